What follows belongs to an exercise in optimizing a design on an open flow for small area; a production flow would make more cautious choices.
RTL that was checked went through simulation tests only; none was proved equivalent to the original.
The runs stand in the order in which they began. Some may have run side by side, so a run need not build on the results above it, and the first need not be the original design.
Some runs may be left out. An edit can pass the tests and still lose a function that they never use.
Only the layout flow was run in run 4; the RTL was not checked for function there.
The clock cells of runs 5, 6 and 8 to 12 come from the design's own scripts or RTL, not from TritonCTS.
The clock input has no modelled driver; a real chip could not lean on it and would need a root buffer or a full tree.
Power figures rest on the tool's default switching activity, not on a simulated workload.

<file path="flow/run.sh">
#!/bin/bash
# synth_recipe.tcl (not shown) runs the flow's synth.tcl, then flattens the netlist and writes it again
# the make line also repeats each setting of config.mk as NAME=value (left out here)
make -C /OpenROAD-flow-scripts/flow DESIGN_CONFIG=/design/flow/config.mk WORK_HOME=/design/flow/orfs CLKGATE_MAP_FILE= SYNTH_SCRIPT=/design/flow/synth_recipe.tcl finish
</file>
<file path="flow/config.mk">
export PLATFORM = sky130hd
export DESIGN_NAME = MOTOR
export DESIGN_NICKNAME = MOTOR
export VERILOG_FILES = /design/flow/design.v
export SDC_FILE = /design/flow/constraint.sdc
export NUM_CORES = 4
export LEC_CHECK = 0
export CAP_MARGIN = 20
export CORE_MARGIN = 2
export CORE_UTILIZATION = 40
export SLEW_MARGIN = 20
</file>
<file path="flow/constraint.sdc">
create_clock -name core_clock -period 8.0 [get_ports {PCLK}]
set_input_delay 1.6000 -clock core_clock [delete_from_list [all_inputs] [get_ports {PCLK}]]
set_output_delay 1.6000 -clock core_clock [all_outputs]
set_load 0.01 [all_outputs]
</file>
<file path="flow/design.v">
`timescale 1ns / 100ps
module HBRIDGE #(
    parameter BASE_ADDR = 16'h0000
)
(
input PCLK,
input PRESERN,
input PSEL,
input PENABLE,
output PREADY,
output PSLVERR,
input PWRITE,
input [31:0] PADDR,
input [31:0] PWDATA,
output [31:0] PRDATA,
output [1:0] HBRIDGE_CMD,
output HBRIDGE_EN
);
localparam HBRIDGE_CMD_REG_ADDR = BASE_ADDR;
localparam HBRIDGE_EN_REG_ADDR = BASE_ADDR + 16'h0004;
assign PSLVERR = 0;
assign PREADY = 1;
wire WRITE_EN = (PENABLE & PWRITE & PSEL);
wire HBRIDGE_CMD_REG_SEL = (WRITE_EN & (PADDR[15:0] == HBRIDGE_CMD_REG_ADDR));
wire HBRIDGE_EN_REG_SEL = (WRITE_EN & (PADDR[15:0] == HBRIDGE_EN_REG_ADDR));
reg[1:0] HBRIDGE_CMD_REG;
reg HBRIDGE_EN_REG;
assign HBRIDGE_EN = HBRIDGE_EN_REG;
assign HBRIDGE_CMD = HBRIDGE_CMD_REG;
assign PRDATA = 0;
always @(posedge PCLK) begin
    if (!PRESERN) begin
        HBRIDGE_CMD_REG <= 2'b0;
        HBRIDGE_EN_REG <= 1'b0;
    end
    else if (HBRIDGE_CMD_REG_SEL) begin
        HBRIDGE_CMD_REG <= PWDATA[1:0];
    end
    else if(HBRIDGE_EN_REG_SEL) begin
        HBRIDGE_EN_REG <= PWDATA[0];
    end
end
endmodule
`timescale 1ns / 100ps
module PWM #(
    parameter BASE_ADDR = 16'h0000,
    parameter DEFAULT_PERIOD_CC = 32'd5000,
    parameter DEFAULT_PULSE_WIDTH_CC = 32'd2500
)
(
    input PCLK,
    input PRESERN,
    input PSEL,
    input PENABLE,
    output PREADY,
    output PSLVERR,
    input PWRITE,
    input [31:0] PADDR,
    input [31:0] PWDATA,
    output [31:0] PRDATA,
    input PWM_EN,
    output PWM_OUT
);
localparam PERIOD_CC_REG_ADDR = BASE_ADDR;
localparam PULSE_WIDTH_CC_REG_ADDR = BASE_ADDR + 4;
assign PSLVERR = 0;
assign PREADY = 1;
wire WRITE_EN = (PENABLE & PWRITE & PSEL);
wire PERIOD_CC_REG_SEL = (PADDR[15:0] == PERIOD_CC_REG_ADDR);
wire PULSE_WIDTH_CC_REG_SEL = (PADDR[15:0] == PULSE_WIDTH_CC_REG_ADDR);
reg [31:0] PERIOD_CC_REG;
reg [31:0] PULSE_WIDTH_CC_REG;
reg [31:0] PRDATA_REG;
reg [31:0] CC_COUNT_REG;
assign PWM_OUT = (PWM_EN & (CC_COUNT_REG < PULSE_WIDTH_CC_REG));
assign PRDATA = PRDATA_REG;
always @(posedge PCLK) begin
    if (!PRESERN) begin
        CC_COUNT_REG <= 0;
    end
    else if (CC_COUNT_REG == PERIOD_CC_REG) begin
        CC_COUNT_REG <= 0;
    end
    else begin
        CC_COUNT_REG <= CC_COUNT_REG + 1;
    end
end
always @(posedge PCLK) begin
    if (!PRESERN) begin
        PERIOD_CC_REG <= DEFAULT_PERIOD_CC;
        PULSE_WIDTH_CC_REG <= DEFAULT_PULSE_WIDTH_CC;
        PRDATA_REG <= 0;
    end
    else if(PULSE_WIDTH_CC_REG_SEL) begin
        PRDATA_REG <= PULSE_WIDTH_CC_REG;
        if(WRITE_EN) begin
            PULSE_WIDTH_CC_REG <= PWDATA;
        end
    end
    else if(PERIOD_CC_REG_SEL) begin
        PRDATA_REG <= PERIOD_CC_REG;
        if(WRITE_EN) begin
            PERIOD_CC_REG <= PWDATA;
        end
    end
    else begin
        PRDATA_REG <= 0;
    end
end
endmodule
`timescale 1ns / 100ps
module MOTOR #(
    parameter BASE_ADDR = 16'h0000
)
(
    PADDR,
    PCLK,
    PENABLE,
    PRESERN,
    PSEL,
    PWDATA,
    PWRITE,
    HBRIDGE_CMD,
    PRDATA,
    PREADY,
    PSLVERR,
    PWM_OUT
);
localparam HBRIDGE_ADDR = BASE_ADDR;
localparam PWM_ADDR = BASE_ADDR + 16'h0008;
input  [31:0] PADDR;
input         PCLK;
input         PENABLE;
input         PRESERN;
input         PSEL;
input  [31:0] PWDATA;
input         PWRITE;
output [1:0]  HBRIDGE_CMD;
output [31:0] PRDATA;
output        PREADY;
output        PSLVERR;
output        PWM_OUT;
wire HBRIDGE_EN;
wire [31:0] PRDATA_0;
assign PREADY = 1'b1;
assign PSLVERR = 1'b0;
assign PRDATA = PRDATA_0;
HBRIDGE #( 
        .BASE_ADDR ( HBRIDGE_ADDR ) 
)
HBRIDGE_0(
        .PCLK        (PCLK),
        .PRESERN     (PRESERN),
        .PSEL        (PSEL),
        .PENABLE     (PENABLE),
        .PWRITE      (PWRITE),
        .PADDR       (PADDR),
        .PWDATA      (PWDATA),
        .PREADY      (),
        .PSLVERR     (),
        .PRDATA      (),
        .HBRIDGE_CMD (HBRIDGE_CMD),
        .HBRIDGE_EN  (HBRIDGE_EN) 
        );
PWM #( 
        .BASE_ADDR              (PWM_ADDR),
        .DEFAULT_PERIOD_CC      (5000),
        .DEFAULT_PULSE_WIDTH_CC (2500)
)
PWM_0(
        .PCLK    (PCLK),
        .PRESERN (PRESERN),
        .PSEL    (PSEL),
        .PENABLE (PENABLE),
        .PWRITE  (PWRITE),
        .PADDR   (PADDR),
        .PWDATA  (PWDATA),
        .PWM_EN  (1'b1),
        .PREADY  (),
        .PSLVERR (),
        .PRDATA  (PRDATA_0),
        .PWM_OUT (PWM_OUT) 
        );
endmodule
</file>
==> results of run 1 <==
-- power by group through the flow --
stage / Sequential [mW] / Combinational [mW] / Clock [mW]
finish: 0.651 / 0.0563 / 0.767
floorplan: 0.665 / 0.0226 / 0
global route: 0.651 / 0.0610 / 0.810
CTS: 0.651 / 0.0569 / 0.781
global placement: 0.665 / 0.0555 / 0
detailed placement: 0.665 / 0.0565 / 0
-- worst reg2reg max path, stage by stage (launching register included) --
cell and delay [ps]:
dfxtp_1 500, xor2_1 140, nor4_1 390, nand4_1 180, o21ai_2 600, buf_4 340, nor2_1 80
-- cell usage after synthesis (4+ instances only) --
cell type,number
a22oi_1,32
and4_1,4
and3_1,5
xor2_1,52
nor4_1,12
nand2_1,109
o21ai_0,8
a21oi_1,11
clkbuf_1,23
a21boi_1,19
inv_1,36
a21boi_0,9
xnor2_1,10
nand4_1,13
mux2i_1,7
ha_1,32
o21ai_1,24
o211ai_1,5
nor2b_1,35
nand3_1,45
nor4_4,5
buf_2,14
nor2_1,41
dfxtp_1,130
nor3_1,8
-- cells by family after synthesis --
logic type | Yosys count | synth area share [%]
compound gates | 116 | 12.44
flops | 130 | 42.15
fa+ha+maj | 32 | 6.484
other cells | 2 | 0.1216
simple gates | 286 | 23.85
buf+inv | 76 | 5.025
xor+xnor | 62 | 8.794
mux | 7 | 1.135
-- stage by stage --
step	hold slack (ps)	cell area (um^2)	std cells
finish	467.4	7752	984
global route	482.3	7752	984
CTS	468.7	7751	984
detailed placement	460.7	7163	952
global placement	454.8	7163	952
floorplan	443.4	6175	711
-- flip-flops by register name, indices dropped and copies added (netlist names) --
signal	cells
PWM_0.PRDATA_REG	32
PWM_0.PULSE_WIDTH_CC_REG	32
HBRIDGE_0.HBRIDGE_CMD_REG	2
PWM_0.CC_COUNT_REG	32
PWM_0.PERIOD_CC_REG	32
-- routing by layer --
layer	vias to the layer above	GRT usage (%)	routed length [um]
li1	2562	-	-
met1	2371	25.36	7097
met2	128	30.07	6981
met3	14	5.634	736
met4	0	4.783	117
met5	-	0	0
-- path summary, 6_finish.rpt --
path,from,to,cells past startpoint
max,PWM_0.CC_COUNT_REG[1],PWM_OUT,6
min reg2reg,PWM_0.PULSE_WIDTH_CC_REG[22],PWM_0.PULSE_WIDTH_CC_REG[22],2
min,PWM_0.PULSE_WIDTH_CC_REG[22],PWM_0.PULSE_WIDTH_CC_REG[22],2
max reg2reg,PWM_0.CC_COUNT_REG[7],PWM_0.CC_COUNT_REG[31],6
-- cell type report --
type                       instances  area [um^2]
timing repair buffer              93        913.4
inverter                          36        135.1
sequential                       130         2603
fill                            1439         7393
multi-input combinational        505         3278
clock inverter                    13        135.1
tap                              188        235.2
clock buffer                      19        452.9
-- cells in the final DEF, fill, tap and decap left out, types with 5 or more instances in the layout --
cell,instances
a21boi_0,9
a21boi_1,19
a21oi_1,11
a22oi_1,32
and3_1,5
buf_4,7
clkbuf_16,17
clkdlybuf4s50_1,86
clkinvlp_4,5
dfxtp_1,130
ha_1,32
inv_1,36
mux2i_1,7
nand2_1,109
nand3_1,45
nand4_1,13
nor2_1,41
nor2b_1,35
nor3_1,7
nor4_1,12
nor4_4,5
o211ai_1,5
o21ai_0,8
o21ai_1,23
xnor2_1,10
xor2_1,52
==> run notes, run 1 <==
* Post-Route Skew at 13.79 ps
* Maxcap violations at 0
* CTS Buffer Depth at 2
* Die X at between 100 and 150 um
* Synth Instances at approximately 710
* CP delay by family, top: compound AO/OA/AOI/OAI gates
* Worst path max stage delay at 580 ps
* Worst-margin pin slew at 703.9 ps
* Hold Path Class: reg2reg
* Int Pwr at 1.153 mW
* Ys async rst share at 0%
* Die H at 128.2 um
* Leakage power at ~2.9 nW
* Fin. Hold Viols at 0
* Final wirelength at 14.93 mm
* Combinational share of power at about 3.8%
* Post-cts resize count at 0
* Layout area overhead at 25.55%
* Initial Utilization at 40.77%
* Share of cells above drive strength 1 at 6.407%
* Avg WL per Cell at 15.17 um
* Pwr Total at 1.475 mW
* PwrDens at 190.2 nW/um^2
* Max_slew headroom at 52.72%
* Total grt overflow at 0
* H-tree depth at 4
* Synth unique cells at between 40 and 50
* Vias per cell at around 5.2
* WP data required at around 6400 ps
* Global-route wire length before repair at between 20 and 25 mm
* GRT Total Usage at 18.98%
* Clk pwr share at between 50 and 60%
* Setup ws final at 3277 ps
* Worst skew pair latency at 430 ps
* Yosys reg bits at 130
* Fin. max-slew vios at 0
* Pre-antenna DRT Iters at 5
* Fin util at 51.19%
* Top Ports at between 100 and 150
* Iteration-0 DRC Markers at between 300 and 400
* Crit Path Class: reg2out
* Postcts setup bufs at 0
* Mean Syn Cell Area at 8.684 um^2
* Crit path cell chain: ha_1 > a2111oi_0 > nor4b_1 > or4_1 > a21oi_1 > clkdlybuf4s50_1
* Tcrit/Tclk final at 59.03%
* Number of flops mapped to enable cells by yosys at 0
* Max frequency at 211.7 MHz
* Yosys warns at 2
* DP Wirelength at 10.32 mm
* Register area share after synthesis at 42.15%
* GP Congestion at between 0.8 and 0.9
* Area leader, netlist: dfxtp_1
* Die Area at roughly 16000 um^2
* Inserted Diodes at 0
* Crit-path max FO at 5
* Vias in the first global route at 4879
* RSZ-0062 raised after global routing: false
* Hold buffers post-CTS at 0
* Root Driver: clkbuf_16
* Reg clk slew, reported paths at 60 ps
* Port Buffers at between 80 and 90
* Synth Cell Area at approximately 6200 um^2
* Synth top area share at 42.15%
* Reg power frac at around 44%
* Total CTS buffers at 17
* Setup TNS Final at 0 ps
* Antenna violations before repair at 0
* Minimum clock period at 4723 ps
* Area contributors post-synth: dfxtp_1 (42%), xor2_1 (7.4%), nand2_1 (6.6%)
* CP max-delay cell: clkdlybuf4s50_1
* Sw frac at 21.80%
* Crit path buffers/inverters at 1
* Largest net degree at the start of global routing at 65
* Psw at 0.3214 mW
* Setup slack, reg-to-reg at 5660 ps
* Row count at between 40 and 50
* CTS tree: built
* Pre-CTS setup slack at 3740 ps
* Routed Antenna Nets at 0
* Core area at 15150 um^2
* Startpoint types: flop
* Maximum vdd drop at 0.1471 mV
* Vias post-DR at 5075
* Critical Path Sink Type: output port
* Critical Path AT at approximately 3100 ps
* Primary FF master, synth: dfxtp_1
* Nets@finish at 884
* Residual DRC at 0
* TritonCTS Sinks at 130
* Outcome: finished clean
* Final setup violation count at 0
* Synth Net Count at 812
==> run 2: changes to the inputs <==
==> flow/design.v (replaced) <==
`timescale 1ns / 100ps
module HBRIDGE (
    input        PCLK,
    input        PRESERN,
    input        WR_CMD,
    input  [1:0] WDATA,
    output reg [1:0] HBRIDGE_CMD
);
always @(posedge PCLK) begin
    if (!PRESERN)
        HBRIDGE_CMD <= 2'b0;
    else if (WR_CMD)
        HBRIDGE_CMD <= WDATA;
end
endmodule
`timescale 1ns / 100ps
module PWM #(
    parameter DEFAULT_PERIOD_CC = 32'd5000,
    parameter DEFAULT_PULSE_WIDTH_CC = 32'd2500
)
(
    input         PCLK,
    input         PRESERN,
    input         WR_PERIOD,
    input         WR_WIDTH,
    input  [31:0] PWDATA,
    output reg [31:0] PERIOD_CC_REG,
    output reg [31:0] PULSE_WIDTH_CC_REG,
    output        PWM_OUT
);
reg [31:0] CC_COUNT_REG;
assign PWM_OUT = (CC_COUNT_REG < PULSE_WIDTH_CC_REG);
always @(posedge PCLK) begin
    if (!PRESERN || CC_COUNT_REG == PERIOD_CC_REG)
        CC_COUNT_REG <= 0;
    else
        CC_COUNT_REG <= CC_COUNT_REG + 1;
end
always @(posedge PCLK) begin
    if (!PRESERN) begin
        PERIOD_CC_REG <= DEFAULT_PERIOD_CC;
        PULSE_WIDTH_CC_REG <= DEFAULT_PULSE_WIDTH_CC;
    end
    else begin
        if (WR_PERIOD) PERIOD_CC_REG <= PWDATA;
        if (WR_WIDTH) PULSE_WIDTH_CC_REG <= PWDATA;
    end
end
endmodule
`timescale 1ns / 100ps
module MOTOR (
    input  [31:0] PADDR,
    input         PCLK,
    input         PENABLE,
    input         PRESERN,
    input         PSEL,
    input  [31:0] PWDATA,
    input         PWRITE,
    output [1:0]  HBRIDGE_CMD,
    output [31:0] PRDATA,
    output        PREADY,
    output        PSLVERR,
    output        PWM_OUT
);
assign PREADY = 1'b1;
assign PSLVERR = 1'b0;
wire WRITE_EN = PSEL & PENABLE & PWRITE;
wire HI_ZERO  = (PADDR[15:4] == 12'd0) & (PADDR[1:0] == 2'd0);
wire SEL_CMD  = HI_ZERO & (PADDR[3:2] == 2'd0);
wire SEL_PER  = HI_ZERO & (PADDR[3:2] == 2'd2);
wire SEL_WID  = HI_ZERO & (PADDR[3:2] == 2'd3);
wire [31:0] PERIOD, WIDTH;
HBRIDGE HBRIDGE_0 (
    .PCLK(PCLK), .PRESERN(PRESERN),
    .WR_CMD(WRITE_EN & SEL_CMD), .WDATA(PWDATA[1:0]),
    .HBRIDGE_CMD(HBRIDGE_CMD));
PWM PWM_0 (
    .PCLK(PCLK), .PRESERN(PRESERN),
    .WR_PERIOD(WRITE_EN & SEL_PER), .WR_WIDTH(WRITE_EN & SEL_WID),
    .PWDATA(PWDATA),
    .PERIOD_CC_REG(PERIOD), .PULSE_WIDTH_CC_REG(WIDTH),
    .PWM_OUT(PWM_OUT));
assign PRDATA = ({32{SEL_PER}} & PERIOD) | ({32{SEL_WID}} & WIDTH);
endmodule
==> run notes, run 2 <==
* Outcome: finished clean (unchanged)
* Leakage power at 2.902 nW (was 2.867 nW)
* Global route hottest layer: met2 (unchanged)
* Reg clk slew, reported paths at 70 ps (was 60 ps)
* Die Area at 14800 um^2 (was 16450 um^2)
* Leading cell type in the layout, fill and taps excluded: dfxtp_1 (unchanged)
* Fill cell count at 1237 (was 1439)
* H-tree depth at 3 (was 4)
* Synth top area share at 35.43% (was 42.15%)
* Cell area after placement at 6500 um^2 (was 7163 um^2)
* Synth Instances at 609 (was 711)
* Avg WL per Cell at 15.58 um (was 15.17 um)
* CP max-delay cell: clkdlybuf4s50_1 (unchanged)
* Vias per cell at 5.075 (was 5.158)
* Max_slew headroom at 27.32% (was 52.72%)
* Routed Antenna Nets at 0 (unchanged)
* Count leader, synth: dfxtp_1 (unchanged)
* Global-route wire length before repair at 21.96 mm (was 24.45 mm)
* Ys async rst share at 0% (unchanged)
* Worst path max stage delay at 560 ps (was 580 ps)
* Largest regs: PWM_0.CC_COUNT_REG: 32 flops, PWM_0.PERIOD_CC_REG: 32 flops, PWM_0.PULSE_WIDTH_CC_REG: 32 flops
* Initial Utilization at 41.33% (was 40.77%)
* Worst skew pair latency at 360 ps (was 430 ps)
* Met1 Use GR at 25.47% (was 25.36%)
* Hold buffers post-CTS at 0 (unchanged)
* Share of cells above drive strength 1 at 4.373% (was 6.407%)
* Area leader, netlist: dfxtp_1 (unchanged)
* GP Congestion at 0.7991 (was 0.8403)
* Core area at 13400 um^2 (was 15150 um^2)
* Fin util at 51.03% (was 51.19%)
* Largest net degree at the start of global routing at 68 (was 65)
* Area contributors post-synth: dfxtp_1 (35%), mux2i_1 (17%), xor2_1 (8.4%) (was dfxtp_1 (42%), xor2_1 (7.4%), nand2_1 (6.6%))
* Vias in the first global route at 4355 (was 4879)
* Synth unique cells at 44 (was 41)
* Antenna violations before repair at 0 (unchanged)
* Maxcap violations at 0 (unchanged)
* Worst-margin pin slew at 1090 ps (was 703.9 ps)
* Fin. max-slew vios at 0 (unchanged)
* Post-cts resize count at 0 (unchanged)
* Setup TNS Final at 0 ps (unchanged)
* Post-synth top cells: dfxtp_1 (98), mux2i_1 (93), nor2_1 (73) (was dfxtp_1 (130), nand2_1 (109), xor2_1 (52))
* Fin area at 6838 um^2 (was 7752 um^2)
* Fin. Hold Viols at 0 (unchanged)
* Met3 global-route usage at 2.996% (was 5.634%)
* Vias post-DR at 4375 (was 5075)
* GRT Total Usage at 19.06% (was 18.98%)
* Synth Net Count at 710 (was 812)
* CTS Buffer Depth at 2 (unchanged)
* PwrDens at 152.6 nW/um^2 (was 190.2 nW/um^2)
* Crit path cell chain: clkdlybuf4s50_1 > nor4_1 > and4_1 > nand2_1 > buf_4 > nor2_1 > clkdlybuf4s50_1 (was ha_1 > a2111oi_0 > nor4b_1 > or4_1 > a21oi_1 > clkdlybuf4s50_1)
* Startpoint types: input pin (was flop)
* Number of flops mapped to enable cells by yosys at 0 (unchanged)
* Nets@finish at 782 (was 884)
* TritonCTS Sinks at 98 (was 130)
* DP Wirelength at 9.579 mm (was 10.32 mm)
* Postcts setup bufs at 0 (unchanged)
* Critical Path Sink Type: output port (unchanged)
* Multi-input combinational cell area at 3291 um^2 (was 3278 um^2)
* Yosys reg bits at 98 (was 130)
* Die H at 121.7 um (was 128.2 um)
* Die X at 121.7 um (was 128.2 um)
* Final wirelength at 13.43 mm (was 14.93 mm)
* Maximum vdd drop at 0.09570 mV (was 0.1471 mV)
* Port Buffers at 87 (unchanged)
* RSZ-0062 raised after global routing: false (unchanged)
* Top cell by count, worst path: clkdlybuf4s50_1
* Tcrit/Tclk final at 65.76% (was 59.03%)
* Root Driver: clkbuf_16 (unchanged)
* Inserted Diodes at 0 (unchanged)
* Minimum clock period at 5261 ps (was 4723 ps)
* Pre-antenna DRT Iters at 4 (was 5)
* GRT met2 Usage at 30.65% (was 30.07%)
* Residual DRC at 0 (unchanged)
* Hold Slack at 500.7 ps (was 467.4 ps)
* Max frequency at 190.1 MHz (was 211.7 MHz)
* Crit-path max FO at 32 (was 5)
* Hold Path Class: reg2reg (unchanged)
* Primary FF master, synth: dfxtp_1 (unchanged)
* CTS tree: built (unchanged)
* Post-Route Skew at 5.657 ps (was 13.79 ps)
* Mean Syn Cell Area at 9.093 um^2 (was 8.684 um^2)
* Row count at 42 (was 45)
* Critical Path AT at 3660 ps (was 3120 ps)
* Total CTS buffers at 9 (was 17)
* Total grt overflow at 0 (unchanged)
* WP data required at 6400 ps (about the same)
* Synth Cell Area at 5538 um^2 (was 6175 um^2)
* Sequential cell area at 1962 um^2 (was 2603 um^2)
* Top Ports at 106 (unchanged)
* Crit Path Class: in2out (was reg2out)
* Yosys warns at 2 (unchanged)
* Commonest non-fill, non-tap cells in the layout: dfxtp_1 (98), mux2i_1 (93), clkdlybuf4s50_1 (86) (was dfxtp_1 (130), nand2_1 (109), clkdlybuf4s50_1 (86))
* Register area share after synthesis at 35.43% (was 42.15%)
* Layout area overhead at 23.47% (was 25.55%)
* Final setup violation count at 0 (unchanged)
* Iteration-0 DRC Markers at 156 (was 363)
run 2: kinds of logic after synthesis:
logic type | Yosys count | share of synthesized area [%]
adder cells (fa/ha/maj) | 32 | 7.230
AO/OA/AOI/OAI | 32 | 3.728
XOR/XNOR | 61 | 9.648
other | 2 | 0.1356
AND/OR/NAND/NOR | 226 | 21.62
flip-flops | 98 | 35.43
multiplexers | 93 | 16.81
buffers and inverters | 65 | 5.400
run 2: critical path, delay by kind of cell:
kind,cells,cell delay (ps)
buf+inv,3,1250
simple gates,4,810
run 2: per-layer routing:
layer | part of all wire (%) | wire, um
met2 | 45 | 6062
met3 | 5.3 | 718
met4 | 2.2 | 293
met5 | 0 | 0
met1 | 47 | 6360
run 2: per-stage QoR:
stage	cells	worst slack, ps	total power, mW
2_1_floorplan	609	3780	0.5262
6_report	862	2739	1.044
5_1_grt	862	2580	1.080
3_3_place_gp	846	2810	0.5588
4_1_cts	862	2743	1.054
3_5_place_dp	846	2756	0.5599
run 2: final timing paths:
kind	end	slack [ps]	cells past startpoint	startpoint
max	PRDATA[15]	2740	7	PADDR[8]
min	PWM_0.CC_COUNT_REG[0]	500	1	PWM_0.CC_COUNT_REG[0]
max reg2reg	PWM_0.CC_COUNT_REG[24]	5510	6	PWM_0.CC_COUNT_REG[10]
min reg2reg	PWM_0.CC_COUNT_REG[0]	500	1	PWM_0.CC_COUNT_REG[0]
run 2: where the power goes:
part / total (mW) / switching, mW / internal [mW]
Combinational: 0.0573 / 0.0223 / 0.0350
Clock: 0.495 / 0.191 / 0.304
Sequential: 0.491 / 0.00208 / 0.489
run 2: layout make-up:
type / instances / area share (%)
multi-input cells: 446 / 48.12
flip-flops and latches: 98 / 28.69
repair buffers: 92 / 13.21
clock buffers: 10 / 3.349
well taps: 176 / 3.220
inverters: 34 / 1.866
clock inverters: 6 / 1.537
==> run 3: changes to the inputs <==
==> flow/design.v (replaced) <==
`timescale 1ns / 100ps
module HBRIDGE (
    input        PCLK,
    input        WR,
    input        HOLD,
    input  [1:0] WDATA,
    output reg [1:0] HBRIDGE_CMD
);
always @(posedge PCLK)
    HBRIDGE_CMD <= ({2{WR}} & WDATA) | ({2{HOLD}} & HBRIDGE_CMD);
endmodule
`timescale 1ns / 100ps
module PWM #(
    parameter [31:0] DEFAULT_PERIOD_CC = 32'd5000,
    parameter [31:0] DEFAULT_PULSE_WIDTH_CC = 32'd2500
)
(
    input         PCLK,
    input         PRESERN,
    input         WR_PERIOD,     
    input         HOLD_PERIOD,   
    input         WR_WIDTH,
    input         HOLD_WIDTH,
    input  [31:0] PWDATA,
    output [31:0] PERIOD_N,      
    output [31:0] WIDTH_N,       
    output        PWM_OUT
);
localparam [31:0] PMASK = DEFAULT_PERIOD_CC;
localparam [31:0] WMASK = DEFAULT_PULSE_WIDTH_CC;
reg [31:0] PERIOD_S, WIDTH_S;    
wire RST = !PRESERN;
assign PERIOD_N = PERIOD_S ^ PMASK;
assign WIDTH_N  = WIDTH_S  ^ WMASK;
wire [31:0] P_NEXT = ({32{WR_PERIOD}} & PWDATA) | ({32{HOLD_PERIOD}} & ~PERIOD_N);
wire [31:0] W_NEXT = ({32{WR_WIDTH}}  & PWDATA) | ({32{HOLD_WIDTH}}  & ~WIDTH_N);
always @(posedge PCLK) begin
    PERIOD_S <= (~P_NEXT ^ PMASK) | ({32{RST}} & PMASK);
    WIDTH_S  <= (~W_NEXT ^ WMASK) | ({32{RST}} & WMASK);
end
reg [31:0] COUNT;
wire [31:0] MATCH = COUNT ^ PERIOD_N;    
wire EQ  = &MATCH;
wire CLR = RST | EQ;
wire [32:0] K;                           
assign K[0] = 1'b1;
genvar i;
generate for (i = 0; i < 32; i = i + 1) begin : g_cnt
    assign K[i+1] = K[i] & COUNT[i];
end endgenerate
always @(posedge PCLK)
    COUNT <= ~{32{CLR}} & (COUNT ^ K[31:0]);
wire [32:0] NLT;
assign NLT[0] = 1'b1;
generate for (i = 0; i < 32; i = i + 1) begin : g_lt
    assign NLT[i+1] = (COUNT[i] & WIDTH_N[i]) | ((COUNT[i] | WIDTH_N[i]) & NLT[i]);
end endgenerate
assign PWM_OUT = ~NLT[32];
endmodule
`timescale 1ns / 100ps
module MOTOR (
    input  [31:0] PADDR,
    input         PCLK,
    input         PENABLE,
    input         PRESERN,
    input         PSEL,
    input  [31:0] PWDATA,
    input         PWRITE,
    output [1:0]  HBRIDGE_CMD,
    output [31:0] PRDATA,
    output        PREADY,
    output        PSLVERR,
    output        PWM_OUT
);
assign PREADY = 1'b1;
assign PSLVERR = 1'b0;
wire HI_ZERO = (PADDR[15:4] == 12'd0) & (PADDR[1:0] == 2'd0);
wire SEL_CMD = HI_ZERO & (PADDR[3:2] == 2'd0);
wire SEL_PER = HI_ZERO & (PADDR[3:2] == 2'd2);
wire SEL_WID = HI_ZERO & (PADDR[3:2] == 2'd3);
wire WE      = PSEL & PENABLE & PWRITE & PRESERN;
wire WR_CMD  = WE & SEL_CMD;
wire WR_PER  = WE & SEL_PER;
wire WR_WID  = WE & SEL_WID;
wire HOLD_CMD = PRESERN & ~WR_CMD;
wire HOLD_PER = PRESERN & ~WR_PER;
wire HOLD_WID = PRESERN & ~WR_WID;
wire [31:0] PERIOD_N, WIDTH_N;
HBRIDGE HBRIDGE_0 (
    .PCLK(PCLK), .WR(WR_CMD), .HOLD(HOLD_CMD), .WDATA(PWDATA[1:0]),
    .HBRIDGE_CMD(HBRIDGE_CMD));
PWM PWM_0 (
    .PCLK(PCLK), .PRESERN(PRESERN),
    .WR_PERIOD(WR_PER), .HOLD_PERIOD(HOLD_PER),
    .WR_WIDTH(WR_WID), .HOLD_WIDTH(HOLD_WID),
    .PWDATA(PWDATA),
    .PERIOD_N(PERIOD_N), .WIDTH_N(WIDTH_N),
    .PWM_OUT(PWM_OUT));
assign PRDATA = ~(({32{~SEL_PER}} | PERIOD_N) & ({32{~SEL_WID}} | WIDTH_N));
endmodule
==> flow/flow/run.sh (new file) <==
#!/bin/bash
# Own layout flow: the standard layout (standard.sh) with
#  - synthesis whose abc step maps for area (flow/synth.tcl, flow/area.abc),
#    and without the adder mapping step;
#  - port buffers of the smallest buffer cell;
#  - a clock tree without dummy loads.
# Each step's full output goes to a log file in the work folder.
set -euo pipefail
W=$PWD
VARS=(
  "SYNTH_SCRIPT=$W/flow/synth.tcl"
  "ADDER_MAP_FILE="
  "BUFFER_PORTS_ARGS=-buffer_cell sky130_fd_sc_hd__buf_1"
  "CTS_ARGS=-sink_clustering_enable -repair_clock_nets -dont_use_dummy_load"
)
bash standard.sh "${VARS[@]}" synth > $W/synth.log 2>&1
bash standard.sh "${VARS[@]}" finish > $W/layout.log 2>&1
==> flow/flow/area.abc (new file) <==
strash
&get -n
&dch
&nf -a
&st
&dch
&nf -a
&st
&dch
&nf -a
&put
==> flow/flow/synth.tcl (new file) <==
# The standard synthesis (synth_recipe.tcl in the work folder), with abc
# mapping for area: abc is given the script area.abc in place of ORFS's.
set flow_dir [file dirname [file normalize [info script]]]
set area_script [file join $flow_dir area.abc]
proc abc {args} {
  set i [lsearch -exact $args -script]
  if { $i >= 0 } {
    set args [lreplace $args $i [expr { $i + 1 }] -script $::area_script]
  }
  yosys abc {*}$args
}
source [file join [file dirname $flow_dir] synth_recipe.tcl]
==> flow/standard.sh (new file) <==
#!/bin/bash
# synth_recipe.tcl (not shown) runs the flow's synth.tcl, then flattens the netlist and writes it again
# the make line also repeats each setting of config.mk as NAME=value (left out here)
make -C /OpenROAD-flow-scripts/flow DESIGN_CONFIG=/design/flow/config.mk WORK_HOME=/design/flow/orfs CLKGATE_MAP_FILE= SYNTH_SCRIPT=/design/flow/synth_recipe.tcl "${@:-finish}"
removed: flow/run.sh
==> run notes, run 3 <==
* Max frequency at 144.2 MHz (was 190.1 MHz)
* Total grt overflow at 0 (unchanged)
* Outcome: finished clean (unchanged)
* Minimum clock period at 6934 ps (was 5261 ps)
* Number of flops mapped to enable cells by yosys at 0 (unchanged)
* Worst skew pair latency at 360 ps (about the same)
* Hold Path Class: reg2reg (unchanged)
* Port Buffers at 87 (unchanged)
* Largest regs: PWM_0.COUNT: 32 flops, PWM_0.PERIOD_S: 32 flops, PWM_0.WIDTH_S: 32 flops (was PWM_0.CC_COUNT_REG: 32 flops, PWM_0.PERIOD_CC_REG: 32 flops, PWM_0.PULSE_WIDTH_CC_REG: 32 flops)
* Top Ports at 106 (unchanged)
* CP delay by family, top: compound AO/OA/AOI/OAI gates (was buffers and inverters)
* Area contributors post-synth: dfxtp_1 (49%), a21oi_1 (8.8%), nor2_1 (8.4%) (was dfxtp_1 (35%), mux2i_1 (17%), xor2_1 (8.4%))
* Hold buffers post-CTS at 0 (unchanged)
* Global-route wire length before repair at 18.64 mm (was 21.96 mm)
* Maxcap violations at 0 (unchanged)
* Pre-antenna DRT Iters at 5 (was 4)
* Final non-filler cell total at 709 (was 862)
* CP max-delay cell: dfxtp_1 (was clkdlybuf4s50_1)
* Post-synthesis mux area share at 0% (was 16.81%)
* PwrDens at 164.8 nW/um^2 (was 152.6 nW/um^2)
* Post-cts resize count at 0 (unchanged)
* Final setup violation count at 0 (unchanged)
* Vias in the first global route at 3759 (was 4355)
* Startpoint types: flop (was input pin)
* Worst-margin pin slew at 637.6 ps (was 1090 ps)
* Post-synth top cells: dfxtp_1 (98), nor2_1 (90), a21oi_1 (71) (was dfxtp_1 (98), mux2i_1 (93), nor2_1 (73))
* Critical Path Sink Type: output port (unchanged)
* Synth unique cells at 34 (was 44)
* H-tree depth at 3 (unchanged)
* Inserted Diodes at 0 (unchanged)
* Maximum vdd drop at 0.07584 mV (was 0.09570 mV)
* CTS Buffer Depth at 2 (unchanged)
* Leakage power at 1.539 nW (was 2.902 nW)
* Crit path buffers/inverters at 1 (was 3)
* Share of cells above drive strength 1 at 3.819% (was 4.373%)
* Placed cell count at 700 (was 846)
* Synth Instances at 474 (was 609)
* Yosys warns at 2 (unchanged)
* Nets@finish at 647 (was 782)
* WP data required at 6400 ps (about the same)
* Critical Path AT at 5330 ps (was 3660 ps)
* Initial Utilization at 41.19% (was 41.33%)
* Mean Syn Cell Area at 8.494 um^2 (was 9.093 um^2)
* Largest net degree at the start of global routing at 36 (was 68)
* DP Wirelength at 7.943 mm (was 9.579 mm)
* Layout area overhead at 16.84% (was 23.47%)
* Yosys reg bits at 98 (unchanged)
* RSZ-0062 raised after global routing: false (unchanged)
* Die X at 104.3 um (was 121.7 um)
* Count leader, synth: dfxtp_1 (unchanged)
* Worst path max stage delay at 370 ps (was 560 ps)
* Avg WL per Cell at 16.27 um (was 15.58 um)
* Top cell by count, worst path: a222oi_1 (was clkdlybuf4s50_1)
* Cell area after placement at 4581 um^2 (was 6500 um^2)
* Routed Antenna Nets at 0 (unchanged)
* Antenna violations before repair at 0 (unchanged)
* Synth Area in Adders at 0% (was 7.230%)
* Fin. max-slew vios at 0 (unchanged)
* GRT Total Usage at 21.07% (was 19.06%)
* Crit path cell chain: o22a_1 > a221oi_1 > o21ai_0 > a222oi_1 > o22ai_1 > a222oi_1 > o21ai_0 > a222oi_1 > o21ai_0 > a222oi_1 > o21ai_0 > a222oi_1 > o21ai_0 > a222oi_1 > o21ai_0 > a222oi_1 > o21ai_0 > a222oi_1 > o21ai_0 > a222oi_1 > a2bb2oi_1 > buf_1 (was clkdlybuf4s50_1 > nor4_1 > and4_1 > nand2_1 > buf_4 > nor2_1 > clkdlybuf4s50_1)
* Leading cell type in the layout, fill and taps excluded: dfxtp_1 (unchanged)
* Post-Route Skew at 16.06 ps (was 5.657 ps)
* Area leader, netlist: dfxtp_1 (unchanged)
* Row count at 36 (was 42)
* Core area at 9774 um^2 (was 13400 um^2)
* Crit-path max FO at 6 (was 32)
* Synth Area in XOR/XNOR at 3.480% (was 9.648%)
* Residual DRC at 0 (unchanged)
* Synth top area share at 48.73% (was 35.43%)
* Final wirelength at 11.54 mm (was 13.43 mm)
* Synth Area in Compound Gates at 27.75% (was 3.728%)
* Vias per cell at 5.636 (was 5.075)
* Die H at 104.3 um (was 121.7 um)
* Die Area at 10880 um^2 (was 14800 um^2)
* Vias post-DR at 3996 (was 4375)
* Reg clk slew, reported paths at 80 ps (was 70 ps)
* Crit Path Class: reg2out (was in2out)
* Max_slew headroom at 57.49% (was 27.32%)
* Ys async rst share at 0% (unchanged)
* TritonCTS Sinks at 98 (unchanged)
* Simple-Gate Fraction of Synth Area at 18.46% (was 21.62%)
* Hold Slack at 486.6 ps (was 500.7 ps)
* Combinational family with the most area after synthesis: compound AO/OA/AOI/OAI gates (was simple AND/OR/NAND/NOR gates)
* Tcrit/Tclk final at 86.67% (was 65.76%)
* Primary FF master, synth: dfxtp_1 (unchanged)
* Synth Cell Area at 4026 um^2 (was 5538 um^2)
* Total CTS buffers at 9 (unchanged)
* Fin. Hold Viols at 0 (unchanged)
* Synth Net Count at 543 (was 710)
* Iteration-0 DRC Markers at 213 (was 156)
* Commonest non-fill, non-tap cells in the layout: dfxtp_1 (98), nor2_1 (88), buf_1 (87) (was dfxtp_1 (98), mux2i_1 (93), clkdlybuf4s50_1 (86))
* Fin area at 4705 um^2 (was 6838 um^2)
* Fin util at 48.13% (was 51.03%)
* Postcts setup bufs at 0 (unchanged)
* Setup TNS Final at 0 ps (unchanged)
* Register area share after synthesis at 48.73% (was 35.43%)
* GP Congestion at 0.8297 (was 0.7991)
* CTS tree: built (unchanged)
* Root Driver: clkbuf_8 (was clkbuf_16)
run 3: per-stage QoR:
stage                     setup WS [ps]  power, mW
after floorplan                    2274     0.5137
after global placement             1452     0.5325
after detailed placement           1516     0.5333
after CTS                          1083     0.7820
after global routing              543.9     0.8002
final                              1066     0.7752
run 3: final cells by class:
cell class | count | area (um^2)
tap | 133 | 166.4
clock buffer | 9 | 123.9
multi-input combinational | 363 | 2024
fill | 1034 | 5070
sequential | 98 | 1962
timing repair buffer | 95 | 386.6
inverter | 11 | 41.29
run 3: power by group:
part | leakage, nW | switching (mW) | internal [mW] | total, mW
combinational | 0.682 | 0.0202 | 0.0112 | 0.0314
sequential | 0.792 | 0.00194 | 0.489 | 0.490
clock | 0.0647 | 0.152 | 0.101 | 0.253
total | 1.54 | 0.174 | 0.601 | 0.775
run 3: kinds of logic after synthesis:
group	Yosys count
AOI/OAI and AO/OA	178
xor gates and xnor gates	16
buffers and inverters	13
DFF	98
other	2
and+or+nand+nor	167
run 3: worst paths after layout:
kind	startpoint	to	slack (ps)	depth (start not counted)
max	PWM_0.COUNT[0]	PWM_OUT	1070	22
min	HBRIDGE_0.HBRIDGE_CMD[1]	HBRIDGE_0.HBRIDGE_CMD[1]	490	1
max reg2reg	PWM_0.COUNT[1]	PWM_0.COUNT[31]	2930	20
min reg2reg	HBRIDGE_0.HBRIDGE_CMD[1]	HBRIDGE_0.HBRIDGE_CMD[1]	490	1
run 3: routing by layer:
layer / track usage, % / share of wire [%] / vias up
met5: 0 / 0 / -
met4: 6.467 / 1.7 / 0
met1: 27.92 / 47 / 1906
li1: - / - / 1980
met3: 4.511 / 4.7 / 15
met2: 34.31 / 47 / 95
==> run 4: changes to the inputs <==
==> flow/design.v (replaced) <==
`timescale 1ns / 100ps
module HBRIDGE (
    input        PCLK,
    input        WR,
    input        HOLD,
    input  [1:0] WDATA,
    output reg [1:0] HBRIDGE_CMD
);
always @(posedge PCLK)
    HBRIDGE_CMD <= ({2{WR}} & WDATA) | ({2{HOLD}} & HBRIDGE_CMD);
endmodule
`timescale 1ns / 100ps
module PWM #(
    parameter [31:0] DEFAULT_PERIOD_CC = 32'd5000,
    parameter [31:0] DEFAULT_PULSE_WIDTH_CC = 32'd2500
)
(
    input         PCLK,
    input         PRESERN,
    input         WR_PERIOD,     
    input         HOLD_PERIOD,   
    input         WR_WIDTH,
    input         HOLD_WIDTH,
    input  [31:0] PWDATA,
    output [31:0] PERIOD,
    output [31:0] WIDTH,
    output        PWM_OUT
);
localparam [31:0] PX = 32'hFFFFFFFF;
localparam [31:0] WX = 32'hFFFFFFFF;
localparam [31:0] CX = 32'h00000000;
reg [31:0] P_S, W_S, C_S;
assign PERIOD = P_S ^ PX;
assign WIDTH  = W_S ^ WX;
wire [31:0] COUNT = C_S ^ CX;
always @(posedge PCLK) begin
    P_S <= (({32{WR_PERIOD}} & PWDATA) | ({32{HOLD_PERIOD}} & PERIOD)
         | ({32{~WR_PERIOD & ~HOLD_PERIOD}} & DEFAULT_PERIOD_CC)) ^ PX;
    W_S <= (({32{WR_WIDTH}} & PWDATA) | ({32{HOLD_WIDTH}} & WIDTH)
         | ({32{~WR_WIDTH & ~HOLD_WIDTH}} & DEFAULT_PULSE_WIDTH_CC)) ^ WX;
end
wire CLR = ~PRESERN | (COUNT == PERIOD);
wire [32:0] K;                   
assign K[0] = 1'b1;
genvar i;
generate for (i = 0; i < 32; i = i + 1) begin : g_cnt
    assign K[i+1] = K[i] & COUNT[i];
end endgenerate
always @(posedge PCLK)
    C_S <= ({32{~CLR}} & (COUNT ^ K[31:0])) ^ CX;
wire [32:0] L;
assign L[0] = 1'b0;
generate for (i = 0; i < 32; i = i + 1) begin : g_lt
    assign L[i+1] = (~COUNT[i] & WIDTH[i]) | ((~COUNT[i] | WIDTH[i]) & L[i]);
end endgenerate
assign PWM_OUT = L[32];
endmodule
`timescale 1ns / 100ps
module MOTOR (
    input  [31:0] PADDR,
    input         PCLK,
    input         PENABLE,
    input         PRESERN,
    input         PSEL,
    input  [31:0] PWDATA,
    input         PWRITE,
    output [1:0]  HBRIDGE_CMD,
    output [31:0] PRDATA,
    output        PREADY,
    output        PSLVERR,
    output        PWM_OUT
);
assign PREADY = 1'b1;
assign PSLVERR = 1'b0;
wire HI_ZERO = (PADDR[15:4] == 12'd0) & (PADDR[1:0] == 2'd0);
wire SEL_CMD = HI_ZERO & (PADDR[3:2] == 2'd0);
wire SEL_PER = HI_ZERO & (PADDR[3:2] == 2'd2);
wire SEL_WID = HI_ZERO & (PADDR[3:2] == 2'd3);
wire WE       = PSEL & PENABLE & PWRITE & PRESERN;
wire WR_CMD   = WE & SEL_CMD;
wire WR_PER   = WE & SEL_PER;
wire WR_WID   = WE & SEL_WID;
wire HOLD_CMD = PRESERN & ~WR_CMD;
wire HOLD_PER = PRESERN & ~WR_PER;
wire HOLD_WID = PRESERN & ~WR_WID;
wire [31:0] PERIOD, WIDTH;
HBRIDGE HBRIDGE_0 (
    .PCLK(PCLK), .WR(WR_CMD), .HOLD(HOLD_CMD), .WDATA(PWDATA[1:0]),
    .HBRIDGE_CMD(HBRIDGE_CMD));
PWM PWM_0 (
    .PCLK(PCLK), .PRESERN(PRESERN),
    .WR_PERIOD(WR_PER), .HOLD_PERIOD(HOLD_PER),
    .WR_WIDTH(WR_WID), .HOLD_WIDTH(HOLD_WID),
    .PWDATA(PWDATA),
    .PERIOD(PERIOD), .WIDTH(WIDTH),
    .PWM_OUT(PWM_OUT));
assign PRDATA = ({32{SEL_PER}} & PERIOD) | ({32{SEL_WID}} & WIDTH);
endmodule
==> flow/flow/area.abc (replaced) <==
strash
&get -n
&dch -f
&nf -a -R 1000
&st
&dch -f
&nf -a -R 1000
&st
&dch -f
&nf -a -R 1000
&st
&dch -f
&nf -a -R 1000
&put
--- a/flow/config.mk
+++ b/flow/config.mk
@@ -8,4 +8,4 @@
 export CAP_MARGIN = 20
 export CORE_MARGIN = 2
-export CORE_UTILIZATION = 40
+export CORE_UTILIZATION = 70
 export SLEW_MARGIN = 20
==> run notes, run 4 <==
* Initial Utilization at 72.27% (was 41.19%)
* GP Congestion at 0.8774 (was 0.8297)
* Commonest non-fill, non-tap cells in the layout: dfxtp_1 (98), a21oi_1 (89), buf_1 (87) (was dfxtp_1 (98), nor2_1 (88), buf_1 (87))
* Tcrit/Tclk final at 76.34% (was 86.67%)
* Crit Path Class: reg2out (unchanged)
* Synth Net Count at 532 (was 543)
* Share of cells above drive strength 1 at 3.552% (was 3.819%)
* Core area at 5473 um^2 (was 9774 um^2)
* Post-cts resize count at 0 (unchanged)
* Postcts setup bufs at 0 (unchanged)
* Die H at 79.17 um (was 104.3 um)
* Startpoint types: flop (unchanged)
* R2R depth at 20 (unchanged)
* Pre-antenna DRT Iters at 6 (was 5)
* Area leader, netlist: dfxtp_1 (unchanged)
* Total grt overflow at 0 (unchanged)
* Hold Path Class: reg2reg (unchanged)
* Ys async rst share at 0% (unchanged)
* Outcome: finished clean (unchanged)
* Register area share after synthesis at 49.60% (was 48.73%)
* PwrDens at 170.0 nW/um^2 (was 164.8 nW/um^2)
* Fin. Hold Viols at 0 (unchanged)
* Met2 WL at 5.338 mm (was 5.379 mm)
* Leading cell type in the layout, fill and taps excluded: dfxtp_1 (unchanged)
* Layout area overhead at 15.41% (was 16.84%)
* Synth unique cells at 29 (was 34)
* Worst path max stage delay at 510 ps (was 370 ps)
* Avg WL per Cell at 17.68 um (was 16.27 um)
* Pre-CTS setup slack at 2492 ps (was 1516 ps)
* Setup slack, reg-to-reg at 2640 ps (was 2930 ps)
* Reg clk slew, reported paths at 90 ps (was 80 ps)
* Antenna violations before repair at 0 (unchanged)
* Setup ws final at 1893 ps (was 1066 ps)
* Top layer in use: met4 (unchanged)
* Root Driver: clkbuf_8 (unchanged)
* Final wirelength at 11.23 mm (was 11.54 mm)
* Wl on met1 at 4.635 mm (was 5.428 mm)
* Vias post-DR at 4182 (was 3996)
* WP data required at 6400 ps (about the same)
* Largest net degree at the start of global routing at 35 (was 36)
* Met3 wire len at 937 um (was 538 um)
* CP max-delay cell: dfxtp_1 (unchanged)
* Die X at 79.17 um (was 104.3 um)
* Area contributors post-synth: dfxtp_1 (50%), a21oi_1 (11%), nor2_1 (7.9%) (was dfxtp_1 (49%), a21oi_1 (8.8%), nor2_1 (8.4%))
* Max_slew headroom at 43.63% (was 57.49%)
* Top Ports at 106 (unchanged)
* Inserted Diodes at 0 (unchanged)
* Maxcap violations at 0 (unchanged)
* Worst skew pair latency at 370 ps (was 360 ps)
* Global-route wire length before repair at 17.80 mm (was 18.64 mm)
* Fin. max-slew vios at 0 (unchanged)
* H-tree depth at 3 (unchanged)
* Hold buffers post-CTS at 0 (unchanged)
* Leakage power at 1.528 nW (was 1.539 nW)
* Number of flops mapped to enable cells by yosys at 0 (unchanged)
* Setup TNS Final at 0 ps (unchanged)
* Nets@finish at 634 (was 647)
* Max frequency at 163.7 MHz (was 144.2 MHz)
* Post-synth top cells: dfxtp_1 (98), a21oi_1 (89), nor2_1 (83) (was dfxtp_1 (98), nor2_1 (90), a21oi_1 (71))
* Final setup violation count at 0 (unchanged)
* Critical Path Sink Type: output port (unchanged)
* DP Wirelength at 7.822 mm (was 7.943 mm)
* Largest regs: PWM_0.C_S: 32 flops, PWM_0.P_S: 32 flops, PWM_0.W_S: 32 flops (was PWM_0.COUNT: 32 flops, PWM_0.PERIOD_S: 32 flops, PWM_0.WIDTH_S: 32 flops)
* Synth Instances at 463 (was 474)
* Yosys warns at 2 (unchanged)
* Synth Cell Area at 3955 um^2 (was 4026 um^2)
* Primary FF master, synth: dfxtp_1 (unchanged)
* Synth top area share at 49.60% (was 48.73%)
* Hold depth at 1 (unchanged)
* Critical Path AT at 4510 ps (was 5330 ps)
* Total CTS buffers at 9 (unchanged)
* GRT Total Usage at 36.09% (was 21.07%)
* CTS Buffer Depth at 2 (unchanged)
* Row count at 27 (was 36)
* Residual DRC at 0 (unchanged)
* Die Area at 6267 um^2 (was 10880 um^2)
* Post-Route Skew at 19.27 ps (was 16.06 ps)
* Routed Antenna Nets at 0 (unchanged)
* Vias in the first global route at 3825 (was 3759)
* Maximum vdd drop at 0.1592 mV (was 0.07584 mV)
* Vias per cell at 6.586 (was 5.636)
* Port Buffers at 87 (unchanged)
* Count leader, synth: dfxtp_1 (unchanged)
* Iteration-0 DRC Markers at 477 (was 213)
* Mean Syn Cell Area at 8.542 um^2 (was 8.494 um^2)
* Yosys reg bits at 98 (unchanged)
* CTS tree: built (unchanged)
* Minimum clock period at 6107 ps (was 6934 ps)
* Fin util at 83.40% (was 48.13%)
* Crit-path max FO at 7 (was 6)
* TritonCTS Sinks at 98 (unchanged)
* Top cell by count, worst path: o21ai_0 (was a222oi_1)
* RSZ-0062 raised after global routing: false (unchanged)
* Worst-margin pin slew at 842.3 ps (was 637.6 ps)
-- run 4: changes by cell type after synthesis, sizes merged, moves of 7 or more --
| cell | previous run | this run |
|---|---|---|
| a21oi | 71 | 89 |
| nand2 | 21 | 10 |
| clkinv | 11 | 1 |
| a222oi | 9 | 0 |
| o22a | 9 | 0 |
| a22oi | 1 | 9 |
| o22ai | 39 | 47 |
| nor2 | 90 | 83 |
-- run 4: path summary, 6_finish.rpt --
path | end | from
hold / removal | HBRIDGE_0.HBRIDGE_CMD[1] | HBRIDGE_0.HBRIDGE_CMD[1]
setup reg to reg | PWM_0.C_S[31] | PWM_0.C_S[1]
hold reg to reg | HBRIDGE_0.HBRIDGE_CMD[1] | HBRIDGE_0.HBRIDGE_CMD[1]
setup / recovery | PWM_OUT | PWM_0.C_S[3]
-- run 4: area by class of cell --
type,count,area (um^2)
Fill cell,357,908.4
Tap cell,72,90.09
Clock buffer,9,123.9
Inverter,1,3.754
Timing Repair Buffer,93,371.6
Multi-Input combinational cell,362,2013
Sequential cell,98,1962
-- run 4: stage by stage --
stage | hold slack, ps | total power [mW] | area (um^2) | std cells
global route | 523.0 | 0.7892 | 4564 | 635
global placement | 456.0 | 0.5309 | 4422 | 626
finish | 487.9 | 0.7760 | 4564 | 635
detailed placement | 464.4 | 0.5326 | 4429 | 626
CTS | 491.2 | 0.7691 | 4553 | 635
floorplan | 466.7 | 0.5149 | 3955 | 463
-- run 4: metal layers --
metal / GRT usage, % / vias up
li1: - / 1964
met1: 45.84 / 1939
met2: 60.42 / 245
met3: 6.591 / 34
met4: 15.34 / 0
met5: 0 / -
-- run 4: critical path, delay by kind of cell (launching register included) --
family | cells | cell delay (ps)
and+or+nand+nor | 1 | 110
DFF | 1 | 510
AOI/OAI and AO/OA | 26 | 3410
buffers and inverters | 1 | 130
-- run 4: kinds of logic after synthesis --
logic type	Yosys count	synth area share, %
AO/OA/AOI/OAI	201	30.43
XOR/XNOR	11	2.436
buffers and inverters	3	0.4743
flip-flops	98	49.60
other	2	0.1899
AND/OR/NAND/NOR	148	16.86
-- run 4: power by group --
group          internal [mW]  switching (mW)
registers              0.489         0.00246
logic                 0.0120          0.0197
clock network          0.101           0.152
total                  0.602           0.174
==> run 5: changes to the inputs <==
--- a/flow/design.v
+++ b/flow/design.v
@@ -52,5 +52,5 @@
 assign L[0] = 1'b0;
 generate for (i = 0; i < 32; i = i + 1) begin : g_lt
-    assign L[i+1] = (~COUNT[i] & WIDTH[i]) | ((~COUNT[i] | WIDTH[i]) & L[i]);
+    assign L[i+1] = (COUNT[i] ^ WIDTH[i]) ? WIDTH[i] : L[i];
 end endgenerate
 assign PWM_OUT = L[32];
--- a/flow/flow/run.sh
+++ b/flow/flow/run.sh
@@ -4,5 +4,6 @@
 #    and without the adder mapping step;
 #  - port buffers of the smallest buffer cell;
-#  - a clock tree without dummy loads.
+#  - a clock tree of four clock buffers fed by the clock port, each driving
+#    the flip-flops nearest to it (flow/clock.tcl, run by ORFS's cts step).
 # Each step's full output goes to a log file in the work folder.
 set -euo pipefail
@@ -12,5 +13,5 @@
   "ADDER_MAP_FILE="
   "BUFFER_PORTS_ARGS=-buffer_cell sky130_fd_sc_hd__buf_1"
-  "CTS_ARGS=-sink_clustering_enable -repair_clock_nets -dont_use_dummy_load"
+  "PRE_CTS_TCL=$W/flow/clock.tcl"
 )
 bash standard.sh "${VARS[@]}" synth > $W/synth.log 2>&1
==> flow/flow/clock.tcl (new file) <==
# Clock distribution without a clock tree synthesis run: the flip-flops are
# split into groups by place (k-means on their locations), and each group's
# clock pins are driven by one clock buffer placed at the group's centroid.
# The clock port feeds only these buffers.
proc my_clock_buffers { master_name ngroups } {
  set db [ord::get_db]
  set block [ord::get_db_block]
  set master [$db findMaster $master_name]
  set port_net [$block findNet PCLK]
  $port_net setSigType CLOCK
  set pins {}
  foreach it [$port_net getITerms] {
    set box [[$it getInst] getBBox]
    lappend pins [list $it [expr {([$box xMin] + [$box xMax]) / 2.0}] [expr {([$box yMin] + [$box yMax]) / 2.0}]]
  }
  set pins [lsort -real -index 1 $pins]
  set n [llength $pins]
  # start from groups of the pins sorted by x
  set cx {}; set cy {}
  for {set g 0} {$g < $ngroups} {incr g} {
    set p [lindex $pins [expr {int(($g + 0.5) * $n / $ngroups)}]]
    lappend cx [lindex $p 1]; lappend cy [lindex $p 2]
  }
  for {set iter 0} {$iter < 50} {incr iter} {
    set sx [lrepeat $ngroups 0.0]; set sy [lrepeat $ngroups 0.0]; set cnt [lrepeat $ngroups 0]
    set assign {}
    foreach p $pins {
      set best 0; set bd 1e30
      for {set g 0} {$g < $ngroups} {incr g} {
        set d [expr {abs([lindex $p 1] - [lindex $cx $g]) + abs([lindex $p 2] - [lindex $cy $g])}]
        if {$d < $bd} { set bd $d; set best $g }
      }
      lappend assign $best
      lset sx $best [expr {[lindex $sx $best] + [lindex $p 1]}]
      lset sy $best [expr {[lindex $sy $best] + [lindex $p 2]}]
      lset cnt $best [expr {[lindex $cnt $best] + 1}]
    }
    for {set g 0} {$g < $ngroups} {incr g} {
      if {[lindex $cnt $g] > 0} {
        lset cx $g [expr {[lindex $sx $g] / [lindex $cnt $g]}]
        lset cy $g [expr {[lindex $sy $g] / [lindex $cnt $g]}]
      }
    }
  }
  for {set g 0} {$g < $ngroups} {incr g} {
    if {[lindex $cnt $g] == 0} { continue }
    set net [odb::dbNet_create $block clknet_${g}_PCLK]
    $net setSigType CLOCK
    set inst [odb::dbInst_create $block $master clkbuf_${g}_PCLK]
    [$inst findITerm A] connect $port_net
    [$inst findITerm X] connect $net
    $inst setLocation [expr {int([lindex $cx $g])}] [expr {int([lindex $cy $g])}]
    $inst setPlacementStatus PLACED
    set k 0
    foreach p $pins a $assign {
      if {$a == $g} { set it [lindex $p 0]; $it disconnect; $it connect $net; incr k }
    }
    puts "clock buffer clkbuf_${g}_PCLK ($master_name) drives $k flip-flops"
  }
}

# cts.tcl sources this file (PRE_CTS_TCL) just before it builds the clock
# tree; the tree is built here instead: four clock buffers, each driving the
# clock pins of the flip-flops nearest to it.
proc clock_tree_synthesis { args } {
  my_clock_buffers sky130_fd_sc_hd__clkbuf_16 4
}
==> run notes, run 5 <==
* Outcome: finished clean (unchanged)
* Fin. Hold Viols at 0 (unchanged)
* Fin area at 4526 um^2 (was 4564 um^2)
* Simple-Gate Fraction of Synth Area at 16.07% (was 16.86%)
* Hold buffers post-CTS at 0 (unchanged)
* Worst-margin pin slew at 927.3 ps (was 842.3 ps)
* Met2 WL at 5.501 mm (was 5.338 mm)
* Combinational family with the most area after synthesis: compound AO/OA/AOI/OAI gates (unchanged)
* Met3 wire len at 976 um (was 937 um)
* Startpoint types: flop (unchanged)
* Worst skew pair latency at 170 ps (was 370 ps)
* Critical Path Sink Type: output port (unchanged)
* Maximum vdd drop at 0.1433 mV (was 0.1592 mV)
* Leading cell type in the layout, fill and taps excluded: dfxtp_1 (unchanged)
* Final wirelength at 11.21 mm (was 11.23 mm)
* Crit Path Class: reg2out (unchanged)
* Core area at 5473 um^2 (unchanged)
* Nets@finish at 619 (was 634)
* Antenna violations before repair at 0 (unchanged)
* Wl on met1 at 4.472 mm (was 4.635 mm)
* Die H at 79.03 um (was 79.17 um)
* Register area share after synthesis at 49.79% (was 49.60%)
* Yosys reg bits at 98 (unchanged)
* Port Buffers at 87 (unchanged)
* GP Congestion at 0.9149 (was 0.8774)
* Largest regs: PWM_0.C_S: 32 flops, PWM_0.P_S: 32 flops, PWM_0.W_S: 32 flops (unchanged)
* Inserted Diodes at 0 (unchanged)
* Primary FF master, synth: dfxtp_1 (unchanged)
* Die X at 79.03 um (was 79.17 um)
* Critical Path AT at 4050 ps (was 4510 ps)
* Hold Path Class: reg2reg (unchanged)
* Iteration-0 DRC Markers at 432 (was 477)
* Maxcap violations at 0 (unchanged)
* Reg clk slew, reported paths at 100 ps (was 90 ps)
* Post-Route Skew at 16.46 ps (was 19.27 ps)
* Area leader, netlist: dfxtp_1 (unchanged)
* Die Area at 6245 um^2 (was 6267 um^2)
* Routed Antenna Nets at 0 (unchanged)
* Max_slew headroom at 38.18% (was 43.63%)
* Vias per cell at 6.700 (was 6.586)
* Post-cts resize count at 0 (unchanged)
* Top Ports at 106 (unchanged)
* Cell area after placement at 4414 um^2 (was 4429 um^2)
* Layout area overhead at 14.86% (was 15.41%)
* Crit-path max FO at 7 (unchanged)
* Fin. max-slew vios at 0 (unchanged)
* Post-synth top cells: dfxtp_1 (98), a21oi_1 (85), nor2_1 (78) (was dfxtp_1 (98), a21oi_1 (89), nor2_1 (83))
* Postcts setup bufs at 0 (unchanged)
* DP Wirelength at 7.789 mm (was 7.822 mm)
* Largest net degree at the start of global routing at 35 (unchanged)
* Hold Slack at 501.1 ps (was 487.9 ps)
* Synth top area share at 49.79% (was 49.60%)
* Synth Cell Area at 3940 um^2 (was 3955 um^2)
* Initial Utilization at 71.99% (was 72.27%)
* Count leader, synth: dfxtp_1 (unchanged)
* RSZ-0062 raised after global routing: false (unchanged)
* Pwr Total at 0.7359 mW (was 0.7760 mW)
* Final setup violation count at 0 (unchanged)
* GRT Total Usage at 34.92% (was 36.09%)
* Row count at 27 (unchanged)
* Global-route wire length before repair at 17.73 mm (was 17.80 mm)
* Minimum clock period at 5652 ps (was 6107 ps)
* Pre-antenna DRT Iters at 5 (was 6)
* Synth unique cells at 30 (was 29)
* Mean Syn Cell Area at 8.698 um^2 (was 8.542 um^2)
* Tcrit/Tclk final at 70.65% (was 76.34%)
* WP data required at 6400 ps (about the same)
* Leakage power at 1.489 nW (was 1.528 nW)
* Synth Net Count at 522 (was 532)
* Top layer in use: met4 (unchanged)
* Max frequency at 176.9 MHz (was 163.7 MHz)
* Post-synthesis mux area share at 0% (unchanged)
* PwrDens at 162.6 nW/um^2 (was 170.0 nW/um^2)
* Setup TNS Final at 0 ps (unchanged)
* Ys async rst share at 0% (unchanged)
* Yosys warns at 2 (unchanged)
* Residual DRC at 0 (unchanged)
* Total grt overflow at 0 (unchanged)
* Vias in the first global route at 3667 (was 3825)
* Avg WL per Cell at 18.07 um (was 17.68 um)
* Share of cells above drive strength 1 at 2.737% (was 3.552%)
* Number of flops mapped to enable cells by yosys at 0 (unchanged)
* Synth Area in XOR/XNOR at 2.445% (was 2.436%)
* Area contributors post-synth: dfxtp_1 (50%), a21oi_1 (11%), o22ai_1 (7.5%) (was dfxtp_1 (50%), a21oi_1 (11%), nor2_1 (7.9%))
* Vias post-DR at 4154 (was 4182)
* Synth Area in Compound Gates at 31.03% (was 30.43%)
* Synth Area in Adders at 0% (unchanged)
* Commonest non-fill, non-tap cells in the layout: dfxtp_1 (98), buf_1 (87), a21oi_1 (85) (was dfxtp_1 (98), a21oi_1 (89), buf_1 (87))
* Synth Instances at 453 (was 463)
[run 5: worst paths after layout]
check	slack (ps)	startpoint	depth (start not counted)	end
setup / recovery	2350	PWM_0.C_S[1]	23	PWM_OUT
hold / removal	500	HBRIDGE_0.HBRIDGE_CMD[1]	1	HBRIDGE_0.HBRIDGE_CMD[1]
setup reg to reg	2590	PWM_0.C_S[0]	20	PWM_0.C_S[31]
hold reg to reg	500	HBRIDGE_0.HBRIDGE_CMD[1]	1	HBRIDGE_0.HBRIDGE_CMD[1]
[run 5: cells by family after synthesis]
group,count (synthesis)
xor+xnor,11
compound gates,200
other cells,2
buf+inv,3
flops,98
simple gates,139
[run 5: layout make-up]
class,instances,area (um^2)
sequential,98,1962
fill,380,947.2
inverter,1,3.754
buffer,4,100.1
multi-input combinational,352,1998
timing repair buffer,93,371.6
tap,72,90.09
[run 5: metrics by stage]
step	std cells	util, %	setup WS (ps)
2_1_floorplan	453	-	3377
3_3_place_gp	616	80.52	2849
6_report	620	82.69	2348
5_1_grt	620	82.69	2086
4_1_cts	620	82.49	2653
3_5_place_dp	616	80.66	2720
[run 5: worst max-delay path, cell delays in order (launching register included)]
cell and delay, ps:
dfxtp_1 390, a211oi_1 240, o21ai_0 120, o221ai_1 90, a21oi_1 90, a221oi_1 220
o21ai_0 180, o221ai_1 130, a21oi_1 130, a221oi_1 230, o21ai_0 130, o221ai_1 100
a21oi_1 100, a221oi_1 260, o21ai_0 150, o221ai_1 110, a21oi_1 110, a221oi_1 270
o21ai_0 150, o221ai_1 90, a21oi_1 100, a221o_1 260, o21ai_0 80, buf_1 170
[run 5: power by group]
group	total [mW]	switching, mW	internal [mW]	leakage [nW]
Combinational	0.0313	0.0197	0.0116	0.648
Sequential	0.491	0.00230	0.489	0.792
Clock	0.214	0.122	0.0918	0.0493
[run 5: routing by layer]
metal	up-vias	global-route usage [%]
li1	1934	-
met1	1959	48.12
met2	234	59.66
met3	27	3.182
met4	0	8.448
met5	-	0
==> run 6: changes to the inputs <==
--- a/flow/config.mk
+++ b/flow/config.mk
@@ -6,6 +6,7 @@
 export NUM_CORES = 4
 export LEC_CHECK = 0
-export CAP_MARGIN = 20
+export CAP_MARGIN = 0
 export CORE_MARGIN = 2
 export CORE_UTILIZATION = 70
-export SLEW_MARGIN = 20
+export GPL_TIMING_DRIVEN = 0
+export SLEW_MARGIN = 0
==> run notes, run 6 <==
* GP Congestion at 0.8909 (was 0.9149)
* Share of cells above drive strength 1 at 3.267% (was 2.737%)
* Tcrit/Tclk final at 70.64% (was 70.65%)
* Combinational family with the most area after synthesis: compound AO/OA/AOI/OAI gates (unchanged)
* Vias in the first global route at 3808 (was 3667)
* Fin area at 4559 um^2 (was 4526 um^2)
* Critical Path Start: PWM_0.C_S[1] (unchanged)
* Routed Antenna Nets at 0 (unchanged)
* Core area at 5473 um^2 (unchanged)
* Area leader, netlist: dfxtp_1 (unchanged)
* Setup TNS Final at 0 ps (unchanged)
* Critical Path AT at 4050 ps (about the same)
* Iteration-0 DRC Markers at 402 (was 432)
* Synth Area in XOR/XNOR at 2.445% (unchanged)
* Synth unique cells at 30 (unchanged)
* Inserted Diodes at 0 (unchanged)
* Synth Cell Area at 3940 um^2 (unchanged)
* Count leader, synth: dfxtp_1 (unchanged)
* Maximum vdd drop at 0.1612 mV (was 0.1433 mV)
* PwrDens at 162.1 nW/um^2 (was 162.6 nW/um^2)
* DP Wirelength at 7.879 mm (was 7.789 mm)
* Minimum clock period at 5651 ps (was 5652 ps)
* Leakage power at 1.489 nW (about the same)
* Row count at 27 (unchanged)
* Crit path cell chain: a211oi_1 > o21ai_0 > o221ai_1 > a21oi_1 > a221oi_1 > o21ai_0 > o221ai_1 > a21oi_1 > a221oi_1 > o21ai_0 > o221ai_1 > a21oi_1 > a221oi_1 > o21ai_0 > o221ai_1 > a21oi_1 > a221oi_1 > o21ai_0 > o221ai_1 > a21oi_1 > a221o_1 > o21ai_0 > buf_1 (unchanged)
* Ys async rst share at 0% (unchanged)
* Max_slew headroom at 9.516% (was 38.18%)
* Worst-margin pin slew at 1357 ps (was 927.3 ps)
* Hold buffers post-CTS at 0 (unchanged)
* Synth Net Count at 522 (unchanged)
* Port Buffers at 87 (unchanged)
* Antenna violations before repair at 0 (unchanged)
* Yosys reg bits at 98 (unchanged)
* GRT Total Usage at 35.73% (was 34.92%)
* Layout area overhead at 15.72% (was 14.86%)
* Top cell by count, worst path: o21ai_0 (unchanged)
* Worst skew pair latency at 160 ps (was 170 ps)
* Vias post-DR at 4206 (was 4154)
* Synth top area share at 49.79% (unchanged)
* Top layer in use: met4 (unchanged)
* CP max-delay cell: dfxtp_1 (unchanged)
* Post-Route Skew at 18.69 ps (was 16.46 ps)
* Fin. Hold Viols at 0 (unchanged)
* Crit-path max FO at 7 (unchanged)
* Nets@finish at 622 (was 619)
* Reg clk slew, reported paths at 90 ps (was 100 ps)
* Top Ports at 106 (unchanged)
* Synth Area in Compound Gates at 31.03% (unchanged)
* Post-synth top cells: dfxtp_1 (98), a21oi_1 (85), nor2_1 (78) (unchanged)
* Simple-Gate Fraction of Synth Area at 16.07% (unchanged)
* Startpoint types: flop (unchanged)
* Largest regs: PWM_0.C_S: 32 flops, PWM_0.P_S: 32 flops, PWM_0.W_S: 32 flops (unchanged)
* Hold Path Class: reg2reg (unchanged)
* Final setup violation count at 0 (unchanged)
* RSZ-0062 raised after global routing: false (unchanged)
* Crit path buffers/inverters at 1 (unchanged)
* Fin. max-slew vios at 0 (unchanged)
* Postcts setup bufs at 0 (unchanged)
* Post-cts resize count at 0 (unchanged)
* Area contributors post-synth: dfxtp_1 (50%), a21oi_1 (11%), o22ai_1 (7.5%) (unchanged)
* Hold wc startpoint: HBRIDGE_0.HBRIDGE_CMD[1] (unchanged)
* Critical Path Sink Type: output port (unchanged)
* Outcome: finished clean (unchanged)
* Met3 wire len at 996 um (was 976 um)
* Residual DRC at 0 (unchanged)
* Register area share after synthesis at 49.79% (unchanged)
* Yosys warns at 2 (unchanged)
* Die X at 79.03 um (unchanged)
* Avg WL per Cell at 18.24 um (was 18.07 um)
* Worst r2r src: PWM_0.C_S[0] (unchanged)
* Wl on met1 at 4.598 mm (was 4.472 mm)
* Commonest non-fill, non-tap cells in the layout: dfxtp_1 (98), buf_1 (87), a21oi_1 (85) (unchanged)
* Vias per cell at 6.751 (was 6.700)
* Number of flops mapped to enable cells by yosys at 0 (unchanged)
* Die Area at 6245 um^2 (unchanged)
* Post-synthesis mux area share at 0% (unchanged)
* Worst path max stage delay at 470 ps (was 390 ps)
* Final wirelength at 11.37 mm (was 11.21 mm)
* Largest net degree at the start of global routing at 35 (unchanged)
* Total grt overflow at 0 (unchanged)
* Crit Path Class: reg2out (unchanged)
* Pre-antenna DRT Iters at 5 (unchanged)
* Fin util at 83.31% (was 82.69%)
* Leading cell type in the layout, fill and taps excluded: dfxtp_1 (unchanged)
* Synth Area in Adders at 0% (unchanged)
* WP data required at 6400 ps (about the same)
* Primary FF master, synth: dfxtp_1 (unchanged)
* Synth Instances at 453 (unchanged)
* Die H at 79.03 um (unchanged)
* Mean Syn Cell Area at 8.698 um^2 (unchanged)
* Max frequency at 177.0 MHz (was 176.9 MHz)
* CP delay by family, top: compound AO/OA/AOI/OAI gates (unchanged)
* Initial Utilization at 71.99% (unchanged)
* Met2 WL at 5.482 mm (was 5.501 mm)
* Maxcap violations at 0 (unchanged)
* Global-route wire length before repair at 18.22 mm (was 17.73 mm)
* Cell area after placement at 4459 um^2 (was 4414 um^2)
run 6: layout make-up:
| type | count | area (um^2) |
|---|---|---|
| Tap cell | 72 | 90.09 |
| Fill cell | 385 | 913.4 |
| Multi-Input combinational cell | 352 | 1979 |
| Buffer | 6 | 115.1 |
| Timing Repair Buffer | 94 | 409.1 |
| Sequential cell | 98 | 1962 |
| Inverter | 1 | 3.754 |
run 6: path summary, 6_finish.rpt:
path                               to  slack (ps)  cells after the start
max                           PWM_OUT        2350                     23
min          HBRIDGE_0.HBRIDGE_CMD[1]         490                      1
max reg2reg             PWM_0.C_S[31]        2480                     20
min reg2reg  HBRIDGE_0.HBRIDGE_CMD[1]         490                      1
run 6: layer usage:
metal  vias up  GRT usage [%]
met2       255          62.12
met1      1968          49.04
met3        35          2.614
met5         -              0
li1       1948              -
met4         0          7.931
run 6: metrics by stage:
stage	setup WS (ps)	hold WS, ps	std cells	power [mW]
finish	2349	489.2	623	0.7389
global route	2005	514.6	623	0.7537
detailed placement	2756	463.5	619	0.5346
CTS	2616	466.7	623	0.6993
global placement	1918	460.9	612	0.5303
floorplan	3377	467.0	453	0.5143
run 6: where the power goes:
group / switching [mW] / leakage, nW / internal (mW) / total [mW]
Combinational: 0.0202 / 0.648 / 0.0135 / 0.0337
Clock: 0.122 / 0.0493 / 0.0919 / 0.214
Sequential: 0.00235 / 0.792 / 0.489 / 0.491
Total: 0.145 / 1.49 / 0.594 / 0.739
run 6: logic make-up (layout without fill, tap and decap cells):
| group | after synthesis | count (layout) |
|---|---|---|
| DFF | 98 | 98 |
| other | 2 | 2 |
| xor gates and xnor gates | 11 | 11 |
| buffers and inverters | 3 | 101 |
| and+or+nand+nor | 139 | 139 |
| AOI/OAI and AO/OA | 200 | 200 |
==> run 7: changes to the inputs <==
--- a/flow/config.mk
+++ b/flow/config.mk
@@ -6,7 +6,6 @@
 export NUM_CORES = 4
 export LEC_CHECK = 0
-export CAP_MARGIN = 0
+export CAP_MARGIN = 20
 export CORE_MARGIN = 2
-export CORE_UTILIZATION = 70
-export GPL_TIMING_DRIVEN = 0
-export SLEW_MARGIN = 0
+export CORE_UTILIZATION = 80
+export SLEW_MARGIN = 20
==> run notes, run 7 <==
* Primary FF master, synth: dfxtp_1 (unchanged)
* Synth unique cells at 30 (unchanged)
* Register area share after synthesis at 49.79% (unchanged)
* Die H at 74.18 um (was 79.03 um)
* Outcome: stopped before the end (was finished clean)
* Ys async rst share at 0% (unchanged)
* Post-synth top cells: dfxtp_1 (98), a21oi_1 (85), nor2_1 (78) (unchanged)
* Initial Utilization at 83.42% (was 71.99%)
* Port Buffers at 87 (unchanged)
* Synth Instances at 453 (unchanged)
* Yosys warns at 2 (unchanged)
* Area contributors post-synth: dfxtp_1 (50%), a21oi_1 (11%), o22ai_1 (7.5%) (unchanged)
* Last stage: global placement
* Mean Syn Cell Area at 8.698 um^2 (unchanged)
* Synth top area share at 49.79% (unchanged)
* First Err: [ERROR GPL-0301] Utilization 103.784 % exceeds 100%.
* Area leader, netlist: dfxtp_1 (unchanged)
* Die X at 74.18 um (was 79.03 um)
* Count leader, synth: dfxtp_1 (unchanged)
* Top Ports at 106 (unchanged)
* Row count at 25 (was 27)
* Yosys reg bits at 98 (unchanged)
* Synth Cell Area at 3940 um^2 (unchanged)
* Number of flops mapped to enable cells by yosys at 0 (unchanged)
* Synth Net Count at 522 (unchanged)
[run 7: cell counts after synthesis]
No cell type changed its count.
[run 7: cell families after synthesis]
logic type	count (synthesis)	share of synthesized area [%]
simple gates	139	16.07
buf+inv	3	0.4761
other cells	2	0.1906
xor+xnor	11	2.445
flops	98	49.79
compound gates	200	31.03
==> run 8: changes to the inputs <==
--- a/flow/config.mk
+++ b/flow/config.mk
@@ -8,4 +8,4 @@
 export CAP_MARGIN = 20
 export CORE_MARGIN = 2
-export CORE_UTILIZATION = 80
+export CORE_UTILIZATION = 60
 export SLEW_MARGIN = 20
==> run notes, run 8 <==
* Largest net degree at the start of global routing at 35
* Port Buffers at 87 (unchanged)
* Initial Utilization at 62.05% (was 83.42%)
* Ys async rst share at 0% (unchanged)
* Iteration-0 DRC Markers at ~310
* Worst-margin pin slew at 836.3 ps
* Pre-CTS setup slack at about 2800 ps
* Worst skew pair latency at ~170 ps
* Vias per cell at 6.388
* Yosys reg bits at 98 (unchanged)
* Fin area at 4532 um^2
* Synth Cell Area at 3940 um^2 (unchanged)
* Critical Path Sink Type: output port
* Residual DRC at 0
* Max_slew headroom at 44.25%
* Post-Route Skew at 25.43 ps
* Maximum vdd drop at 0.1594 mV
* Reg-to-Reg End: PWM_0.C_S[31]
* Routed Antenna Nets at 0
* Inserted Diodes at 0
* Commonest non-fill, non-tap cells in the layout: dfxtp_1 (98), buf_1 (87), a21oi_1 (85)
* Top Ports at 106 (unchanged)
* Crit-path max FO at 7
* Vias in the first global route at 3642
* Critical Path AT at 3840 ps
* Core area at 6350 um^2
* Max frequency at 183.9 MHz
* Global-route wire length before repair at approximately 18 mm
* Leakage power at 1.493 nW
* Outcome: finished clean (was stopped before the end)
* Fin util at 71.37%
* Hold wc startpoint: HBRIDGE_0.HBRIDGE_CMD[0]
* Crit Path Class: reg2out
* Avg WL per Cell at 17.50 um
* GP Congestion at a little over 0.9
* Synth top area share at 49.79% (unchanged)
* WP data required at around 6400 ps
* Die H at 85.04 um (was 74.18 um)
* Worst hold path endpoint: HBRIDGE_0.HBRIDGE_CMD[0]
* Reg clk slew, reported paths at 90 ps
* Mean Syn Cell Area at 8.698 um^2 (unchanged)
* Fin. max-slew vios at 0
* Worst r2r src: PWM_0.C_S[0]
* Vias post-DR at 3999
* Crit path cell chain: a211oi_1 > o21ai_0 > o221ai_1 > a21oi_1 > a221oi_1 > o21ai_0 > o221ai_1 > a21oi_1 > a221oi_1 > o21ai_0 > o221ai_1 > a21oi_1 > a221oi_1 > o21ai_0 > o221ai_1 > a21oi_1 > a221oi_1 > o21ai_0 > o221ai_1 > a21oi_1 > a221o_1 > o21ai_0 > buf_1
* Cell area after placement at 4432 um^2
* Top cell by count, worst path: o21ai_0
* Sequential cell area at 1962 um^2
* Hold Path Class: reg2reg
* Post-cts resize count at 0
* Minimum clock period at between 5000 and 6000 ps
* Tcrit/Tclk final at between 60% and 70%
* Startpoint types: flop
* Final setup violation count at 0
* Count leader, synth: dfxtp_1 (unchanged)
* R2R depth at 20
* Layout area overhead at 15.02%
* Post-synth top cells: dfxtp_1 (98), a21oi_1 (85), nor2_1 (78) (unchanged)
* Synth Instances at 453 (unchanged)
* Final wirelength at 10.95 mm
* Hold buffers post-CTS at 0
* Maxcap violations at 0
* Share of cells above drive strength 1 at ~2.9%
* DP Wirelength at 7.919 mm
* Fill cell count at 545
* Number of flops mapped to enable cells by yosys at 0 (unchanged)
* Hold depth at 1
* CP delay by family, top: compound AO/OA/AOI/OAI gates
* Setup slack, reg-to-reg at 2590 ps
* Largest regs: PWM_0.C_S: 32 flops, PWM_0.P_S: 32 flops, PWM_0.W_S: 32 flops
* Synth unique cells at 30 (unchanged)
* Nets@finish at 620
* Pre-antenna DRT Iters at 5
* Row count at 29 (was 25)
* Die X at 85.04 um (was 74.18 um)
* Area contributors post-synth: dfxtp_1 (50%), a21oi_1 (11%), o22ai_1 (7.5%) (unchanged)
* GRT Total Usage at approximately 29%
* Leading cell type in the layout, fill and taps excluded: dfxtp_1
* Worst path max stage delay at 390 ps
* PwrDens at 161.9 nW/um^2
* Yosys warns at 2 (unchanged)
* Postcts setup bufs at 0
* RSZ-0062 raised after global routing: false
* Setup ws final at 2564 ps
* Multi-input combinational cell area at 1991 um^2
* Synth Net Count at 522 (unchanged)
* Primary FF master, synth: dfxtp_1 (unchanged)
* Pwr Total at 0.7337 mW
* Die Area at ~7200 um^2
* Crit path buffers/inverters at 1
* Total grt overflow at 0
* Fin. Hold Viols at 0
* Area leader, netlist: dfxtp_1 (unchanged)
* Register area share after synthesis at 49.79% (unchanged)
* Setup TNS Final at 0 ps
* Antenna violations before repair at 0
* CP max-delay cell: dfxtp_1
run 8: cell counts after synthesis:
No cell type changed its count.
run 8: report_power, final:
part	internal (mW)	switching, mW	leakage (nW)	total [mW]
Clock	0.0918	0.120	0.0493	0.211
Combinational	0.0117	0.0197	0.651	0.0314
Sequential	0.489	0.00235	0.792	0.491
run 8: logic make-up after synthesis:
logic type,Yosys count,share of synthesized area [%]
buf+inv,3,0.4761
xor+xnor,11,2.445
flops,98,49.79
simple gates,139,16.07
compound gates,200,31.03
other cells,2,0.1906
run 8: per-layer routing:
layer | up-vias | track usage [%] | routed length [um]
met5 | - | 0 | 0
met4 | 0 | 5.916 | 152
met3 | 14 | 2.432 | 960
met2 | 207 | 48.79 | 5102
met1 | 1848 | 41.05 | 4736
li1 | 1930 | - | -
run 8: how the worst max path moves through the flow:
stage	start	endpoint	slack [ps]	depth (start not counted)
after global routing	PWM_0.C_S[1]	PWM_OUT	2180	23
after detailed placement	PWM_0.C_S[0]	PWM_0.C_S[31]	2760	20
after floorplan	PWM_0.C_S[0]	PWM_0.C_S[30]	3380	20
after CTS	PWM_0.C_S[0]	PWM_0.C_S[31]	2690	20
after global placement	PWM_0.C_S[1]	PWM_OUT	2850	23
final	PWM_0.C_S[1]	PWM_OUT	2560	23
run 8: layout make-up:
class | instances | area share [%]
timing repair buffer | 94 | 8.366
sequential | 98 | 43.29
multi-input combinational | 352 | 43.93
inverter | 1 | 0.08283
buffer | 4 | 2.209
tap | 77 | 2.126
run 8: per-stage QoR:
stage	hold WS, ps	cells
floorplan	467.0	453
global placement	458.2	622
detailed placement	465.6	622
CTS	472.4	626
global route	530.0	626
finish	492.3	626
==> run 9: changes to the inputs <==
--- a/flow/flow/run.sh
+++ b/flow/flow/run.sh
@@ -4,5 +4,5 @@
 #    and without the adder mapping step;
 #  - port buffers of the smallest buffer cell;
-#  - a clock tree of four clock buffers fed by the clock port, each driving
+#  - a clock tree of four buffers fed by the clock port, each driving
 #    the flip-flops nearest to it (flow/clock.tcl, run by ORFS's cts step).
 # Each step's full output goes to a log file in the work folder.
--- a/flow/flow/clock.tcl
+++ b/flow/flow/clock.tcl
@@ -61,7 +61,7 @@
 
 # cts.tcl sources this file (PRE_CTS_TCL) just before it builds the clock
-# tree; the tree is built here instead: four clock buffers, each driving the
+# tree; the tree is built here instead: four buffers, each driving the
 # clock pins of the flip-flops nearest to it.
 proc clock_tree_synthesis { args } {
-  my_clock_buffers sky130_fd_sc_hd__clkbuf_16 4
+  my_clock_buffers sky130_fd_sc_hd__buf_12 4
 }
--- a/flow/config.mk
+++ b/flow/config.mk
@@ -8,4 +8,4 @@
 export CAP_MARGIN = 20
 export CORE_MARGIN = 2
-export CORE_UTILIZATION = 60
+export CORE_UTILIZATION = 70
 export SLEW_MARGIN = 20
==> run notes, run 9 <==
* Pre-antenna DRT Iters at 5 (unchanged)
* Layout area overhead at 14.35% (was 15.02%)
* Postcts setup bufs at 0 (unchanged)
* Hold Slack at 503.8 ps (was 492.3 ps)
* Row count at 27 (was 29)
* Total grt overflow at 0 (unchanged)
* Crit-path max FO at 7 (unchanged)
* Share of cells above drive strength 1 at 2.737% (was 2.914%)
* Yosys warns at 2 (unchanged)
* Commonest non-fill, non-tap cells in the layout: dfxtp_1 (98), buf_1 (87), a21oi_1 (85) (unchanged)
* Synth top area share at 49.79% (unchanged)
* Core area at 5473 um^2 (was 6350 um^2)
* Hold buffers post-CTS at 0 (unchanged)
* Vias in the first global route at 3649 (was 3642)
* Met3 global-route usage at 1.705% (was 2.432%)
* Synth Cell Area at 3940 um^2 (unchanged)
* Reg clk slew, reported paths at 110 ps (was 90 ps)
* Hold Path Class: reg2reg (unchanged)
* Pwr Total at 0.7244 mW (was 0.7337 mW)
* Met1 Use GR at 48.56% (was 41.05%)
* Tcrit/Tclk final at 71.21% (was 67.96%)
* Port Buffers at 87 (unchanged)
* Area contributors post-synth: dfxtp_1 (50%), a21oi_1 (11%), o22ai_1 (7.5%) (unchanged)
* Outcome: finished clean (unchanged)
* Nets@finish at 619 (was 620)
* GRT met2 Usage at 59.83% (was 48.79%)
* Largest regs: PWM_0.C_S: 32 flops, PWM_0.P_S: 32 flops, PWM_0.W_S: 32 flops (unchanged)
* Avg WL per Cell at 17.96 um (was 17.50 um)
* Top Ports at 106 (unchanged)
* Initial Utilization at 71.99% (was 62.05%)
* Number of flops mapped to enable cells by yosys at 0 (unchanged)
* Synth unique cells at 30 (unchanged)
* Residual DRC at 0 (unchanged)
* Die Area at 6245 um^2 (was 7231 um^2)
* Post-Route Skew at 16.52 ps (was 25.43 ps)
* Yosys reg bits at 98 (unchanged)
* Ys async rst share at 0% (unchanged)
* Antenna violations before repair at 0 (unchanged)
* WP data required at 6400 ps (about the same)
* Post-cts resize count at 0 (unchanged)
* Primary FF master, synth: dfxtp_1 (unchanged)
* GP Congestion at 0.9149 (was 0.9241)
* Leakage power at 1.477 nW (was 1.493 nW)
* Setup TNS Final at 0 ps (unchanged)
* Max frequency at 175.5 MHz (was 183.9 MHz)
* Final setup violation count at 0 (unchanged)
* Mean Syn Cell Area at 8.698 um^2 (unchanged)
* RSZ-0062 raised after global routing: false (unchanged)
* Vias post-DR at 4146 (was 3999)
* DP Wirelength at 7.789 mm (was 7.919 mm)
* Minimum clock period at 5697 ps (was 5436 ps)
* Global-route wire length before repair at 17.66 mm (was 17.53 mm)
* Post-synth top cells: dfxtp_1 (98), a21oi_1 (85), nor2_1 (78) (unchanged)
* Synth Instances at 453 (unchanged)
* Global route hottest layer: met2 (unchanged)
* Fin. max-slew vios at 0 (unchanged)
* Critical Path Sink Type: output port (unchanged)
* Vias per cell at 6.687 (was 6.388)
* Area leader, netlist: dfxtp_1 (unchanged)
* Crit Path Class: reg2out (unchanged)
* Iteration-0 DRC Markers at 420 (was 314)
* Leading cell type in the layout, fill and taps excluded: dfxtp_1 (unchanged)
* Final wirelength at 11.14 mm (was 10.95 mm)
* Routed Antenna Nets at 0 (unchanged)
* Critical Path AT at 4100 ps (was 3840 ps)
* Fin. Hold Viols at 0 (unchanged)
* Die X at 79.03 um (was 85.04 um)
* GRT Total Usage at 34.65% (was 28.97%)
* Die H at 79.03 um (was 85.04 um)
* Worst-margin pin slew at 871.2 ps (was 836.3 ps)
* Maxcap violations at 0 (unchanged)
* Worst skew pair latency at 140 ps (was 170 ps)
* Inserted Diodes at 0 (unchanged)
* Register area share after synthesis at 49.79% (unchanged)
* Synth Net Count at 522 (unchanged)
* Count leader, synth: dfxtp_1 (unchanged)
* Maximum vdd drop at 0.1349 mV (was 0.1594 mV)
* Startpoint types: flop (unchanged)
* PwrDens at 160.8 nW/um^2 (was 161.9 nW/um^2)
* Max_slew headroom at 41.92% (was 44.25%)
* Largest net degree at the start of global routing at 35 (unchanged)
==> run 9: report_power, final <==
group,internal [mW],switching (mW)
Clock,0.0814,0.121
Sequential,0.489,0.00229
Combinational,0.0116,0.0196
==> run 9: cell type report <==
cell class,instances,area [um^2]
inverter,1,3.754
timing repair buffer,93,371.6
fill,389,967.2
buffer,4,80.08
multi-input combinational,352,1998
sequential,98,1962
tap,72,90.09
==> run 9: worst paths after layout <==
kind	cells after the start	slack (ps)	startpoint	endpoint
setup / recovery	23	2300	PWM_0.C_S[1]	PWM_OUT
hold / removal	1	500	HBRIDGE_0.HBRIDGE_CMD[1]	HBRIDGE_0.HBRIDGE_CMD[1]
setup reg to reg	20	2590	PWM_0.C_S[0]	PWM_0.C_S[31]
hold reg to reg	1	500	HBRIDGE_0.HBRIDGE_CMD[1]	HBRIDGE_0.HBRIDGE_CMD[1]
==> run 9: through the flow <==
stage                     setup slack (ps)  std cells  instance area (um^2)  util, %
after global placement                2849        616                  4407    80.52
after detailed placement              2720        616                  4414    80.66
final                                 2303        620                  4506    82.33
after CTS                             2673        620                  4494    82.12
after global routing                  2125        620                  4506    82.33
after floorplan                       3377        453                  3940        -
==> run 9: cell families (layout without fill, tap and decap cells) <==
family	count (synthesis)	in the layout	synth area share (%)
buffers and inverters	3	98	0.4761
other	2	2	0.1906
AO/OA/AOI/OAI	200	200	31.03
XOR/XNOR	11	11	2.445
AND/OR/NAND/NOR	139	139	16.07
flip-flops	98	98	49.79
==> run 9: worst max-delay path: stages (launching register included) <==
cell and delay, ps:
dfxtp_1 460, a211oi_1 110, o21ai_0 180, o221ai_1 150
a21oi_1 150, a221oi_1 60, o21ai_0 290, o221ai_1 220
a21oi_1 210, a221oi_1 70, o21ai_0 210, o221ai_1 170
a21oi_1 180, a221oi_1 80, o21ai_0 190, o221ai_1 160
a21oi_1 180, a221oi_1 80, o21ai_0 170, o221ai_1 140
a21oi_1 150, a221o_1 120, o21ai_0 80, buf_1 140
==> run 9: layer usage <==
metal  vias up  share of wire, %
met5         -                 0
met4         0               2.4
met3        36               9.0
met2       252                48
met1      1924                40
li1       1934                 -
==> run 10: changes to the inputs <==
--- a/flow/config.mk
+++ b/flow/config.mk
@@ -9,3 +9,4 @@
 export CORE_MARGIN = 2
 export CORE_UTILIZATION = 70
+export GPL_TIMING_DRIVEN = 0
 export SLEW_MARGIN = 20
==> run notes, run 10 <==
* Outcome: finished clean (unchanged)
* RSZ-0062 raised after global routing: false (unchanged)
* Critical Path AT at 3920 ps (was 4100 ps)
* Crit Path Class: reg2out (unchanged)
* Die X at 79.03 um (unchanged)
* CP delay by family, top: compound AO/OA/AOI/OAI gates (unchanged)
* Synth Cell Area at 3940 um^2 (unchanged)
* Port Buffers at 87 (unchanged)
* Crit path cell chain: a211oi_1 > o21ai_0 > o221ai_1 > a21oi_1 > a221oi_1 > o21ai_0 > o221ai_1 > a21oi_1 > a221oi_1 > o21ai_0 > o221ai_1 > a21oi_1 > a221oi_1 > o21ai_0 > o221ai_1 > a21oi_1 > a221oi_1 > o21ai_0 > o221ai_1 > a21oi_1 > a221o_1 > o21ai_0 > buf_1 (unchanged)
* Mean Syn Cell Area at 8.698 um^2 (unchanged)
* Synth top area share at 49.79% (unchanged)
* Postcts setup bufs at 0 (unchanged)
* Tcrit/Tclk final at 68.98% (was 71.21%)
* Fin. Hold Viols at 0 (unchanged)
* Minimum clock period at 5519 ps (was 5697 ps)
* Yosys warns at 2 (unchanged)
* Antenna violations before repair at 0 (unchanged)
* Residual DRC at 0 (unchanged)
* Commonest non-fill, non-tap cells in the layout: dfxtp_1 (98), buf_1 (87), a21oi_1 (85) (unchanged)
* Top cell by count, worst path: o21ai_0 (unchanged)
* Vias post-DR at 4153 (was 4146)
* Number of flops mapped to enable cells by yosys at 0 (unchanged)
* Avg WL per Cell at 17.95 um (was 17.96 um)
* Worst skew pair latency at 140 ps (about the same)
* Routed Antenna Nets at 0 (unchanged)
* Synth Net Count at 522 (unchanged)
* Hold buffers post-CTS at 0 (unchanged)
* Share of cells above drive strength 1 at 3.279% (was 2.737%)
* Vias per cell at 6.688 (was 6.687)
* Count leader, synth: dfxtp_1 (unchanged)
* Post-cts resize count at 0 (unchanged)
* Vias in the first global route at 3821 (was 3649)
* Largest net degree at the start of global routing at 35 (unchanged)
* Leakage power at 1.469 nW (was 1.477 nW)
* Iteration-0 DRC Markers at 396 (was 420)
* Total grt overflow at 0 (unchanged)
* Largest regs: PWM_0.C_S: 32 flops, PWM_0.P_S: 32 flops, PWM_0.W_S: 32 flops (unchanged)
* Inserted Diodes at 0 (unchanged)
* Primary FF master, synth: dfxtp_1 (unchanged)
* Pwr Total at 0.7276 mW (was 0.7244 mW)
* Worst-margin pin slew at 887.0 ps (was 871.2 ps)
* Fin. max-slew vios at 0 (unchanged)
* Critical Path Sink Type: output port (unchanged)
* Ys async rst share at 0% (unchanged)
* Critical Path Start: PWM_0.C_S[1] (unchanged)
* Die H at 79.03 um (unchanged)
* Crit-path max FO at 7 (unchanged)
* Synth Instances at 453 (unchanged)
* Initial Utilization at 71.99% (unchanged)
* Setup TNS Final at 0 ps (unchanged)
* Startpoint types: flop (unchanged)
* Final setup violation count at 0 (unchanged)
* Area contributors post-synth: dfxtp_1 (50%), a21oi_1 (11%), o22ai_1 (7.5%) (unchanged)
* Area leader, netlist: dfxtp_1 (unchanged)
* DP Wirelength at 7.746 mm (was 7.789 mm)
* Final wirelength at 11.15 mm (was 11.14 mm)
* Crit path buffers/inverters at 1 (unchanged)
* PwrDens at 160.0 nW/um^2 (was 160.8 nW/um^2)
* Nets@finish at 620 (was 619)
* CP max-delay cell: dfxtp_1 (unchanged)
* Fill cell count at 382 (was 389)
* Worst r2r src: PWM_0.C_S[0] (unchanged)
* Leading cell type in the layout, fill and taps excluded: dfxtp_1 (unchanged)
* WP data required at 6400 ps (about the same)
* Core area at 5473 um^2 (unchanged)
* Register area share after synthesis at 49.79% (unchanged)
* Hold Path Class: reg2reg (unchanged)
* Post-Route Skew at 17.44 ps (was 16.52 ps)
* Global-route wire length before repair at 18.10 mm (was 17.66 mm)
* Synth unique cells at 30 (unchanged)
* Multi-input combinational cell area at 2008 um^2 (was 1998 um^2)
* Sequential cell area at 1962 um^2 (unchanged)
* Maxcap violations at 0 (unchanged)
* Yosys reg bits at 98 (unchanged)
* Reg clk slew, reported paths at 100 ps (was 110 ps)
* Worst path max stage delay at 460 ps (about the same)
* Layout area overhead at 15.43% (was 14.35%)
* GRT Total Usage at 35.41% (was 34.65%)
* Max_slew headroom at 40.87% (was 41.92%)
* Hold wc startpoint: HBRIDGE_0.HBRIDGE_CMD[1] (unchanged)
* GP Congestion at 0.8909 (was 0.9149)
* Pre-antenna DRT Iters at 6 (was 5)
* Max frequency at 181.2 MHz (was 175.5 MHz)
* Top Ports at 106 (unchanged)
* Maximum vdd drop at 0.1720 mV (was 0.1349 mV)
* Row count at 27 (unchanged)
* Post-synth top cells: dfxtp_1 (98), a21oi_1 (85), nor2_1 (78) (unchanged)
* Die Area at 6245 um^2 (unchanged)
-- run 10: cell count changes in the layout (fill, tap and decap cells not counted) --
| cell | change |
|---|---|
| or3_1 | -1 |
| nor2_2 | -2 |
| nor2_4 | +2 |
| buf_16 | +1 |
| o41ai_4 | -1 |
| o41ai_2 | +1 |
| o21ai_4 | +1 |
| o21ai_2 | -1 |
| nand2_1 | -1 |
| nand2_2 | +1 |
| buf_8 | +1 |
| or3_2 | +1 |
| buf_4 | -2 |
| buf_2 | +1 |
-- run 10: worst paths after layout --
path	endpoint	slack [ps]	depth (start not counted)
max	PWM_OUT	2480	23
min reg2reg	HBRIDGE_0.HBRIDGE_CMD[1]	500	1
max reg2reg	PWM_0.C_S[31]	2530	20
min	HBRIDGE_0.HBRIDGE_CMD[1]	500	1
-- run 10: cell type report --
| cell class | instances | area share (%) |
|---|---|---|
| Inverter | 1 | 0.08253 |
| Sequential cell | 98 | 43.14 |
| Tap cell | 72 | 1.981 |
| Multi-Input combinational cell | 352 | 44.15 |
| Buffer | 6 | 2.091 |
| Timing Repair Buffer | 92 | 8.556 |
-- run 10: logic make-up after synthesis --
family	after synthesis	share of synthesized area [%]
AO/OA/AOI/OAI	200	31.03
flip-flops	98	49.79
XOR/XNOR	11	2.445
other	2	0.1906
buffers and inverters	3	0.4761
AND/OR/NAND/NOR	139	16.07
-- run 10: per-stage QoR --
stage                     std cells  util [%]  setup WS [ps]  cell area [um^2]  hold slack (ps)
after floorplan                 453         -           3377              3940            467.0
after global placement          612     79.61           1918              4357            460.9
after detailed placement        617     81.64           2725              4468            471.7
after CTS                       621     83.10           2673              4548            477.8
after global routing            621     83.10           2065              4548            533.9
final                           621     83.10           2481              4548            503.3
-- run 10: power by group --
part           switching, mW  internal [mW]  total, mW
clock network          0.123         0.0815      0.204
logic                 0.0200         0.0123     0.0322
registers            0.00239          0.489      0.491
-- run 10: layer usage --
layer  part of all wire (%)  vias up  wire length, um  global-route usage, %
met5                      0        -                0                      0
met4                    1.8        0              206                  6.724
met3                    9.1       27             1011                  2.386
met2                     49      253             5466                  62.54
met1                     40     1935             4463                  48.34
li1                       -     1938                -                      -
==> run 11: changes to the inputs <==
--- a/flow/config.mk
+++ b/flow/config.mk
@@ -6,7 +6,6 @@
 export NUM_CORES = 4
 export LEC_CHECK = 0
-export CAP_MARGIN = 20
+export CAP_MARGIN = 0
 export CORE_MARGIN = 2
 export CORE_UTILIZATION = 70
-export GPL_TIMING_DRIVEN = 0
-export SLEW_MARGIN = 20
+export SLEW_MARGIN = 0
==> run notes, run 11 <==
* Initial Utilization at 71.99% (unchanged)
* Post-Route Skew at 14.46 ps (was 17.44 ps)
* Inserted Diodes at 0 (unchanged)
* Pre-antenna DRT Iters at 6 (unchanged)
* Sequential cell area at 1962 um^2 (unchanged)
* Startpoint types: flop (unchanged)
* Critical Path Sink Type: output port (unchanged)
* Top Ports at 106 (unchanged)
* Hold buffers post-CTS at 0 (unchanged)
* GRT Total Usage at 34.71% (was 35.41%)
* Row count at 27 (unchanged)
* Reg clk slew, reported paths at 100 ps (about the same)
* Global route hottest layer: met2 (unchanged)
* Number of flops mapped to enable cells by yosys at 0 (unchanged)
* Postcts setup bufs at 0 (unchanged)
* Crit-path max FO at 7 (unchanged)
* Die Area at 6245 um^2 (unchanged)
* Fill cell count at 385 (was 382)
* Multi-input combinational cell area at 1979 um^2 (was 2008 um^2)
* Top cell by count, worst path: o21ai_0 (unchanged)
* Global-route wire length before repair at 17.71 mm (was 18.10 mm)
* Largest net degree at the start of global routing at 35 (unchanged)
* WP data required at 6400 ps (about the same)
* Leading cell type in the layout, fill and taps excluded: dfxtp_1 (unchanged)
* PwrDens at 161.3 nW/um^2 (was 160.0 nW/um^2)
* Largest regs: PWM_0.C_S: 32 flops, PWM_0.P_S: 32 flops, PWM_0.W_S: 32 flops (unchanged)
* Final setup violation count at 0 (unchanged)
* GRT met2 Usage at 57.63% (was 62.54%)
* Commonest non-fill, non-tap cells in the layout: dfxtp_1 (98), buf_1 (87), a21oi_1 (85) (unchanged)
* Tcrit/Tclk final at 70.09% (was 68.98%)
* Antenna violations before repair at 0 (unchanged)
* Worst-margin pin slew at 1295 ps (was 887.0 ps)
* Hold Path Class: reg2reg (unchanged)
* Ys async rst share at 0% (unchanged)
* Share of cells above drive strength 1 at 2.737% (was 3.279%)
* Setup ws final at 2392 ps (was 2481 ps)
* Hold Slack at 504.0 ps (was 503.3 ps)
* GP Congestion at 0.9149 (was 0.8909)
* Iteration-0 DRC Markers at 392 (was 396)
* Max frequency at 178.3 MHz (was 181.2 MHz)
* Leakage power at 1.453 nW (was 1.469 nW)
* Maxcap violations at 0 (unchanged)
* Register area share after synthesis at 49.79% (unchanged)
* Crit path cell chain: a211oi_1 > o21ai_0 > o221ai_1 > a21oi_1 > a221oi_1 > o21ai_0 > o221ai_1 > a21oi_1 > a221oi_1 > o21ai_0 > o221ai_1 > a21oi_1 > a221oi_1 > o21ai_0 > o221ai_1 > a21oi_1 > a221oi_1 > o21ai_0 > o221ai_1 > a21oi_1 > a221o_1 > o21ai_0 > buf_1 (unchanged)
* Worst path max stage delay at 390 ps (was 460 ps)
* Pre-CTS setup slack at 2715 ps (was 2725 ps)
* Crit Path Class: reg2out (unchanged)
* Pwr Total at 0.7235 mW (was 0.7276 mW)
* Yosys reg bits at 98 (unchanged)
* Layout area overhead at 13.88% (was 15.43%)
* Area contributors post-synth: dfxtp_1 (50%), a21oi_1 (11%), o22ai_1 (7.5%) (unchanged)
* Avg WL per Cell at 17.94 um (was 17.95 um)
* Routed Antenna Nets at 0 (unchanged)
* Residual DRC at 0 (unchanged)
* Synth unique cells at 30 (unchanged)
* Vias per cell at 6.634 (was 6.688)
* Outcome: finished clean (unchanged)
* Met3 global-route usage at 3.068% (was 2.386%)
* Primary FF master, synth: dfxtp_1 (unchanged)
* Max_slew headroom at 12.73% (was 40.87%)
* Mean Syn Cell Area at 8.698 um^2 (unchanged)
* Fin util at 81.98% (was 83.10%)
* Area leader, netlist: dfxtp_1 (unchanged)
* Core area at 5473 um^2 (unchanged)
* Post-synth top cells: dfxtp_1 (98), a21oi_1 (85), nor2_1 (78) (unchanged)
* Vias in the first global route at 3678 (was 3821)
* Minimum clock period at 5608 ps (was 5519 ps)
* Die H at 79.03 um (unchanged)
* Vias post-DR at 4113 (was 4153)
* Nets@finish at 619 (was 620)
* Fin. Hold Viols at 0 (unchanged)
* Critical Path AT at 4010 ps (was 3920 ps)
* Worst skew pair latency at 140 ps (about the same)
* Yosys warns at 2 (unchanged)
* Synth Cell Area at 3940 um^2 (unchanged)
* Final wirelength at 11.13 mm (was 11.15 mm)
* Maximum vdd drop at 0.1508 mV (was 0.1720 mV)
* Fin. max-slew vios at 0 (unchanged)
* Total grt overflow at 0 (unchanged)
* Synth Instances at 453 (unchanged)
* RSZ-0062 raised after global routing: false (unchanged)
* Port Buffers at 87 (unchanged)
* DP Wirelength at 7.852 mm (was 7.746 mm)
* Met1 Use GR at 49.71% (was 48.34%)
* Post-cts resize count at 0 (unchanged)
* CP max-delay cell: dfxtp_1 (unchanged)
* Count leader, synth: dfxtp_1 (unchanged)
* Setup TNS Final at 0 ps (unchanged)
* Die X at 79.03 um (unchanged)
* Synth Net Count at 522 (unchanged)
* Synth top area share at 49.79% (unchanged)
==> run 11: cell counts after synthesis <==
No cell type changed its count.
==> run 11: metrics by stage <==
stage               std cells  cell area [um^2]
CTS                       620              4487
global placement          616              4407
global route              620              4487
detailed placement        616              4407
floorplan                 453              3940
finish                    620              4487
==> run 11: where the power goes <==
| part | leakage (nW) | internal, mW | switching (mW) |
|---|---|---|---|
| logic | 0.623 | 0.0112 | 0.0193 |
| clock network | 0.0376 | 0.0815 | 0.120 |
| registers | 0.792 | 0.489 | 0.00227 |
| total | 1.45 | 0.582 | 0.142 |
==> run 11: area by class of cell <==
| cell class | instances | area share, % |
|---|---|---|
| timing repair buffer | 93 | 8.282 |
| tap | 72 | 2.008 |
| multi-input combinational | 352 | 44.12 |
| sequential | 98 | 43.73 |
| buffer | 4 | 1.785 |
| inverter | 1 | 0.08366 |
==> run 11: cells by family after synthesis <==
| kind of cell | after synthesis | synth area share [%] |
|---|---|---|
| AO/OA/AOI/OAI | 200 | 31.03 |
| XOR/XNOR | 11 | 2.445 |
| buffers and inverters | 3 | 0.4761 |
| flip-flops | 98 | 49.79 |
| other | 2 | 0.1906 |
| AND/OR/NAND/NOR | 139 | 16.07 |
==> run 11: path summary, 6_finish.rpt <==
kind | start | endpoint | slack, ps | cells after the start
setup / recovery | PWM_0.C_S[1] | PWM_OUT | 2390 | 23
hold / removal | HBRIDGE_0.HBRIDGE_CMD[1] | HBRIDGE_0.HBRIDGE_CMD[1] | 500 | 1
setup reg to reg | PWM_0.C_S[0] | PWM_0.C_S[31] | 2570 | 20
hold reg to reg | HBRIDGE_0.HBRIDGE_CMD[1] | HBRIDGE_0.HBRIDGE_CMD[1] | 500 | 1
==> run 11: critical path, delay by kind of cell, from the launching register on <==
family	cells	cell delay, ps
flip-flops	1	390
buffers and inverters	1	180
AO/OA/AOI/OAI	22	3290
==> run 11: layer usage <==
layer  part of all wire [%]  wire (um)  vias to the layer above
met4                    1.9        206                        0
met5                      0          0                        -
li1                       -          -                     1931
met1                     41       4571                     1915
met2                     47       5275                      243
met3                    9.6       1071                       24
==> run 12: changes to the inputs <==
--- a/flow/config.mk
+++ b/flow/config.mk
@@ -8,4 +8,4 @@
 export CAP_MARGIN = 0
 export CORE_MARGIN = 2
-export CORE_UTILIZATION = 70
+export CORE_UTILIZATION = 75
 export SLEW_MARGIN = 0
==> run notes, run 12 <==
* Outcome: finished clean (unchanged)
* Yosys reg bits at 98 (unchanged)
* Post-Route Skew at 9.051 ps (was 14.46 ps)
* RSZ-0062 raised after global routing: false (unchanged)
* Top Ports at 106 (unchanged)
* Vias post-DR at 4251 (was 4113)
* WP data required at 6400 ps (about the same)
* Row count at 26 (was 27)
* GP Congestion at 0.9048 (was 0.9149)
* Synth Net Count at 522 (unchanged)
* Final setup violation count at 0 (unchanged)
* Pwr Total at 0.7230 mW (was 0.7235 mW)
* Largest net degree at the start of global routing at 37 (was 35)
* Primary FF master, synth: dfxtp_1 (unchanged)
* Commonest non-fill, non-tap cells in the layout: dfxtp_1 (98), buf_1 (87), a21oi_1 (85) (unchanged)
* Crit-path max FO at 7 (unchanged)
* Ys async rst share at 0% (unchanged)
* Antenna violations before repair at 0 (unchanged)
* Final non-filler cell total at 617 (was 620)
* Maximum vdd drop at 0.1358 mV (was 0.1508 mV)
* Post-cts resize count at 0 (unchanged)
* Vias in the first global route at 3967 (was 3678)
* Final wirelength at 11.64 mm (was 11.13 mm)
* Reg clk slew, reported paths at 100 ps (about the same)
* Hold Slack at 492.1 ps (was 504.0 ps)
* Routed Antenna Nets at 0 (unchanged)
* Hold Path Class: reg2reg (unchanged)
* Synth Cell Area at 3940 um^2 (unchanged)
* Crit Path Class: reg2out (unchanged)
* Nets@finish at 618 (was 619)
* Port Buffers at 87 (unchanged)
* Inserted Diodes at 0 (unchanged)
* Synth top area share at 49.79% (unchanged)
* Mean Syn Cell Area at 8.698 um^2 (unchanged)
* Share of cells above drive strength 1 at 2.559% (was 2.737%)
* Number of flops mapped to enable cells by yosys at 0 (unchanged)
* Fin. Hold Viols at 0 (unchanged)
* Postcts setup bufs at 0 (unchanged)
* Synth unique cells at 30 (unchanged)
* Startpoint types: flop (unchanged)
* Post-synth top cells: dfxtp_1 (98), a21oi_1 (85), nor2_1 (78) (unchanged)
* Fin. max-slew vios at 0 (unchanged)
* Max_slew headroom at 6.612% (was 12.73%)
* Core area at 5075 um^2 (was 5473 um^2)
* Die H at 76.48 um (was 79.03 um)
* Tcrit/Tclk final at 72.31% (was 70.09%)
* GRT Total Usage at 38.18% (was 34.71%)
* Worst-margin pin slew at 1397 ps (was 1295 ps)
* Critical Path AT at 4180 ps (was 4010 ps)
* Leading cell type in the layout, fill and taps excluded: dfxtp_1 (unchanged)
* Register area share after synthesis at 49.79% (unchanged)
* Multi-input combinational cell area at 1979 um^2 (unchanged)
* Minimum clock period at 5785 ps (was 5608 ps)
* Pre-antenna DRT Iters at 5 (was 6)
* Iteration-0 DRC Markers at 528 (was 392)
* Placed cell count at 613 (was 616)
* Global-route wire length before repair at 18.68 mm (was 17.71 mm)
* Residual DRC at 0 (unchanged)
* Largest regs: PWM_0.C_S: 32 flops, PWM_0.P_S: 32 flops, PWM_0.W_S: 32 flops (unchanged)
* Initial Utilization at 77.64% (was 71.99%)
* Count leader, synth: dfxtp_1 (unchanged)
* DP Wirelength at 7.777 mm (was 7.852 mm)
* Fin util at 88.22% (was 81.98%)
* Yosys warns at 2 (unchanged)
* Hold buffers post-CTS at 0 (unchanged)
* Worst skew pair latency at 130 ps (was 140 ps)
* Max frequency at 172.9 MHz (was 178.3 MHz)
* Vias per cell at 6.890 (was 6.634)
* Area contributors post-synth: dfxtp_1 (50%), a21oi_1 (11%), o22ai_1 (7.5%) (unchanged)
* Critical Path Sink Type: output port (unchanged)
* Maxcap violations at 0 (unchanged)
* Synth Instances at 453 (unchanged)
* Avg WL per Cell at 18.87 um (was 17.94 um)
* PwrDens at 161.5 nW/um^2 (was 161.3 nW/um^2)
* Setup TNS Final at 0 ps (unchanged)
* Die X at 76.48 um (was 79.03 um)
* Sequential cell area at 1962 um^2 (unchanged)
* Layout area overhead at 13.62% (was 13.88%)
* Fill cell count at 286 (was 385)
* Area leader, netlist: dfxtp_1 (unchanged)
* Total grt overflow at 0 (unchanged)
* Die Area at 5849 um^2 (was 6245 um^2)
* Leakage power at 1.449 nW (was 1.453 nW)
==> run 12: changes by cell type in the layout (fill, tap and decap cells not counted), sizes merged <==
cell	before	now
buf	97	96
==> run 12: area by class of cell <==
type | instances | share of cell area (%)
plain buffers | 4 | 1.789
inverters | 1 | 0.08385
multi-input cells | 352 | 44.21
flip-flops and latches | 98 | 43.82
well taps | 70 | 1.956
repair buffers | 92 | 8.133
==> run 12: cells by family after synthesis <==
| family | Yosys count | share of synthesized area, % |
|---|---|---|
| AO/OA/AOI/OAI | 200 | 31.03 |
| other | 2 | 0.1906 |
| buffers and inverters | 3 | 0.4761 |
| flip-flops | 98 | 49.79 |
| AND/OR/NAND/NOR | 139 | 16.07 |
| XOR/XNOR | 11 | 2.445 |
==> run 12: worst max-delay path: stages (launching register included) <==
cell and delay [ps]:
dfxtp_1 400, a211oi_1 250, o21ai_0 120, o221ai_1 100
a21oi_1 110, a221oi_1 300, o21ai_0 170, o221ai_1 140
a21oi_1 140, a221oi_1 220, o21ai_0 140, o221ai_1 100
a21oi_1 100, a221oi_1 310, o21ai_0 150, o221ai_1 120
a21oi_1 120, a221oi_1 250, o21ai_0 130, o221ai_1 80
a21oi_1 90, a221o_1 250, o21ai_0 70, buf_1 180
==> run 12: per-layer routing <==
metal,routed length (um),vias up,GRT usage [%],part of all wire [%]
met5,0,-,0,0
met4,268,0,9.636,2.3
met3,1369,42,6.398,12
met2,5737,349,66.81,49
met1,4269,1925,49.23,37
li1,-,1935,-,-
==> run 12: through the flow <==
stage / instance area, um^2 / setup WS, ps
3_5_place_dp: 4397 / 2582
5_1_grt: 4477 / 1977
4_1_cts: 4477 / 2582
2_1_floorplan: 3940 / 3377
6_report: 4477 / 2215
3_3_place_gp: 4397 / 2868
==> run 12: path summary, 6_finish.rpt <==
path	from	to	slack (ps)	cells after the start
worst max-delay path	PWM_0.C_S[1]	PWM_OUT	2220	23
worst min-delay path	HBRIDGE_0.HBRIDGE_CMD[0]	HBRIDGE_0.HBRIDGE_CMD[0]	490	1
worst max register to register	PWM_0.C_S[1]	PWM_0.C_S[31]	2380	20
worst min register to register	HBRIDGE_0.HBRIDGE_CMD[0]	HBRIDGE_0.HBRIDGE_CMD[0]	490	1
==> run 12: report_power, final <==
part           internal (mW)  switching (mW)  total, mW  leakage [nW]
Combinational         0.0112          0.0192     0.0304         0.619
Clock                 0.0814           0.120      0.201        0.0376
Sequential             0.489         0.00240      0.491         0.792

afterwards: timing with drivers on the ports:
The results above use ideal ports. As a check the final layouts listed here were re-extracted and re-timed, cells and wires unchanged.
Step 1, drivers: a clkbuf_16 drives PCLK and a buf_2 each remaining input, both assumed.
Step 2, shift: input delay + t, output delay - t, t = (earliest + latest rising clock arrival at the registers) / 2. This alone moves slack from input paths to output paths.
a / b / c = ideal ports / drivers / drivers and shift; a / b = the first two.
| run | t (ns) | setup slack, ns | hold slack, ns | worst register clock-pin slew, ns |
|---|---|---|---|---|
| run 1 | 0.463 | 3.277 / 3.237 / 3.700 | 0.467 / 0.467 / 0.467 | 0.06 / 0.06 |
| run 2 | 0.389 | 2.739 / 2.714 / 2.714 | 0.501 / 0.501 / 0.501 | 0.07 / 0.07 |
| run 3 | 0.381 | 1.066 / 1.035 / 1.416 | 0.487 / 0.487 / 0.487 | 0.09 / 0.09 |
| run 4 | 0.389 | 1.893 / 1.861 / 2.249 | 0.488 / 0.488 / 0.488 | 0.09 / 0.09 |
| run 5 | 0.231 | 2.348 / 2.274 / 2.505 | 0.501 / 0.501 / 0.501 | 0.10 / 0.10 |
| run 6 | 0.229 | 2.349 / 2.274 / 2.483 | 0.489 / 0.489 / 0.489 | 0.10 / 0.10 |
| run 8 | 0.233 | 2.564 / 2.486 / 2.587 | 0.492 / 0.492 / 0.492 | 0.11 / 0.11 |
| run 9 | 0.213 | 2.303 / 2.222 / 2.435 | 0.504 / 0.504 / 0.504 | 0.11 / 0.11 |
| run 10 | 0.212 | 2.481 / 2.400 / 2.526 | 0.503 / 0.503 / 0.503 | 0.11 / 0.11 |
| run 11 | 0.214 | 2.392 / 2.309 / 2.523 | 0.504 / 0.504 / 0.504 | 0.10 / 0.10 |
| run 12 | 0.214 | 2.215 / 2.131 / 2.345 | 0.492 / 0.492 / 0.492 | 0.10 / 0.10 |
After both steps setup and hold are still met in every run listed. The setup slack of run 2, which loses most, moves by -0.025 ns with the drivers and by -0.025 ns with both steps.
